What follows belongs to an exercise in optimizing a design on an open flow for a short achievable clock period and few clock cycles; a production flow would make more cautious choices.
Where RTL was checked, it was by simulation tests only, not by an equivalence proof against the original.
Order is by start time. A run may have started before the one above it ended, and the first run may already hold edits.
Not every run is shown, and edits may drop behaviour that the tests do not exercise.
The RTL of runs 2 to 4 was laid out without a check of its function.
No activity file was given, so power comes from the tool's default toggle rates.

File: design/flow/design.v
module control(
input rst_cpu,
input [6:0] opcode,
input [2:0] funct3,
input [6:0] funct7,
output reg [2:0] branch,
output reg [2:0] imm_sel,
output reg [1:0] wd_sel,
output reg rd_we,
output reg [2:0] alu_sel,
output reg rs2_sel,
output reg dram_we,
output reg id_re
    );
always@(*) begin
    if(rst_cpu)
        imm_sel = 0;
    else if(opcode == 7'b001_0011 || opcode == 7'b000_0011 || opcode == 7'b110_0111)
        imm_sel = 'b001;
    else if(opcode == 7'b010_0011)
        imm_sel = 'b010;
    else if(opcode == 7'b110_0011)
        imm_sel = 'b011;
    else if(opcode == 7'b011_0111)
        imm_sel = 'b100;
    else if(opcode == 7'b110_1111)
        imm_sel = 'b101;
    else 
        imm_sel = 0;
end   
always@(*) begin
    if(opcode == 7'b001_0011 || opcode == 7'b011_0011)
        wd_sel = 'b00;                                               
    if(opcode == 7'b000_0011)  
        wd_sel = 'b01;                                              
    else if(opcode == 7'b011_0111) 
        wd_sel = 'b11;                                               
    else if(opcode == 7'b110_1111 || opcode == 7'b110_0111) 
        wd_sel = 'b10;                                               
    else 
        wd_sel = 0;
end
always@(*)
begin 
    if(rst_cpu) 
        branch = 0;
    else if(opcode == 7'b110_1111)
        branch = 3'b101;                 
    else if(opcode == 7'b110_0111) 
        branch = 3'b110;                
    else if(opcode == 7'b110_0011)
        begin
            if(funct3 == 3'b000) 
                branch = 3'b001;                    
            else if(funct3 == 3'b101) 
                branch = 3'b011;              
            else if(funct3 == 3'b001) 
                branch = 3'b010;              
            else if(funct3 == 3'b100) 
                branch = 3'b100;              
            else 
                branch = 3'b000;
        end
    else branch = 3'b000;
end
always@(*)
begin
    if(rst_cpu)id_re = 0;
    else if(opcode == 7'b110_1111 || opcode == 7'b011_0111)id_re = 0; 
    else id_re = 1;
end
always@(*) begin
    if(rst_cpu)
        rd_we = 1'b0;
    else if(opcode == 7'b011_0011 || opcode == 7'b001_0011) 
        rd_we = 1'b1;                                    
    else if(opcode == 7'b000_0011 || opcode ==  7'b110_0111 || opcode == 7'b110_1111)
        rd_we = 1'b1;                                    
    else if(opcode == 7'b011_0111) 
        rd_we = 1'b1;                                   
    else 
        rd_we = 1'b0;
end
always@(*) begin
    alu_sel = 'b000;
    if(opcode ==  7'b011_0011) begin
        if(funct3 == 3'b000 && funct7 == 7'b000_0000)            alu_sel = 'b000;
        else if(funct3 == 3'b000 && funct7 == 7'b010_0000)       alu_sel = 'b001;
        else if(funct3 == 3'b001 && funct7 == 7'b000_0000)       alu_sel = 'b101;
        else if(funct3 == 3'b100 && funct7 == 7'b000_0000)       alu_sel = 'b100;
        else if(funct3 == 3'b101 && funct7 == 7'b000_0000)       alu_sel = 'b110;
        else if(funct3 == 3'b101 && funct7 == 7'b010_0000)       alu_sel = 'b111;
        else if(funct3 == 3'b110 && funct7 == 7'b000_0000)       alu_sel = 'b011;
        else if(funct3 == 3'b111 && funct7 == 7'b000_0000)       alu_sel = 'b010;
        else alu_sel = 0;
        end
     else if(opcode == 7'b001_0011) begin
        if(funct3 == 3'b000)                                     alu_sel = 'b000;
        else if(funct3 == 3'b001)                                alu_sel = 'b101;
        else if(funct3 == 3'b100)                                alu_sel = 'b100;
        else if(funct3 == 3'b101 && funct7 == 7'b000_0000)       alu_sel = 'b110;
        else if(funct3 == 3'b101 && funct7 == 7'b010_0000)       alu_sel = 'b111;
        else if(funct3 == 3'b110)                                alu_sel = 'b011;
        else if(funct3 == 3'b111)                                alu_sel = 'b010;
        else alu_sel = 0;
     end
     else if(opcode == 7'b000_0011)                              alu_sel = 'b000; 
     else if(opcode == 7'b110_0111)                              alu_sel = 'b000; 
     else if(opcode == 7'b010_0011)                              alu_sel = 'b000;  
     else if(opcode == 7'b110_0011)                              alu_sel = 'b001; 
end
always@(*) begin
    if(opcode == 7'b011_0011)                                    
        rs2_sel = 1'b0;
    else if(opcode == 7'b110_0011) 
        rs2_sel = 1'b0;
    else 
        rs2_sel = 1'b1;      
end
always@(*) begin
    if(opcode == 7'b010_0011)
        dram_we = 1'b1;
    else 
        dram_we = 1'b0;
end
endmodule
module hazard(
input clk_cpu,
input rst_cpu,
input [4:0]rs1_id,
input [4:0]rs2_id,
input [1:0]wd_sel_ex,
input [4:0]rd_ex,
input [4:0]rd_mem, 
input rd_we_ex,          
input id_re,
input rd_we_mem,
input [4:0]rd_wb,
input rd_we_wb,
output reg [2:0]rD1_sel,
output reg [2:0]rD2_sel,
output reg stop
    );
 reg flag_stop;
    always@(posedge clk_cpu or posedge rst_cpu)
    begin
        if(rst_cpu)
            flag_stop <= 1;
        else if(stop) 
            flag_stop <= 0;     
        else 
            flag_stop <= 1;
    end
always@(*)
begin
	if(rst_cpu == 1)
		rD1_sel = 0;
	else if(rs1_id == rd_ex && rd_we_ex && id_re && rd_ex != 0 && flag_stop) 
		begin if(wd_sel_ex == 'b00 )
			rD1_sel = 'b001 ;
			else
			rD1_sel = 'b010 ;
		end
	else if(rs1_id == rd_mem && rd_we_mem && id_re && rd_mem != 0)
		rD1_sel = 'b011 ;
	else if(rs1_id == rd_wb && rd_we_wb && id_re && rd_wb != 0)
		rD1_sel = 'b100 ;
	else 	rD1_sel = 'b000 ;
end
always@(*)
begin
	if(rst_cpu == 1)
		rD2_sel = 0;
	else if(rs2_id == rd_ex && rd_we_ex && id_re && rd_ex != 0 && flag_stop) 
		begin if(wd_sel_ex == 'b00 )
			rD2_sel = 'b001 ;
			else
			rD2_sel = 'b010 ;
		end
	else if(rs2_id == rd_mem && rd_we_mem && id_re && rd_mem != 0)
		rD2_sel = 'b011 ;
	else if(rs2_id == rd_wb && rd_we_wb && id_re && rd_wb != 0)
		rD2_sel = 'b100 ;
	else 	rD2_sel = 'b000 ;
end
always@(*)
begin		
	if(rst_cpu == 1)
		stop = 0;
	else if(flag_stop && (rs1_id == rd_ex || rs2_id == rd_ex) && rd_we_ex && id_re && wd_sel_ex == 'b01)
		stop = 1;
	else	stop = 0;
end
endmodule
module IF(
input clk_cpu,
input rst_cpu,
input stop,
input pc_sel,
input npc_sel,
input [31:0]pc_imm, 
input [31:0]res_alu,               
input [31:0]inst,               
output reg [31:0]pc
);
always@(posedge clk_cpu or posedge rst_cpu)
begin
    if(rst_cpu) 
        pc <= 32'hffff_fffc;        
    else if(stop)
        pc <= pc;                   
    else if(pc_sel == 'b1) 
        pc <= (res_alu & (~1));       
    else if(npc_sel == 'b1) 
        pc <= pc_imm;
    else 
        pc <= pc + 4;
end
endmodule
module IF_ID(
input clk_cpu,
input rst_cpu,
input [31:0] pc_if,
input [31:0] inst_if,
input flush,
input stop,
output reg[31:0] pc_id,
output reg[31:0] inst_id
);
always@(posedge clk_cpu or posedge rst_cpu)
begin
    if(rst_cpu)
    begin
        inst_id <= 0;
        pc_id <= 32'hffff_fffc;
    end
    else if(stop)begin                             
        inst_id <= inst_id;
        pc_id <= pc_id;
    end                               
    else if(flush) begin                           
        inst_id <= 0;
        pc_id <= 32'hffff_fffc;
    end
    else begin                                    
        pc_id <= pc_if;
        inst_id <= inst_if;
    end
end
endmodule
module ID(                               
input clk_cpu,
input rst_cpu,
input [31:0]inst,                            
input [2:0] imm_sel,
input rd_we_wb,                                
input [31:0] data_wb,                       
input [4:0] rd_wb,
output [31:0] rD1_id,                        
output [31:0] rD2_id,                        
output [31:0] imm_id,                       
output [4:0] rs1_id,
output [4:0] rs2_id,
output [6:0] funct7,
output [2:0] funct3,
output [6:0] opcode,                          
output [4:0] rd_id
);
assign rs1_id = inst[19:15];
assign rs2_id = inst[24:20];
assign funct7 = inst[31:25];
assign funct3 = inst[14:12];
assign opcode = inst[6:0];
assign rd_id = inst[11:7];
assign imm_id = imm_sel == 'b001 ? {{20{inst[31]}},inst[31:20]} : 
            (imm_sel == 'b010 ? {{20{inst[31]}},inst[31:25],inst[11:7]}: 
            (imm_sel == 'b011 ? {{20{inst[31]}},inst[31],inst[7],inst[30:25],inst[11:8]}: 
            (imm_sel == 'b100 ? {inst[31:12],12'b0}:
            {{20{inst[31]}},inst[31],inst[19:12],inst[20],inst[30:21]})));
reg[31:0] Register [31:0];
integer i;
always@(posedge clk_cpu or posedge rst_cpu)           
begin
    if(rst_cpu)
    begin
        for(i = 0;i < 32;i = i + 1)
            Register[i] <= 0;                                   
    end
    else begin
    if(rd_we_wb == 1 && rd_wb != 0)
        begin
            Register[rd_wb] <= data_wb;                       
        end
    end
end
assign rD1_id = (rs1_id == 0) ? 0 : Register[rs1_id];
assign rD2_id = (rs2_id == 0) ? 0 : Register[rs2_id];        
endmodule
module ID_EX(
input clk_cpu,
input rst_cpu,
input rs2_sel_id,
input rd_we_id,
input dram_we_id,
input [2:0] rD1_sel,
input [2:0] rD2_sel,
input [31:0] hazard_ex_res,
input [31:0] hazard_ex_imm,
input [31:0] hazard_mem_data,
input [31:0] hazard_wb_wdata,
input [2:0] alu_sel_id,
input [1:0] wd_sel_id,
input [31:0] pc_id,
input [31:0]rD1_id,
input [31:0]rD2_id,
input [4:0]rd_id,
input [31:0]imm_id,
input [2:0] branch_id,
input flush,
input stop,
output reg rs2_sel_ex,
output reg rd_we_ex,
output reg dram_we_ex,
output reg [1:0] wd_sel_ex,
output reg [2:0] alu_sel_ex,
output reg[31:0] rD1_ex,
output reg[31:0] rD2_ex,
output reg [4:0] rd_ex,
output reg [31:0] pc_ex,
output reg [31:0] imm_ex,
output reg [2:0] branch_ex,
output reg flag_ex
);
always@(posedge clk_cpu or posedge rst_cpu)
begin
    if(rst_cpu)
        flag_ex <= 0;
    else if(flush) 
        flag_ex <= 1;
    else 
        flag_ex <= 0;
end
always@(posedge clk_cpu or posedge rst_cpu)
begin
    if(rst_cpu) 
        branch_ex <= 0;
    else if(stop)
        branch_ex <= branch_ex;
    else if(flush) 
        branch_ex <= 0;
    else 
        branch_ex <= branch_id;
end
always@(posedge clk_cpu or posedge rst_cpu)
begin
    if(rst_cpu) 
        rs2_sel_ex <= 0;
    else if(stop) 
        rs2_sel_ex <= rs2_sel_ex;
    else if(flush) 
        rs2_sel_ex <= 0;
    else 
        rs2_sel_ex <= rs2_sel_id;
end
always@(posedge clk_cpu or posedge rst_cpu)
begin
    if(rst_cpu) 
        alu_sel_ex <= 0;
    else if(stop) 
        alu_sel_ex <= alu_sel_ex;
    else if(flush) 
        alu_sel_ex <= 0;
    else 
        alu_sel_ex <= alu_sel_id;
end
always@(posedge clk_cpu or posedge rst_cpu)
begin
    if(rst_cpu) 
        rd_we_ex <= 0;
    else if(stop)
        rd_we_ex <= rd_we_ex;
    else if(flush) 
        rd_we_ex <= 0;
    else 
        rd_we_ex <= rd_we_id;
end
always@(posedge clk_cpu or posedge rst_cpu)
begin
    if(rst_cpu) 
        dram_we_ex <= 0;
    else if(stop)
        dram_we_ex <= dram_we_ex;
    else if(flush) 
        dram_we_ex <= 0;
    else 
        dram_we_ex <= dram_we_id;
end
always@(posedge clk_cpu or posedge rst_cpu)
begin
    if(rst_cpu) 
        wd_sel_ex <= 0;
    else if(stop) 
        wd_sel_ex <= wd_sel_ex;
    else if(flush) 
        wd_sel_ex <= 0;
    else 
        wd_sel_ex <= wd_sel_id;
end
always@(posedge clk_cpu or posedge rst_cpu)
begin
    if(rst_cpu) 
        rd_ex <= 0;
    else if(stop)
        rd_ex <= rd_ex;
    else if(flush) 
        rd_ex <= 0;
    else 
        rd_ex <= rd_id;
end
always@(posedge clk_cpu or posedge rst_cpu)
begin
    if(rst_cpu)
        pc_ex <= 32'hffff_fffc;
    else if(stop)
        pc_ex <= pc_ex;
    else if(flush) 
        pc_ex <= 32'hffff_fffc;
    else 
        pc_ex <= pc_id;
end
always@(posedge clk_cpu or posedge rst_cpu)
begin
    if(rst_cpu)
        imm_ex <= 0;
    else if(stop)
        imm_ex <= imm_ex;
    else if(flush) 
        imm_ex <= 0;
    else 
        imm_ex <= imm_id;
end
always@(posedge clk_cpu or posedge rst_cpu)
begin
    if(rst_cpu) rD1_ex <= 0;
    else if(stop) rD1_ex <= rD1_ex;
    else if(flush) rD1_ex <= 0;
    else if(rD1_sel == 'b000) rD1_ex <= rD1_id;             
    else if(rD1_sel == 'b001) rD1_ex <= hazard_ex_res;       
    else if(rD1_sel == 'b010) rD1_ex <= hazard_ex_imm;       
    else if(rD1_sel == 'b011) rD1_ex <= hazard_mem_data;     
    else if(rD1_sel == 'b100) rD1_ex <= hazard_wb_wdata;     
end
always@(posedge clk_cpu or posedge rst_cpu)
begin
    if(rst_cpu)rD2_ex <= 0;
    else if(stop) rD2_ex <= rD2_ex;
    else if(flush) rD2_ex <= 0;
    else if(rD2_sel == 'b000) rD2_ex <= rD2_id;
    else if(rD2_sel == 'b001) rD2_ex <= hazard_ex_res;
    else if(rD2_sel == 'b010) rD2_ex <= hazard_ex_imm;
    else if(rD2_sel == 'b011) rD2_ex <= hazard_mem_data;
    else if(rD2_sel == 'b100) rD2_ex <= hazard_wb_wdata;
end
endmodule
module EX(
input rst_cpu,
input [31:0]pc_ex,
input [31:0]rD1_ex, 
input [31:0]rD2_ex,
input [31:0]imm_ex,
input [2:0]alu_sel_ex,
input [2:0]branch_ex,
input rs2_sel_ex,   
output reg [31:0]res_ex,
output [31:0]pc_imm_ex,
output reg flush,
output reg pc_sel,
output reg npc_sel
);
reg [1:0]flag_branch;
wire signed [31:0]data2;
wire signed [31:0]data1;
wire signed [31:0]res_sub;
assign data2 = (rs2_sel_ex == 1'b1 ? imm_ex : rD2_ex);
assign data1 = rD1_ex;
assign res_sub = data1 + (~data2 + 1);  
always@(*) begin                                                           
    if(alu_sel_ex == 'b000)      res_ex = data1 + data2;
    else if(alu_sel_ex == 'b001) res_ex = data1 + ~data2 + 1;
    else if(alu_sel_ex == 'b010) res_ex = data1 & data2;
    else if(alu_sel_ex == 'b011)  res_ex = data1 | data2;
    else if(alu_sel_ex == 'b100) res_ex = data1 ^ data2;
    else if(alu_sel_ex == 'b101) res_ex = (data1 << data2[4:0]);
    else if(alu_sel_ex == 'b110) res_ex = (data1 >> data2[4:0]);
    else if(alu_sel_ex == 'b111) res_ex = (data1 >>> data2[4:0]);
    else res_ex = 0;
    if(res_sub == 0) flag_branch = 'b01;
    else if(data1 < data2) flag_branch = 'b11;
    else if(data1 > data2) flag_branch = 'b10;
    else flag_branch = 0;
end
assign pc_imm_ex = pc_ex + (imm_ex << 1);
always@(*) begin                                                      
    if(rst_cpu)
        flush = 'b0;
    else if(branch_ex == 3'b101)                                     
        flush = 'b1;                                                
    else if(branch_ex == 3'b110)                                     
        flush = 'b1;                                               
    else if(branch_ex == 3'b001 && flag_branch == 'b01)            
        flush = 'b1;
    else if(branch_ex == 3'b010 && flag_branch != 'b01)            
        flush = 'b1;
    else if(branch_ex == 3'b011 && (flag_branch == 'b01 || flag_branch == 'b10))         
        flush = 'b1;
    else if(branch_ex == 3'b100 && flag_branch == 'b11)             
        flush = 'b1;
    else
        flush = 'b0;
end
always@(*)
begin
    if(rst_cpu)
    begin
        pc_sel = 'b0;
        npc_sel = 'b0;
    end
    else if(branch_ex == 3'b101)
    begin
        pc_sel = 'b0;
        npc_sel = 'b1;
    end
    else if(branch_ex == 3'b110)
    begin
        pc_sel = 'b1;
        npc_sel = 'b0;
    end
    else if(branch_ex == 3'b001 && flag_branch == 'b01)
    begin
        pc_sel = 'b0;
        npc_sel = 'b1;
    end
    else if(branch_ex == 3'b010 && flag_branch != 'b01)
    begin
        pc_sel = 'b0;
        npc_sel = 'b1;
    end
    else if(branch_ex == 3'b011 && (flag_branch == 'b01 || flag_branch== 'b10))
        begin
        pc_sel = 'b0;
        npc_sel = 'b1;
    end
    else if(branch_ex == 3'b100 && flag_branch == 'b11)
        begin
        pc_sel = 'b0;
        npc_sel = 'b1;
    end
    else
        begin
        pc_sel = 'b0;
        npc_sel = 'b0;
    end    
end
endmodule
module EX_MEM(
input clk_cpu,
input rst_cpu,
input dram_we_ex,
input rd_we_ex,
input [1:0] wd_sel_ex,
input [4:0] rd_ex,
input [31:0]res_ex,
input [31:0]rD2_ex,
input [31:0]imm_ex,
input [31:0]pc_ex,
input flag_ex,
output reg[31:0]addr_mem,
output reg rd_we_mem,
output reg dram_we_mem,
output reg [1:0]wd_sel_mem,
output reg [4:0]rd_mem,
output reg [31:0]rD2_mem,
output reg [31:0]imm_mem,
output reg [31:0]pc_mem,
output reg flag_mem
);
always@(posedge clk_cpu or posedge rst_cpu) begin
    if(rst_cpu) begin
        addr_mem <= 0;
        rd_we_mem <= 0;
        dram_we_mem <= 0;
        wd_sel_mem <= 0;
        rd_mem <= 0;
        rD2_mem <= 0;
        imm_mem <= 0;
        flag_mem <= 0;
        pc_mem <= 32'hffff_fffc;
    end
    else begin
        addr_mem <= res_ex;
        rd_we_mem <= rd_we_ex;
        dram_we_mem <= dram_we_ex;
        wd_sel_mem <= wd_sel_ex;
        rd_mem <= rd_ex;
        rD2_mem <= rD2_ex;
        imm_mem <= imm_ex;
        flag_mem <= flag_ex;
        pc_mem <= pc_ex;
    end
end
endmodule
module MEM(
input clk_cpu,
input [31:0]addr_mem,
input [31:0]rD2_mem,
input [31:0]imm_mem,
input dram_we_mem,
input [1:0]wd_sel_mem,
input [31:0]dmem_rdata,
output [31:0]wd_data_mem,
output [31:0]hazard_mem_data
);
assign hazard_mem_data = (wd_sel_mem == 'b00 ? addr_mem : (wd_sel_mem == 'b01 ? wd_data_mem : imm_mem));
assign wd_data_mem = dmem_rdata;
endmodule
module MEM_WB(
input clk_cpu,
input rst_cpu,
input rd_we_mem,
input [1:0]wd_sel_mem,
input [31:0]wd_data_mem,
input [31:0]addr_mem,
input [31:0]imm_mem,
input [31:0]pc_mem,
input [4:0] rd_mem,
input flag_mem,
output reg rd_we_wb,
output reg[31:0]data_wb,
output reg[4:0]rd_wb,
output reg [31:0]pc_wb,
output reg have_inst
);
always@(posedge clk_cpu or posedge rst_cpu)
begin
    if(rst_cpu)
        have_inst <= 0;
    else if(pc_wb != pc_mem && ~flag_mem)
        have_inst <= 1;
    else 
        have_inst <= 0;
end
always@(posedge clk_cpu or posedge rst_cpu)
begin
    if(rst_cpu)
        rd_we_wb <= 0;
    else 
        rd_we_wb <= rd_we_mem;
end
always@(posedge clk_cpu or posedge rst_cpu)
begin
    if(rst_cpu)
        rd_wb <= 0;
    else 
        rd_wb <= rd_mem;
end
always@(posedge clk_cpu or posedge rst_cpu)
begin
    if(rst_cpu)
        pc_wb <= 32'hffff_fffc;
    else 
        pc_wb <= pc_mem;
end
always@(posedge clk_cpu or posedge rst_cpu)
begin
    if(rst_cpu) 
        data_wb <= 0;
    else 
    case(wd_sel_mem)
    'b00:data_wb <= addr_mem;
    'b11:data_wb <= imm_mem;
    'b10:data_wb <= pc_mem + 4;
    'b01:data_wb <= wd_data_mem;
    endcase
end
endmodule
module minirv_pipe(
    input clk,
    input rst_n,
    output [13:0] imem_addr,             
    input  [31:0] imem_rdata,            
    output [13:0] dmem_addr,             
    output [31:0] dmem_wdata,            
    output        dmem_we,               
    input  [31:0] dmem_rdata,            
    output        debug_wb_have_inst,    
    output [31:0] debug_wb_pc,           
    output        debug_wb_ena,          
    output [4:0]  debug_wb_reg,          
    output [31:0] debug_wb_value         
);
wire [31:0]inst;
wire [31:0]res;
wire [31:0]wdata;
wire dram_we;
wire [31:0]rdata;
wire [31:0]pc;
assign debug_wb_pc = pc_wb;
assign debug_wb_ena =rd_we_wb ;
assign debug_wb_value =data_wb ;
assign debug_wb_reg = rd_wb;
assign debug_wb_have_inst = have_inst;
wire [31:0] pc_if;
wire [31:0] addr_mem;
wire [31:0] rD2_mem;
wire dram_we_mem;
wire [31:0] pc_wb;
wire rd_we_wb ;
wire [4:0]  rd_wb;
wire [31:0] data_wb ;
wire have_inst;
assign pc = pc_if;
assign res = addr_mem;
assign wdata = rD2_mem;
assign dram_we = dram_we_mem;
wire rst_cpu;
assign rst_cpu = ~rst_n;
wire [31:0]inst_if;
assign inst_if = inst;
wire [31:0]pc_id;
wire [31:0]inst_id;
wire rs2_sel_id;
wire rd_we_id;
wire dram_we_id;
wire [2:0] alu_sel_id;
wire [1:0] wd_sel_id;
wire [31:0] rD1_id;
wire [31:0] rD2_id;
wire [4:0] rs1_id;
wire [4:0] rs2_id;
wire [4:0] rd_id;
wire [31:0] imm_id;
wire rs2_sel_ex;
wire rd_we_ex;
wire dram_we_ex;
wire[1:0] wd_sel_ex;
wire[2:0] alu_sel_ex;
wire[31:0] rD1_ex;
wire[31:0] rD2_ex;
wire[4:0] rs1_ex;
wire[4:0] rs2_ex;
wire[4:0] rd_ex;
wire[31:0] pc_ex;
wire[31:0] imm_ex;
wire [31:0] pc_imm_ex;
wire[31:0] res_ex;
wire npc_sel_ex;
wire pc_sel_ex;
wire rd_we_mem;
wire[1:0] wd_sel_mem;
wire[4:0] rd_mem;
wire [31:0] wd_data_mem;
wire [31:0] imm_mem;
wire [31:0] pc_mem;
wire [4:0] rs1_mem;
wire [4:0] rs2_mem;
wire flush;
wire [2:0] branch_id;
wire [2:0] branch_ex;
wire [31:0] res_ex_risk;
wire [31:0] imm_ex_risk;
wire [31:0] mem_data_risk;
wire [31:0] wb_data_risk;
wire [2:0] rD1_sel;
wire [2:0] rD2_sel;
wire stop;
wire flag_ex;
wire flag_mem;
wire [6:0]funct7;
wire [2:0]funct3;
wire [6:0]opcode;
wire [2:0]imm_sel;
wire id_re;
assign res_ex_risk = res_ex;
assign imm_ex_risk = imm_ex;
assign wb_data_risk = data_wb;
assign imem_addr = pc[15:2];
assign inst = imem_rdata;
assign dmem_addr = res[15:2];
assign dmem_wdata = wdata;
assign dmem_we = dram_we;
assign rdata = dmem_rdata;
IF u_IF(.clk_cpu(clk),
              .rst_cpu(rst_cpu),
              .stop(stop),
              .pc_sel(pc_sel_ex),
              .npc_sel(npc_sel_ex),
              .pc_imm(pc_imm_ex),
              .res_alu(res_ex),
              .pc(pc_if),
              .inst(inst) );
IF_ID u_IF_ID(.clk_cpu(clk),
              .rst_cpu(rst_cpu),
              .pc_if(pc_if),
              .inst_if(inst_if),
              .flush(flush),
              .stop(stop),
              .pc_id(pc_id),
              .inst_id(inst_id) );
ID u_ID(.clk_cpu(clk),
                .rst_cpu(rst_cpu),
                .inst(inst_id),
                .imm_sel(imm_sel),
                .rd_we_wb(rd_we_wb),
                .data_wb(data_wb),
                .rD1_id(rD1_id),
                .rD2_id(rD2_id),
                .imm_id(imm_id),
                .funct3(funct3),
                .funct7(funct7),
                .opcode(opcode),
                .rd_wb(rd_wb),
                .rd_id(rd_id),
                .rs1_id(rs1_id),
                .rs2_id(rs2_id) );
ID_EX u_ID_EX(.clk_cpu(clk),
              .rst_cpu(rst_cpu),
              .rs2_sel_id(rs2_sel_id),
              .rd_we_id(rd_we_id),
              .dram_we_id(dram_we_id),
              .rD1_sel(rD1_sel),
              .rD2_sel(rD2_sel),
              .hazard_ex_res(res_ex_risk),
              .hazard_ex_imm(imm_ex_risk),
              .hazard_mem_data(mem_data_risk),
              .hazard_wb_wdata(wb_data_risk),
              .alu_sel_id(alu_sel_id),
              .wd_sel_id(wd_sel_id),
              .pc_id(pc_id),
              .rD1_id(rD1_id),
              .rD2_id(rD2_id),
              .rd_id(rd_id),
              .imm_id(imm_id),
              .branch_id(branch_id),
              .flush(flush),
              .stop(stop),
              .rs2_sel_ex(rs2_sel_ex),
              .rd_we_ex(rd_we_ex),
              .dram_we_ex(dram_we_ex),
              .wd_sel_ex(wd_sel_ex),
              .alu_sel_ex(alu_sel_ex),
              .rD1_ex(rD1_ex),
              .rD2_ex(rD2_ex),
              .rd_ex(rd_ex),
              .pc_ex(pc_ex),
              .imm_ex(imm_ex),
              .branch_ex(branch_ex),
              .flag_ex(flag_ex) );
EX u_EX(.rst_cpu(rst_cpu),
                  .pc_ex(pc_ex),
                  .rD1_ex(rD1_ex),
                  .rD2_ex(rD2_ex),
                  .imm_ex(imm_ex),
                  .alu_sel_ex(alu_sel_ex),
                  .branch_ex(branch_ex),
                  .rs2_sel_ex(rs2_sel_ex),
                  .res_ex(res_ex),
                  .pc_imm_ex(pc_imm_ex),
                  .flush(flush),
                  .pc_sel(pc_sel_ex),
                  .npc_sel(npc_sel_ex) );
EX_MEM u_EX_MEM(.clk_cpu(clk),
                .rst_cpu(rst_cpu),
                .dram_we_ex(dram_we_ex),
                .rd_we_ex(rd_we_ex),
                .wd_sel_ex(wd_sel_ex),
                .rd_ex(rd_ex),
                .res_ex(res_ex),
                .rD2_ex(rD2_ex),
                .imm_ex(imm_ex),
                .pc_ex(pc_ex),
                .flag_ex(flag_ex),
                .addr_mem(addr_mem),
                .rd_we_mem(rd_we_mem),
                .dram_we_mem(dram_we_mem),
                .wd_sel_mem(wd_sel_mem),
                .rd_mem(rd_mem),
                .rD2_mem(rD2_mem),
                .imm_mem(imm_mem),
                .pc_mem(pc_mem),
                .flag_mem(flag_mem) );
MEM u_MEM(.clk_cpu(clk),
                .addr_mem(addr_mem),
                .rD2_mem(rD2_mem),
                .imm_mem(imm_mem),
                .dram_we_mem(dram_we_mem),
                .wd_sel_mem(wd_sel_mem),
                .dmem_rdata(rdata),
                .wd_data_mem(wd_data_mem),
                .hazard_mem_data(mem_data_risk) );
MEM_WB u_MEM_WB(.clk_cpu(clk),
                .rst_cpu(rst_cpu),
                .rd_we_mem(rd_we_mem),
                .wd_sel_mem(wd_sel_mem),
                .wd_data_mem(wd_data_mem),
                .addr_mem(addr_mem),
                .imm_mem(imm_mem),
                .pc_mem(pc_mem),
                .rd_mem(rd_mem),
                .flag_mem(flag_mem),
                .rd_we_wb(rd_we_wb),
                .data_wb(data_wb),
                .rd_wb(rd_wb),
                .pc_wb(pc_wb),
                .have_inst(have_inst) );
hazard u_hazard(.clk_cpu(clk),
            .rst_cpu(rst_cpu),
            .rs1_id(rs1_id),
            .rs2_id(rs2_id),
            .wd_sel_ex(wd_sel_ex),
            .rd_ex(rd_ex),
            .rd_mem(rd_mem),
            .rd_we_ex(rd_we_ex),
            .id_re(id_re),
            .rd_we_mem(rd_we_mem),
            .rd_wb(rd_wb),
            .rd_we_wb(rd_we_wb),
            .rD1_sel(rD1_sel),
            .rD2_sel(rD2_sel),
            .stop(stop) );
control u_control(.rst_cpu(rst_cpu),
                  .funct3(funct3),
                  .funct7(funct7),
                  .opcode(opcode),
                  .branch(branch_id),
                  .imm_sel(imm_sel),
                  .wd_sel(wd_sel_id),
                  .rd_we(rd_we_id),
                  .alu_sel(alu_sel_id),
                  .rs2_sel(rs2_sel_id),
                  .dram_we(dram_we_id),
                  .id_re(id_re) );
endmodule
File: design/flow/run.sh
#!/bin/bash
# synth_recipe.tcl (not shown) runs the flow's synth.tcl, then flattens the netlist and writes it again
# the make line also repeats each setting of config.mk as NAME=value (left out here)
make -C /OpenROAD-flow-scripts/flow DESIGN_CONFIG=/design/flow/config.mk WORK_HOME=/design/flow/orfs CLKGATE_MAP_FILE= SYNTH_SCRIPT=/design/flow/synth_recipe.tcl finish
File: design/flow/config.mk
export PLATFORM = sky130hd
export DESIGN_NAME = minirv_pipe
export DESIGN_NICKNAME = minirv_pipe
export VERILOG_FILES = /design/flow/design.v
export SDC_FILE = /design/flow/constraint.sdc
export NUM_CORES = 4
export LEC_CHECK = 0
export CAP_MARGIN = 20
export CORE_MARGIN = 2
export CORE_UTILIZATION = 40
export PLACE_DENSITY = 0.6
export SLEW_MARGIN = 20
File: design/flow/constraint.sdc
create_clock -name core_clock -period 10.0 [get_ports {clk}]
set_input_delay 2.0000 -clock core_clock [delete_from_list [all_inputs] [get_ports {clk}]]
set_output_delay 2.0000 -clock core_clock [all_outputs]
set_load 0.01 [all_outputs]
==> impl_metrics.toml, run 1 <==
[outcome]
status = "complete, no violations"

[route]
drc_errors = 0
vias = 74079
routedWlPerCell_um = 40.5
wirelength_um = 416000
drtIter0Drc = 13822
viasPerCell = 7.20
drtAntennaViolNets = 0
drt_first_pass_iters = 9

[power]
pwr-share-seq_pct = 43.8
total_power_mw = 15.3
p_int_mw = 10.6
combinationalPowerShare_pct = 16.6
vdd_drop_max_mv = 0.155
clkPwrFrac_pct = 39.6
power_density_mw_per_mm2 = 168
p_sw_share_pct = 31.1
p_leak_nw = 40.0
switchingPower_mw = 4.77

[finish]
layoutNonFillerInstCount = 10284
area_delta_synth_final_pct = 13.3
multi_input_area_mm2 = 0.0420
drive_above_1_share_pct = 25.1
nets = 7709
final_util_pct = 45.7
regArea_mm2 = 0.0363
fillers = 18752

[timing]
fmax_mhz = 126
final-hold-violation-count = 0
setup_viol = 0
fin_crit_sh_pct = 79.7
slew_viol_final = 0
tightest_slew_ns = 1.26
fin_skew_ns = 0.0566
min_period_ns = 7.97
setup_tns_ns = 0
grt_setup_unrepaired = "no"
max_slew_margin_pct = 15.1

[clock_tree]
cts_resized = 0
clk_pin_slew_ns = 0.07
cts_max_level = 4
worst_skew_pair.late_latency_ns = 0.85
cts_hold_buf = 0
cts_buffers = 154
cts_tree = "built"
cts_root_buf = "clkbuf_16"
clockBufferDepth = 3
cts_sinks = 1443
postCtsSetupBuffers = 0

[placement]
hpwl_um = 263000
port_buffers = 197
placed_cells = 9991
gp_congestion = 1.02

[grt]
grt_use_total_pct = 39.3
grt_pass1_wl_um = 569000
grt_max_degree = 189
grt_pass1_vias = 70388
antenna_found_initial = 47
gr-total-overflow = 0

[die]
die_y_um = 453
die_w_um = 453
ios = 198
rows = 164
die-area_mm2 = 0.205
start_util_pct = 40.3
core_mm2 = 0.200

[logic_synthesis]
synth_cells = 7573
ys.flop_type = "dfrtp_1"
ys_seq_elements = 1443
synth_edf_count = 0
syn_area_mm2 = 0.0807
yosys-top-cells-area = "dfrtp_1 40%, mux2_2 15%, dfstp_2 4.9%"
yosysWarnings = 10
synth_top_area_share_pct = 40.0
ys_types = 89
yosysTopAreaCell = "dfrtp_1"
yosysMostFrequentCell = "dfrtp_1"
avgSynthCellArea_um2 = 10.7
ys_seq_area_share_pct = 45.0
syn_nets = 7789
synthTopCellsByCount = "1,292 x dfrtp_1, 1,057 x mux2_2, 533 x clkbuf_1, 411 x nor2_1, 390 x a21oi_1"
synthArstFlopShare_pct = 100

[worst_setup_path]
cp-startpoint = "u_ID_EX.rs2_sel_ex"
end_kind = "register"
cp_slowest_cell = "dfrtp_2"
required_ns = 10.71
reg2regPathDepth = 25
setup.worst_path.end = "u_IF.pc[0]"
regToRegStartpoint = "u_ID_EX.rs2_sel_ex"
slowest_delay_ns = 0.71
critPathKind = "reg2reg"
cp.arrival_ns = 8.67
cp_max_fo = 26
r2r_slack_ns = 2.03
r2r-end = "u_IF.pc[0]"
critPathLaunchType = "register"

[min_path]
timing.hold.worst.class = "reg2reg"

[job]
drv_cap = 0
[metrics by stage]
step	setup slack, ns	instance area, um2	hold WS [ns]
global placement	2.24	86000	0.365
global route	1.80	91400	0.374
finish	2.03	91400	0.375
floorplan	3.72	80700	0.331
detailed placement	2.21	86000	0.369
CTS	2.19	91300	0.368
[cell families after synthesis]
family	after synthesis	synth area share (%)
compound gates	2181	19.6
xor+xnor	184	2.00
fa+ha+maj	150	2.35
buf+inv	818	4.05
flops	1443	45.0
mux	1316	18.3
simple gates	1481	8.75
[worst max-delay path, delay by kind of cell (launching register included)]
kind	cells	cell delay (ns)
AND/OR/NAND/NOR	9	2.29
buffers and inverters	6	1.72
AO/OA/AOI/OAI	7	1.58
adder cells (fa/ha/maj)	2	1.03
flip-flops	1	0.71
multiplexers	1	0.49
[power groups by stage]
| stage | clock [mW] | combinational [mW] | sequential, mW |
|---|---|---|---|
| after detailed placement | 0 | 2.44 | 6.81 |
| after global routing | 6.32 | 2.65 | 6.75 |
| final | 6.06 | 2.54 | 6.72 |
| after CTS | 6.08 | 2.46 | 6.70 |
| after global placement | 0 | 2.43 | 6.79 |
| after floorplan | 0 | 1.32 | 6.65 |
[metal layers]
| metal | vias to the layer above | wire length (um) | global-route usage, % |
|---|---|---|---|
| met1 | 37432 | 154000 | 48.8 |
| met5 | - | 654 | 0.420 |
| li1 | 28645 | - | - |
| met3 | 1819 | 54400 | 14.7 |
| met2 | 6145 | 175000 | 57.1 |
| met4 | 38 | 32300 | 25.0 |
[registers in the layout (all words and copies together), names as in the netlist, 32 cells and up]
register,count
u_EX_MEM.addr_mem,32
u_EX_MEM.imm_mem,32
u_EX_MEM.pc_mem,32
u_EX_MEM.rD2_mem,32
u_ID.Register,992
u_ID_EX.imm_ex,32
u_ID_EX.pc_ex,32
u_ID_EX.rD1_ex,32
u_ID_EX.rD2_ex,32
u_IF.pc,32
u_IF_ID.inst_id,32
u_IF_ID.pc_id,32
u_MEM_WB.data_wb,32
u_MEM_WB.pc_wb,32
[layout make-up]
| type | instances | area share [%] |
|---|---|---|
| Multi-Input combinational cell | 5312 | 46.0 |
| Sequential cell | 1443 | 39.7 |
| Clock buffer | 211 | 4.70 |
| Timing Repair Buffer | 452 | 4.37 |
| Tap cell | 2656 | 3.63 |
| Clock inverter | 68 | 1.05 |
| Inverter | 130 | 0.536 |
| Antenna cell | 12 | 0.0328 |
[how the worst min path moves through the flow]
stage / startpoint / slack (ns) / end / cells past startpoint
after detailed placement: u_ID_EX.dram_we_ex / 0.37 / u_EX_MEM.dram_we_mem / 0
after global routing: u_ID_EX.pc_ex[6] / 0.37 / u_EX_MEM.pc_mem[6] / 0
final: u_ID_EX.pc_ex[6] / 0.37 / u_EX_MEM.pc_mem[6] / 0
after floorplan: u_ID_EX.flag_ex / 0.33 / u_EX_MEM.flag_mem / 0
after global placement: u_EX_MEM.rd_we_mem / 0.37 / u_MEM_WB.rd_we_wb / 0
after CTS: u_ID_EX.pc_ex[6] / 0.37 / u_EX_MEM.pc_mem[6] / 0
[placed cells by master (no fill, tap or decap), drive strengths merged, types with 34 or more instances in the layout]
cell,count
a211oi,74
a21oi,390
a221oi,257
a222oi,64
a22o,288
a22oi,366
a31oi,47
a32o,43
and3,40
buf,255
clkbuf,212
clkdlybuf4s50,196
clkinv,47
dfrtp,1292
dfstp,151
ha,147
inv,129
mux2,1057
mux2i,238
nand2,357
nand3,156
nand4,172
nor2,412
nor2b,36
nor3,149
nor4,34
o211ai,49
o21ai,292
o22a,64
o22ai,41
xnor2,123
xor2,61
Testbench counts, summed over its fixed seeds: cycles 144,769.
==> run 2: changes to the inputs <==
==> design/flow/design.v (replaced) <==
module minirv_pipe(
    input clk,
    input rst_n,
    output [13:0] imem_addr,
    input  [31:0] imem_rdata,
    output [13:0] dmem_addr,
    output [31:0] dmem_wdata,
    output        dmem_we,
    input  [31:0] dmem_rdata,
    output        debug_wb_have_inst,
    output [31:0] debug_wb_pc,
    output        debug_wb_ena,
    output [4:0]  debug_wb_reg,
    output [31:0] debug_wb_value
);
localparam OP_LUI = 7'b0110111, OP_JAL = 7'b1101111, OP_JALR = 7'b1100111,
           OP_BR = 7'b1100011, OP_LD = 7'b0000011, OP_ST = 7'b0100011,
           OP_IMM = 7'b0010011, OP_REG = 7'b0110011;
reg [31:0] pc_f;
reg        v_d;
reg [31:0] ir_d, pc_d, ptgt_d;
reg        bp_d;
reg        v_e;
reg [31:0] a_e, b_e, r1_e, sd_e, imm_e, alt_e, ptgt_e, pc_e;
reg        sdfl_e, br_e, jalr_e, bp_e, ld_e, st_e, rdwe_e;
reg [2:0]  f3_e;
reg [4:0]  rd_e;
reg [7:0]  alu_e;    
reg        v_m;
reg [31:0] res_m, sd_m, pc_m;
reg        ld_m, st_m, rdwe_m;
reg [4:0]  rd_m;
reg        v_w;
reg [31:0] val_w, pc_w;
reg        rdwe_w;
reg [4:0]  rd_w;
reg [31:0] rf [1:31];
reg [31:1] rfv;
reg [31:0] ras0, ras1;
reg [1:0]  rasv;
wire [31:0] add_e = a_e + b_e;
wire [31:0] sub_e = a_e - b_e;
wire [31:0] sll_e = a_e << b_e[4:0];
wire [31:0] srl_e = a_e >> b_e[4:0];
wire [31:0] sra_e = $signed(a_e) >>> b_e[4:0];
wire [31:0] res_e = ({32{alu_e[0]}} & add_e) | ({32{alu_e[1]}} & sub_e) |
                    ({32{alu_e[2]}} & (a_e & b_e)) | ({32{alu_e[3]}} & (a_e | b_e)) |
                    ({32{alu_e[4]}} & (a_e ^ b_e)) | ({32{alu_e[5]}} & sll_e) |
                    ({32{alu_e[6]}} & srl_e) | ({32{alu_e[7]}} & sra_e);
wire eq_e = a_e == b_e;
wire lt_e = $signed(a_e) < $signed(b_e);
wire tk_e = f3_e[2] ? (lt_e ^ f3_e[0]) : (eq_e ^ f3_e[0]);
wire [31:0] jt_e = (r1_e + imm_e) & ~32'd1;
wire mis_e = v_e & ((br_e & (tk_e ^ bp_e)) | (jalr_e & (jt_e != ptgt_e)));
wire [31:0] rtgt_e = jalr_e ? jt_e : alt_e;
wire [6:0] op_d = ir_d[6:0];
wire [4:0] rs1_d = ir_d[19:15], rs2_d = ir_d[24:20], rd_d = ir_d[11:7];
wire [2:0] f3_d = ir_d[14:12];
wire d_lui = op_d == OP_LUI, d_jal = op_d == OP_JAL, d_jalr = op_d == OP_JALR,
     d_br = op_d == OP_BR, d_ld = op_d == OP_LD, d_st = op_d == OP_ST,
     d_imm = op_d == OP_IMM, d_reg = op_d == OP_REG;
wire use1_d = !(d_lui | d_jal);
wire use2_d = d_br | d_reg;
wire rdwe_d = d_lui | d_jal | d_jalr | d_ld | d_imm | d_reg;
wire [31:0] immi_d = {{20{ir_d[31]}}, ir_d[31:20]};
wire [31:0] imms_d = {{20{ir_d[31]}}, ir_d[31:25], ir_d[11:7]};
wire [31:0] immu_d = {ir_d[31:12], 12'b0};
wire [31:0] immb_d = {{20{ir_d[31]}}, ir_d[7], ir_d[30:25], ir_d[11:8], 1'b0};
wire [31:0] imm_d = d_lui ? immu_d : d_st ? imms_d : immi_d;
wire alu_reg_imm = d_reg | d_imm;
wire [7:0] alu_d;
assign alu_d[1] = d_reg & f3_d == 3'b000 & ir_d[30];
assign alu_d[0] = !alu_reg_imm | (f3_d == 3'b000 & !alu_d[1]);
assign alu_d[2] = alu_reg_imm & f3_d == 3'b111;
assign alu_d[3] = alu_reg_imm & f3_d == 3'b110;
assign alu_d[4] = alu_reg_imm & f3_d == 3'b100;
assign alu_d[5] = alu_reg_imm & f3_d == 3'b001;
assign alu_d[6] = alu_reg_imm & f3_d == 3'b101 & !ir_d[30];
assign alu_d[7] = alu_reg_imm & f3_d == 3'b101 & ir_d[30];
wire fe1 = v_e & rdwe_e & (rd_e != 5'd0) & (rd_e == rs1_d);
wire fe2 = v_e & rdwe_e & (rd_e != 5'd0) & (rd_e == rs2_d);
wire fm1 = v_m & rdwe_m & (rd_m != 5'd0) & (rd_m == rs1_d);
wire fm2 = v_m & rdwe_m & (rd_m != 5'd0) & (rd_m == rs2_d);
wire fw1 = v_w & rdwe_w & (rd_w != 5'd0) & (rd_w == rs1_d);
wire fw2 = v_w & rdwe_w & (rd_w != 5'd0) & (rd_w == rs2_d);
wire [31:0] mval = ld_m ? dmem_rdata : res_m;
wire [31:0] rf1 = (rs1_d != 5'd0 && rfv[rs1_d]) ? rf[rs1_d] : 32'd0;
wire [31:0] rf2 = (rs2_d != 5'd0 && rfv[rs2_d]) ? rf[rs2_d] : 32'd0;
wire [31:0] r1_d = fe1 ? res_e : fm1 ? mval : fw1 ? val_w : rf1;
wire [31:0] r2_d = fe2 ? res_e : fm2 ? mval : fw2 ? val_w : rf2;
wire stall = v_d & v_e & ld_e & ((use1_d & fe1) | (use2_d & fe2));
wire sdfl_d = d_st & fe2 & ld_e;
wire [31:0] alt_d = pc_d + (bp_d ? 32'd4 : immb_d);
assign imem_addr = pc_f[15:2];
wire [31:0] ir_f = imem_rdata;
wire f_jal  = ir_f[6:0] == OP_JAL;
wire f_br   = ir_f[6:0] == OP_BR;
wire f_jalr = ir_f[6:0] == OP_JALR;
wire [31:0] jimm_f = {{12{ir_f[31]}}, ir_f[19:12], ir_f[20], ir_f[30:21], 1'b0};
wire [31:0] bimm_f = {{20{ir_f[31]}}, ir_f[7], ir_f[30:25], ir_f[11:8], 1'b0};
wire [31:0] pc4_f = pc_f + 32'd4;
wire [31:0] tj_f = pc_f + jimm_f;
wire [31:0] tb_f = pc_f + bimm_f;
wire bp_f = f_br & ir_f[31];
wire lnk_rd_f = ir_f[11:7] == 5'd1 || ir_f[11:7] == 5'd5;
wire lnk_rs_f = ir_f[19:15] == 5'd1 || ir_f[19:15] == 5'd5;
wire push_f = (f_jal | f_jalr) & lnk_rd_f;
wire pop_f = f_jalr & lnk_rs_f & !lnk_rd_f;
wire rp_f = pop_f & rasv[0];
wire [31:0] pnpc_f = f_jal ? tj_f : bp_f ? tb_f : rp_f ? ras0 : pc4_f;
wire adv_f = !stall & !mis_e;
assign dmem_addr = res_m[15:2];
assign dmem_wdata = sd_m;
assign dmem_we = v_m & st_m;
assign debug_wb_have_inst = v_w;
assign debug_wb_pc = pc_w;
assign debug_wb_ena = rdwe_w;
assign debug_wb_reg = rd_w;
assign debug_wb_value = val_w;
always @(posedge clk or negedge rst_n) begin
    if (!rst_n) begin
        pc_f <= 32'd0;
        v_d <= 1'b0;
        v_e <= 1'b0;
        v_m <= 1'b0;
        v_w <= 1'b0;
        rasv <= 2'b00;
        rfv <= 31'd0;
    end else begin
        if (mis_e) pc_f <= rtgt_e;
        else if (!stall) pc_f <= pnpc_f;
        if (mis_e) v_d <= 1'b0;
        else if (!stall) v_d <= 1'b1;
        v_e <= v_d & !mis_e & !stall;
        v_m <= v_e;
        v_w <= v_m;
        if (adv_f) begin
            if (push_f) rasv <= {rasv[0], 1'b1};
            else if (rp_f) rasv <= {1'b0, rasv[1]};
        end
        if (v_w && rdwe_w && rd_w != 5'd0) rfv[rd_w] <= 1'b1;
    end
end
always @(posedge clk) begin
    if (adv_f) begin
        ir_d <= ir_f;
        pc_d <= pc_f;
        bp_d <= bp_f;
        ptgt_d <= pnpc_f;
        if (push_f) begin
            ras0 <= pc4_f;
            ras1 <= ras0;
        end else if (rp_f) begin
            ras0 <= ras1;
        end
    end
    if (!stall) begin
        a_e <= (d_lui) ? 32'd0 : (d_jal | d_jalr) ? pc_d : r1_d;
        b_e <= d_reg | d_br ? r2_d : (d_jal | d_jalr) ? 32'd4 : imm_d;
        r1_e <= r1_d;
        sd_e <= r2_d;
        sdfl_e <= sdfl_d;
        imm_e <= immi_d;
        alt_e <= alt_d;
        ptgt_e <= ptgt_d;
        pc_e <= pc_d;
        br_e <= d_br;
        jalr_e <= d_jalr;
        bp_e <= bp_d;
        ld_e <= d_ld;
        st_e <= d_st;
        rdwe_e <= rdwe_d;
        f3_e <= f3_d;
        rd_e <= rd_d;
        alu_e <= alu_d;
    end
    res_m <= res_e;
    sd_m <= sdfl_e ? dmem_rdata : sd_e;
    pc_m <= pc_e;
    ld_m <= ld_e;
    st_m <= st_e;
    rdwe_m <= rdwe_e;
    rd_m <= rd_e;
    val_w <= mval;
    pc_w <= pc_m;
    rdwe_w <= rdwe_m;
    rd_w <= rd_m;
    if (v_w && rdwe_w && rd_w != 5'd0) rf[rd_w] <= val_w;
end
endmodule
--- a/design/flow/config.mk
+++ b/design/flow/config.mk
@@ -6,7 +6,9 @@
 export NUM_CORES = 4
 export LEC_CHECK = 0
+export ABC_CLOCK_PERIOD_IN_PS = 3000
 export CAP_MARGIN = 20
 export CORE_MARGIN = 2
 export CORE_UTILIZATION = 40
 export PLACE_DENSITY = 0.6
+export SETUP_SLACK_MARGIN = 5
 export SLEW_MARGIN = 20
==> run 2 against run 1 <==
  * Still clean
  * Non-clock buffer count decreased by 50
  * Die area is 8.4% higher
  * Critical path depth down 12
  * Worst setup slack improved by 3.0 ns
  * Cell count down 7.2%
  * Final area up 9.3%
  * First-iteration DRC count decreased by 49%
  * Worst hold slack got worse by 0.055 ns
  * Largest power group unchanged
==> impl_metrics.toml, run 2 <==
[logic_synthesis]
yosys-top-cells-area = "edfxtp_1 48%, mux4_2 16%, dfxtp_1 4.2%"
synth_edf_count = 1410
synthArstFlopShare_pct = 4.15
yosysWarnings = 1
synth_cells = 6391
ys_seq_area_share_pct = 54.5
synthTopCellsByCount = "1,410 x edfxtp_1, 620 x mux4_2, 459 x nor2_1, 387 x nand2_1, 345 x a21oi_1"
synth_xor_area_share_pct = 1.83
synth_top_area_share_pct = 48.3
synth-compound-area-share_pct = 10.6
avgSynthCellArea_um2 = 13.7
syn_nets = 6678
yosysTopAreaCell = "edfxtp_1"
ys_seq_elements = 1663
ys.flop_type = "edfxtp_1"
syn_area_mm2 = 0.0876
synth_fa_ha_area_share_pct = 3.21
synth-simple-area-share_pct = 6.88
synth.area.mux_share_pct = 20.1
yosysMostFrequentCell = "edfxtp_1"
synth_top_family_by_area = "multiplexers"
ys_types = 96

[clock_tree]
cts_root_buf = "clkbuf_16"
clockBufferDepth = 3
cts_hold_buf = 0
worst_skew_pair.late_latency_ns = 0.89
cts_tree = "built"
cts_max_level = 4
clk_pin_slew_ns = 0.06
cts_buffers = 178
cts_sinks = 1663

[route]
drtIter0Drc = 6997
viasPerCell = 6.32
drt_first_pass_iters = 6
vias = 60284
wirelength_um = 311000
drtAntennaViolNets = 0
drc_errors = 0
routedWlPerCell_um = 32.6

[timing]
setup_tns_ns = 0
slew_viol_final = 0
setup_viol = 0
min_period_ns = 4.97
final-hold-violation-count = 0
tightest_slew_ns = 1.24
fin_skew_ns = 0.0759
fin_crit_sh_pct = 49.7
fmax_mhz = 201
max_slew_margin_pct = 16.7
grt_setup_unrepaired = "yes"
holdWs_ns = 0.320

[placement]
port_buffers = 197
gp_congestion = 0.974
hpwl_um = 207000
placed_cells = 9176

[finish]
layoutNonFillerInstCount = 9541
largest_reg_flops = 992
regArea_mm2 = 0.0478
layout_common_cells = "1,410 x edfxtp_1, 620 x mux4_2, 425 x nor2_1"
area_delta_synth_final_pct = 14.0
fillers = 19101
top_register = "rf"
drive_above_1_share_pct = 20.2
nets = 6818
multi_input_area_mm2 = 0.0381
layout_commonest_cell = "edfxtp_1"

[worst_setup_path]
critPathKind = "reg2reg"
regToRegStartpoint = "b_e[4]"
cp.arrival_ns = 5.57
cp_slowest_cell = "a211oi_1"
crit_cells = 13
r2r-end = "b_e[9]"
slowest_delay_ns = 1.02
cp_max_fo = 38
cp_common_cell = "a211oi_1"
r2r_slack_ns = 5.03
cp.buffers_inverters = 3
path_cells = "clkbuf_8 -> inv_1 -> buf_4 -> ha_2 -> or3_1 -> o211a_1 -> a211oi_1 -> or2_2 -> nor2_1 -> a211o_1 -> a211oi_1 -> o21ai_1 -> a22o_1"
cpLargestDelayFamily = "compound AO/OA/AOI/OAI gates"
reg2regPathDepth = 13
cp-startpoint = "b_e[4]"
required_ns = 10.60
critPathLaunchType = "register"
end_kind = "register"
setup.worst_path.end = "b_e[9]"

[min_path]
timing.hold.worst.class = "reg2reg"

[grt]
antenna_found_initial = 17
grt_pass1_wl_um = 440000
grt_max_degree = 90
grt_use_total_pct = 27.4
gr-total-overflow = 0
grt_pass1_vias = 58951

[power]
total_power_mw = 20.6
power_density_mw_per_mm2 = 206
p_leak_nw = 34.9
vdd_drop_max_mv = 0.179

[job]
drv_cap = 0

[die]
core_mm2 = 0.217
ios = 198
die-area_mm2 = 0.223
die_y_um = 472
start_util_pct = 40.3
rows = 171
die_w_um = 472

[outcome]
status = "complete, no violations"
[run 2: logic make-up after synthesis]
kind of cell / after synthesis
fa+ha+maj: 221
mux: 977
compound gates: 1408
simple gates: 1312
flops: 1663
xor+xnor: 177
buf+inv: 633
[run 2: worst min path at each step]
stage,start,to,slack [ns],cells past startpoint
floorplan,pc_m[0],pc_w[0],0.31,0
global placement,pc_m[13],pc_w[13],0.31,0
detailed placement,pc_m[18],pc_w[18],0.31,0
CTS,pc_m[30],pc_w[30],0.33,0
global route,pc_m[26],pc_w[26],0.33,0
finish,pc_m[21],pc_w[21],0.32,0
[run 2: layout make-up]
type | count | share of cell area (%)
Sequential cell | 1663 | 47.8
Multi-Input combinational cell | 4098 | 38.1
Clock buffer | 215 | 4.78
Timing Repair Buffer | 402 | 3.71
Tap cell | 2854 | 3.57
Clock inverter | 114 | 1.26
Inverter | 188 | 0.706
Antenna cell | 7 | 0.0175
[run 2: metrics by stage]
| stage | util (%) | area (um2) | setup slack, ns |
|---|---|---|---|
| 2_1_floorplan | - | 87600 | 5.02 |
| 3_3_place_gp | 42.8 | 93100 | 3.85 |
| 3_5_place_dp | 42.8 | 93100 | 3.65 |
| 4_1_cts | 45.8 | 99500 | 4.98 |
| 5_1_grt | 46.0 | 99900 | 4.92 |
| 6_report | 46.0 | 99900 | 5.03 |
[run 2: power by group]
part / switching (mW) / internal (mW)
logic: 2.73 / 1.84
clock network: 2.97 / 3.82
registers: 0.757 / 8.51
[run 2: routing by layer]
layer	vias up	routed length (um)	global-route usage (%)	share of wire, %
li1	25533	-	-	-
met1	31125	121000	35.5	39
met2	2933	150000	45.0	48
met3	685	23800	4.65	7.6
met4	8	17100	12.9	5.5
met5	-	63	0	0.020
[run 2: repair_timing]
item	4_1_cts	5_1_grt
gates cloned	3	0
pin swaps	7	6
setup endpoints to repair	348	397
buffers inserted	17	9
gates resized for setup	45	81
==> run 3: changes to the inputs <==
--- a/design/flow/design.v
+++ b/design/flow/design.v
@@ -22,5 +22,5 @@
 reg        bp_d;
 reg        v_e;
-reg [31:0] a_e, b_e, r1_e, sd_e, imm_e, alt_e, ptgt_e, pc_e;
+reg [31:0] a_e, b_e, r1_e, sd_e, imm_e, alt_e, jx0_e, jx1_e, pc_e;
 reg        sdfl_e, br_e, jalr_e, bp_e, ld_e, st_e, rdwe_e;
 reg [2:0]  f3_e;
@@ -52,5 +52,6 @@
 wire tk_e = f3_e[2] ? (lt_e ^ f3_e[0]) : (eq_e ^ f3_e[0]);
 wire [31:0] jt_e = (r1_e + imm_e) & ~32'd1;
-wire mis_e = v_e & ((br_e & (tk_e ^ bp_e)) | (jalr_e & (jt_e != ptgt_e)));
+wire jok_e = (r1_e == jx0_e) | (r1_e == jx1_e);
+wire mis_e = v_e & ((br_e & (tk_e ^ bp_e)) | (jalr_e & !jok_e));
 wire [31:0] rtgt_e = jalr_e ? jt_e : alt_e;
 wire [6:0] op_d = ir_d[6:0];
@@ -92,5 +93,8 @@
 wire sdfl_d = d_st & fe2 & ld_e;
 wire [31:0] alt_d = pc_d + (bp_d ? 32'd4 : immb_d);
-assign imem_addr = pc_f[15:2];
+wire [31:0] jx0_d = ptgt_d - immi_d;
+wire [31:0] jx1_d = jx0_d + 32'd1;
+reg [13:0] fa_o;
+assign imem_addr = fa_o;
 wire [31:0] ir_f = imem_rdata;
 wire f_jal  = ir_f[6:0] == OP_JAL;
@@ -109,16 +113,23 @@
 wire rp_f = pop_f & rasv[0];
 wire [31:0] pnpc_f = f_jal ? tj_f : bp_f ? tb_f : rp_f ? ras0 : pc4_f;
-wire adv_f = !stall & !mis_e;
-assign dmem_addr = res_m[15:2];
-assign dmem_wdata = sd_m;
-assign dmem_we = v_m & st_m;
-assign debug_wb_have_inst = v_w;
-assign debug_wb_pc = pc_w;
-assign debug_wb_ena = rdwe_w;
-assign debug_wb_reg = rd_w;
-assign debug_wb_value = val_w;
+wire [31:0] jp_f = rp_f ? ras0 : pc4_f;
+reg [13:0] da_o;
+reg [31:0] dw_o, pc_o, val_o;
+reg        we_o, hv_o, ena_o;
+reg [4:0]  rd_o;
+assign dmem_addr = da_o;
+assign dmem_wdata = dw_o;
+assign dmem_we = we_o;
+assign debug_wb_have_inst = hv_o;
+assign debug_wb_pc = pc_o;
+assign debug_wb_ena = ena_o;
+assign debug_wb_reg = rd_o;
+assign debug_wb_value = val_o;
 always @(posedge clk or negedge rst_n) begin
     if (!rst_n) begin
         pc_f <= 32'd0;
+        fa_o <= 14'd0;
+        we_o <= 1'b0;
+        hv_o <= 1'b0;
         v_d <= 1'b0;
         v_e <= 1'b0;
@@ -128,6 +139,13 @@
         rfv <= 31'd0;
     end else begin
-        if (mis_e) pc_f <= rtgt_e;
-        else if (!stall) pc_f <= pnpc_f;
+        if (mis_e) begin
+            pc_f <= rtgt_e;
+            fa_o <= rtgt_e[15:2];
+        end else if (!stall) begin
+            pc_f <= pnpc_f;
+            fa_o <= pnpc_f[15:2];
+        end
+        we_o <= v_e & st_e;
+        hv_o <= v_m;
         if (mis_e) v_d <= 1'b0;
         else if (!stall) v_d <= 1'b1;
@@ -135,5 +153,5 @@
         v_m <= v_e;
         v_w <= v_m;
-        if (adv_f) begin
+        if (!stall) begin
             if (push_f) rasv <= {rasv[0], 1'b1};
             else if (rp_f) rasv <= {1'b0, rasv[1]};
@@ -143,9 +161,9 @@
 end
 always @(posedge clk) begin
-    if (adv_f) begin
+    if (!stall) begin
         ir_d <= ir_f;
         pc_d <= pc_f;
         bp_d <= bp_f;
-        ptgt_d <= pnpc_f;
+        ptgt_d <= jp_f;
         if (push_f) begin
             ras0 <= pc4_f;
@@ -155,5 +173,5 @@
         end
     end
-    if (!stall) begin
+    begin
         a_e <= (d_lui) ? 32'd0 : (d_jal | d_jalr) ? pc_d : r1_d;
         b_e <= d_reg | d_br ? r2_d : (d_jal | d_jalr) ? 32'd4 : imm_d;
@@ -163,5 +181,6 @@
         imm_e <= immi_d;
         alt_e <= alt_d;
-        ptgt_e <= ptgt_d;
+        jx0_e <= jx0_d;
+        jx1_e <= jx1_d;
         pc_e <= pc_d;
         br_e <= d_br;
@@ -176,5 +195,11 @@
     end
     res_m <= res_e;
+    da_o <= res_e[15:2];
     sd_m <= sdfl_e ? dmem_rdata : sd_e;
+    dw_o <= sdfl_e ? dmem_rdata : sd_e;
+    val_o <= mval;
+    pc_o <= pc_m;
+    ena_o <= rdwe_m;
+    rd_o <= rd_m;
     pc_m <= pc_e;
     ld_m <= ld_e;
==> design/flow/flow/run.sh (new file) <==
#!/bin/bash
cp standard.sh standard_sh.txt
export SETUP_SLACK_MARGIN=${MY_SETUP_MARGIN:-6.3}
bash standard.sh > standard.log 2>&1
==> design/flow/standard.sh (new file) <==
#!/bin/bash
# synth_recipe.tcl (not shown) runs the flow's synth.tcl, then flattens the netlist and writes it again
# the make line also repeats each setting of config.mk as NAME=value (left out here)
make -C /OpenROAD-flow-scripts/flow DESIGN_CONFIG=/design/flow/config.mk WORK_HOME=/design/flow/orfs CLKGATE_MAP_FILE= SYNTH_SCRIPT=/design/flow/synth_recipe.tcl "${@:-finish}"
--- a/design/flow/config.mk
+++ b/design/flow/config.mk
@@ -6,9 +6,8 @@
 export NUM_CORES = 4
 export LEC_CHECK = 0
-export ABC_CLOCK_PERIOD_IN_PS = 3000
+export ABC_CLOCK_PERIOD_IN_PS = 3300
 export CAP_MARGIN = 20
 export CORE_MARGIN = 2
 export CORE_UTILIZATION = 40
 export PLACE_DENSITY = 0.6
-export SETUP_SLACK_MARGIN = 5
 export SLEW_MARGIN = 20
removed: design/flow/run.sh
==> run 3 against run 2 <==
  * Clock skew decreased by 0.017 ns
  * Core utilization up 3.0 points
  * Critical path depth rose by 3
  * Critical endpoint is now pc_f[29]
  * Largest power group unchanged
==> impl_metrics.toml, run 3 <==
[outcome]
status = "complete, no violations"

[grt]
grt_pass1_vias = 62076
antenna_found_initial = 20
grt_max_degree = 93
grt_use_total_pct = 29.4
use_met3_pct = 5.78
grt-busiest-layer = "met2"
grt_pass1_wl_um = 468000
met1_usage_pct = 37.3
use_met2_pct = 46.5
gr-total-overflow = 0

[clock_tree]
clockBufferDepth = 3
cts_buffers = 180
cts_tree = "built"
cts_hold_buf = 0
cts_sinks = 1695
cts_max_level = 4
clk_pin_slew_ns = 0.06
worst_skew_pair.late_latency_ns = 0.88
cts_root_buf = "clkbuf_16"

[worst_setup_path]
critPathLaunchType = "input port"
reg2regPathDepth = 17
required_ns = 10.73
path_cells = "buf_8 -> ha_4 -> inv_2 -> fa_2 -> nor2b_1 -> o21a_1 -> o21ai_2 -> a21oi_2 -> o211ai_1 -> o21bai_2 -> a21oi_4 -> buf_6 -> a31o_4 -> or3b_4 -> a21oi_4 -> a221oi_2"
cp_common_cell = "a21oi_4"
slowest_delay_ns = 0.38
end_kind = "register"
cpLargestDelayFamily = "compound AO/OA/AOI/OAI gates"
cp-startpoint = "imem_rdata[8]"
cp_max_fo = 6
r2r_slack_ns = 6.05
cp.buffers_inverters = 3
regToRegStartpoint = "ir_d[20]"
r2r-end = "b_e[2]"
critPathKind = "in2reg"
cp_slowest_cell = "or3b_4"
cp.arrival_ns = 4.72

[power]
vdd_drop_max_mv = 0.173
total_power_mw = 22.0
p_leak_nw = 38.2
power_density_mw_per_mm2 = 207

[finish]
nets = 7444
top_register = "rf"
area_delta_synth_final_pct = 21.6
layoutNonFillerInstCount = 10138
largest_reg_flops = 992
fillers = 18728
design_area_mm2 = 0.106
final_util_pct = 48.9
layout_commonest_cell = "edfxtp_1"
layout_common_cells = "1,153 x edfxtp_1, 634 x mux4_2, 481 x nor2_1"
drive_above_1_share_pct = 30.0

[timing]
final-hold-violation-count = 0
fin_crit_sh_pct = 39.9
slew_viol_final = 0
max_slew_margin_pct = 23.9
setup_tns_ns = 0
grt_setup_unrepaired = "yes"
fin_skew_ns = 0.0586
holdWs_ns = 0.304
min_period_ns = 3.99
setup_viol = 0
fmax_mhz = 251
tightest_slew_ns = 1.14
fin_ws_ns = 6.01

[logic_synthesis]
ys.flop_type = "edfxtp_1"
synth_edf_count = 1153
avgSynthCellArea_um2 = 13.1
yosysMostFrequentCell = "edfxtp_1"
yosysWarnings = 1
ys_seq_area_share_pct = 52.4
synth_cells = 6677
yosys-top-cells-area = "edfxtp_1 40%, mux4_2 16%, dfxtp_1 11%"
syn_nets = 6997
ys_types = 97
syn_area_mm2 = 0.0874
synthArstFlopShare_pct = 4.13
synth_top_area_share_pct = 39.6
synthTopCellsByCount = "1,153 x edfxtp_1, 634 x mux4_2, 556 x nor2_1, 472 x dfxtp_1, 416 x a21oi_1"
ys_seq_elements = 1695
yosysTopAreaCell = "edfxtp_1"

[die]
die-area_mm2 = 0.222
core_mm2 = 0.217
die_w_um = 471
rows = 171
start_util_pct = 40.2
ios = 198
die_y_um = 471

[min_path]
holdPathStages = 0
hold_path.startpoint = "pc_m[3]"
min_to = "pc_o[3]"
timing.hold.worst.class = "reg2reg"

[placement]
gp_congestion = 0.995
port_buffers = 197
place_ws_ns = 4.11
hpwl_um = 207000
place_area_mm2 = 0.0930
placed_cells = 9461

[route]
drc_errors = 0
drt_first_pass_iters = 6
vias = 64325
drtAntennaViolNets = 0
wirelength_um = 337000
drtIter0Drc = 7734
viasPerCell = 6.34
routedWlPerCell_um = 33.2

[job]
drv_cap = 0
==> run 3: report_power, final <==
group	switching (mW)	internal (mW)	total (mW)
logic	3.56	2.61	6.17
registers	0.684	8.42	9.10
clock network	2.97	3.79	6.76
==> run 3: cell families after synthesis <==
group           synth area share (%)
mux                             20.0
simple gates                    7.48
fa+ha+maj                       3.70
flops                           52.4
compound gates                  10.5
buf+inv                         3.07
xor+xnor                        2.77
==> run 3: worst max path at each step <==
stage | end | slack (ns) | cells past startpoint
finish | pc_f[29] | 6.01 | 16
global route | jx1_e[30] | 5.90 | 14
CTS | jx1_e[31] | 6.08 | 15
detailed placement | pc_f[31] | 4.11 | 15
global placement | pc_f[31] | 4.08 | 15
floorplan | pc_f[31] | 5.33 | 14
==> run 3: layer usage <==
metal	share of wire [%]	up-vias
li1	-	26848
met1	37	32890
met2	46	3678
met3	9.5	903
met4	7.5	6
met5	0.0098	-
==> run 3: timing repair <==
action,CTS,global route
pin swaps,124,168
cloned,41,7
gates resized for setup,941,318
endpoints found under the setup margin,583,251
buffers inserted,177,110
==> run 3: layout make-up <==
type / count / area (um2) / share of cell area (%)
diodes: 8 / 20.0 / 0.0188
clock buffers: 228 / 4790 / 4.50
clock inverters: 106 / 1150 / 1.08
inverters: 235 / 942 / 0.886
multi-input cells: 4328 / 42200 / 39.7
flip-flops and latches: 1695 / 46100 / 43.4
well taps: 2854 / 3570 / 3.36
repair buffers: 682 / 7550 / 7.10
repair inverters: 2 / 25.0 / 0.0235
==> run 4: changes to the inputs <==
==> design/flow/design.v (replaced) <==
module minirv_pipe(
    input clk,
    input rst_n,
    output [13:0] imem_addr,
    input  [31:0] imem_rdata,
    output [13:0] dmem_addr,
    output [31:0] dmem_wdata,
    output        dmem_we,
    input  [31:0] dmem_rdata,
    output        debug_wb_have_inst,
    output [31:0] debug_wb_pc,
    output        debug_wb_ena,
    output [4:0]  debug_wb_reg,
    output [31:0] debug_wb_value
);
localparam OP_LUI = 7'b0110111, OP_JAL = 7'b1101111, OP_JALR = 7'b1100111,
           OP_BR = 7'b1100011, OP_LD = 7'b0000011, OP_ST = 7'b0100011,
           OP_IMM = 7'b0010011, OP_REG = 7'b0110011;
function [10:0] inc11(input [10:0] x);
    integer k;
    begin
        for (k = 0; k < 11; k = k + 1) inc11[k] = x[k] ^ ((x & ((11'd1 << k) - 11'd1)) == ((11'd1 << k) - 11'd1));
    end
endfunction
function [10:0] dec11(input [10:0] x);
    integer k;
    begin
        for (k = 0; k < 11; k = k + 1) dec11[k] = x[k] ^ ((x & ((11'd1 << k) - 11'd1)) == 11'd0);
    end
endfunction
function [18:0] inc19(input [18:0] x);
    integer k;
    begin
        for (k = 0; k < 19; k = k + 1) inc19[k] = x[k] ^ ((x & ((19'd1 << k) - 19'd1)) == ((19'd1 << k) - 19'd1));
    end
endfunction
function [18:0] dec19(input [18:0] x);
    integer k;
    begin
        for (k = 0; k < 19; k = k + 1) dec19[k] = x[k] ^ ((x & ((19'd1 << k) - 19'd1)) == 19'd0);
    end
endfunction
reg [31:0] pc_f;
reg        v_d;
reg [31:0] ir_d, pc_d, ptgt_d;
reg        bp_d, sp_d;
reg [31:1] s1_d, s2_d;    
reg        v_e;
reg [31:0] a_e, b_e, r1_e, imm_e, alt_e, jx0_e, jx1_e, pc_e;
reg        br_e, jalr_e, bp_e, sp_e, ld_e, rdwe_e;
reg [2:0]  f3_e;
reg [4:0]  rd_e;
reg [7:0]  alu_e;    
reg [13:0] da_o;
reg [31:0] dw_o;
reg        we_o;
reg        v_w;
reg [31:0] val_w;
reg        rdwe_w;
reg [4:0]  rd_w;
reg [13:0] fa_o;    
reg        hv_o;
reg [31:0] pc_n, val_n;
reg        ena_n;
reg [4:0]  rd_n;
reg [31:0] rf [1:31];
reg [31:1] rfv;
reg [31:0] ras0, ras1;
reg [1:0]  rasv;
reg [1:0]  bht [0:63];
reg        bu_v, bu_ag;    
reg [5:0]  bu_ix;
integer i, j, k2;
wire [31:0] add_e = a_e + b_e;
wire [31:0] sub_e = a_e - b_e;
wire [31:0] sll_e = a_e << b_e[4:0];
wire [31:0] srl_e = a_e >> b_e[4:0];
wire [31:0] sra_e = $signed(a_e) >>> b_e[4:0];
wire [31:0] alu_r = ({32{alu_e[0]}} & add_e) | ({32{alu_e[1]}} & sub_e) |
                    ({32{alu_e[2]}} & (a_e & b_e)) | ({32{alu_e[3]}} & (a_e | b_e)) |
                    ({32{alu_e[4]}} & (a_e ^ b_e)) | ({32{alu_e[5]}} & sll_e) |
                    ({32{alu_e[6]}} & srl_e) | ({32{alu_e[7]}} & sra_e);
wire [31:0] res_e = ld_e ? dmem_rdata : alu_r;
wire eq_e = a_e == b_e;
wire lt_e = $signed(a_e) < $signed(b_e);
wire tk_e = f3_e[2] ? (lt_e ^ f3_e[0]) : (eq_e ^ f3_e[0]);
wire [31:0] jt_e = (r1_e + imm_e) & ~32'd1;
wire jok_e = (r1_e == jx0_e) | (r1_e == jx1_e);
wire mis_e = v_e & ((br_e & (tk_e ^ bp_e)) | (jalr_e & !jok_e));
wire [31:0] rtgt_e = jalr_e ? jt_e : alt_e;
wire [6:0] op_d = ir_d[6:0];
wire [4:0] rs1_d = ir_d[19:15], rs2_d = ir_d[24:20], rd_d = ir_d[11:7];
wire [2:0] f3_d = ir_d[14:12];
wire d_lui = op_d == OP_LUI, d_jal = op_d == OP_JAL, d_jalr = op_d == OP_JALR,
     d_br = op_d == OP_BR, d_ld = op_d == OP_LD, d_st = op_d == OP_ST,
     d_imm = op_d == OP_IMM, d_reg = op_d == OP_REG;
wire rdwe_d = d_lui | d_jal | d_jalr | d_ld | d_imm | d_reg;
wire [31:0] immi_d = {{20{ir_d[31]}}, ir_d[31:20]};
wire [31:0] imms_d = {{20{ir_d[31]}}, ir_d[31:25], ir_d[11:7]};
wire [31:0] immu_d = {ir_d[31:12], 12'b0};
wire [31:0] immb_d = {{20{ir_d[31]}}, ir_d[7], ir_d[30:25], ir_d[11:8], 1'b0};
wire [31:0] imm_d = d_lui ? immu_d : immi_d;
wire [15:0] immm_d = d_st ? imms_d[15:0] : immi_d[15:0];
wire alu_ri = d_reg | d_imm;
wire [7:0] alu_d;
assign alu_d[1] = d_reg & f3_d == 3'b000 & ir_d[30];
assign alu_d[0] = !alu_ri | (f3_d == 3'b000 & !alu_d[1]);
assign alu_d[2] = alu_ri & f3_d == 3'b111;
assign alu_d[3] = alu_ri & f3_d == 3'b110;
assign alu_d[4] = alu_ri & f3_d == 3'b100;
assign alu_d[5] = alu_ri & f3_d == 3'b001;
assign alu_d[6] = alu_ri & f3_d == 3'b101 & !ir_d[30];
assign alu_d[7] = alu_ri & f3_d == 3'b101 & ir_d[30];
wire fe1 = v_e & rdwe_e & (rd_e != 5'd0) & (rd_e == rs1_d);
wire fe2 = v_e & rdwe_e & (rd_e != 5'd0) & (rd_e == rs2_d);
wire fw1 = v_w & rdwe_w & (rd_w != 5'd0) & (rd_w == rs1_d);
wire fw2 = v_w & rdwe_w & (rd_w != 5'd0) & (rd_w == rs2_d);
reg [31:0] rf1, rf2;
always @* begin
    rf1 = 32'd0;
    rf2 = 32'd0;
    for (j = 1; j < 32; j = j + 1) begin
        rf1 = rf1 | ({32{s1_d[j] & rfv[j]}} & rf[j]);
        rf2 = rf2 | ({32{s2_d[j] & rfv[j]}} & rf[j]);
    end
end
wire [31:0] q1_d = fw1 ? val_w : rf1;
wire [31:0] q2_d = fw2 ? val_w : rf2;
wire [31:0] r1_d = fe1 ? res_e : q1_d;
wire [31:0] r2_d = fe2 ? res_e : q2_d;
wire [15:0] ea_d = q1_d[15:0] + immm_d;
wire off0_d = d_st ? (ir_d[31:25] == 7'd0 && ir_d[11:7] == 5'd0) : (ir_d[31:20] == 12'd0);
wire stall = v_d & (d_ld | d_st) & fe1 & !off0_d;
wire [31:0] alt_d = pc_d + (bp_d ? 32'd4 : immb_d);
wire [31:0] jx0_d = ptgt_d - immi_d;
wire [31:0] jx1_d = (ptgt_d | 32'd1) - immi_d;    
wire [31:0] ir_f = imem_rdata;
wire f_jal  = ir_f[6:0] == OP_JAL;
wire f_br   = ir_f[6:0] == OP_BR;
wire f_jalr = ir_f[6:0] == OP_JALR;
wire [31:0] jimm_f = {{12{ir_f[31]}}, ir_f[19:12], ir_f[20], ir_f[30:21], 1'b0};
wire [31:0] bimm_f = {{20{ir_f[31]}}, ir_f[7], ir_f[30:25], ir_f[11:8], 1'b0};
wire [31:0] pc4_f = pc_f + 32'd4;
wire [21:0] tjl_f = {1'b0, pc_f[20:0]} + {1'b0, jimm_f[20:0]};
wire [10:0] pjh_f = inc11(pc_f[31:21]), mjh_f = dec11(pc_f[31:21]);
wire [31:0] tj_f = {(tjl_f[21] == jimm_f[20]) ? pc_f[31:21] : tjl_f[21] ? pjh_f : mjh_f, tjl_f[20:0]};
wire [13:0] tbl_f = {1'b0, pc_f[12:0]} + {1'b0, bimm_f[12:0]};
wire [18:0] pbh_f = inc19(pc_f[31:13]), mbh_f = dec19(pc_f[31:13]);
wire [31:0] tb_f = {(tbl_f[13] == bimm_f[12]) ? pc_f[31:13] : tbl_f[13] ? pbh_f : mbh_f, tbl_f[12:0]};
wire sp_f = ir_f[31] | ir_f[14:12] == 3'b001 | ir_f[14:12] == 3'b101;
wire [1:0] bc_f = bht[pc_f[7:2]];
wire bp_f = f_br & (sp_f ^ bc_f[1]);
wire lnk_rd_f = ir_f[11:7] == 5'd1 || ir_f[11:7] == 5'd5;
wire lnk_rs_f = ir_f[19:15] == 5'd1 || ir_f[19:15] == 5'd5;
wire push_f = (f_jal | f_jalr) & lnk_rd_f;
wire pop_f = f_jalr & lnk_rs_f & !lnk_rd_f;
wire rp_f = pop_f & rasv[0];
wire [31:0] jp_f = rp_f ? ras0 : pc4_f;
wire [31:0] pnpc_f = f_jal ? tj_f : bp_f ? tb_f : jp_f;
wire [31:0] npc_f = mis_e ? rtgt_e : stall ? pc_f : pnpc_f;
assign imem_addr = fa_o;
assign dmem_addr = da_o;
assign dmem_wdata = dw_o;
assign dmem_we = we_o;
assign debug_wb_have_inst = hv_o;
assign debug_wb_pc = ~pc_n;
assign debug_wb_ena = ~ena_n;
assign debug_wb_reg = ~rd_n;
assign debug_wb_value = ~val_n;
always @(posedge clk or negedge rst_n) begin
    if (!rst_n) begin
        pc_f <= 32'd0;
        v_d <= 1'b0;
        v_e <= 1'b0;
        v_w <= 1'b0;
        we_o <= 1'b0;
        rasv <= 2'b00;
        bu_v <= 1'b0;
        rfv <= 31'd0;
        for (i = 0; i < 64; i = i + 1) bht[i] <= 2'd0;
    end else begin
        pc_f <= npc_f;
        if (mis_e) v_d <= 1'b0;
        else if (!stall) v_d <= 1'b1;
        v_e <= v_d & !mis_e & !stall;
        we_o <= v_d & d_st & !mis_e & !stall;
        v_w <= v_e;
        if (!stall) begin
            if (push_f) rasv <= {rasv[0], 1'b1};
            else if (rp_f) rasv <= {1'b0, rasv[1]};
        end
        if (v_w && rdwe_w && rd_w != 5'd0) rfv[rd_w] <= 1'b1;
        bu_v <= v_e & br_e;
        if (bu_v) begin
            if (bu_ag) begin
                if (bht[bu_ix] != 2'd0) bht[bu_ix] <= bht[bu_ix] - 2'd1;
            end else begin
                if (bht[bu_ix] != 2'd3) bht[bu_ix] <= bht[bu_ix] + 2'd1;
            end
        end
    end
end
always @(posedge clk) begin
    if (!stall) begin
        ir_d <= ir_f;
        for (k2 = 1; k2 < 32; k2 = k2 + 1) begin
            s1_d[k2] <= ir_f[19:15] == k2;
            s2_d[k2] <= ir_f[24:20] == k2;
        end
        pc_d <= pc_f;
        bp_d <= bp_f;
        sp_d <= sp_f;
        ptgt_d <= jp_f;
        if (push_f) begin
            ras0 <= pc4_f;
            ras1 <= ras0;
        end else if (rp_f) begin
            ras0 <= ras1;
        end
    end
    a_e <= d_lui ? 32'd0 : (d_jal | d_jalr) ? pc_d : r1_d;
    b_e <= (d_reg | d_br) ? r2_d : (d_jal | d_jalr) ? 32'd4 : imm_d;
    r1_e <= r1_d;
    imm_e <= immi_d;
    alt_e <= alt_d;
    jx0_e <= jx0_d;
    jx1_e <= jx1_d;
    pc_e <= pc_d;
    br_e <= d_br;
    jalr_e <= d_jalr;
    bp_e <= bp_d;
    sp_e <= sp_d;
    ld_e <= d_ld;
    rdwe_e <= rdwe_d;
    f3_e <= f3_d;
    rd_e <= rd_d;
    alu_e <= alu_d;
    bu_ix <= pc_e[7:2];
    bu_ag <= tk_e == sp_e;
    da_o <= fe1 ? res_e[15:2] : ea_d[15:2];
    dw_o <= r2_d;
    val_w <= res_e;
    rdwe_w <= rdwe_e;
    rd_w <= rd_e;
    fa_o <= rst_n ? npc_f[15:2] : 14'd0;
    hv_o <= rst_n & v_e;
    val_n <= ~res_e;
    pc_n <= ~pc_e;
    ena_n <= ~rdwe_e;
    rd_n <= ~rd_e;
    if (v_w && rdwe_w && rd_w != 5'd0) rf[rd_w] <= val_w;
end
endmodule
==> design/flow/flow/run.sh (replaced) <==
#!/bin/bash
cp standard.sh standard_sh.txt
export SETUP_SLACK_MARGIN=${MY_SETUP_MARGIN:-6.5}
bash standard.sh > standard.log 2>&1
==> run 4 against run 3 <==
  * Die area rose by 3.4%
  * Register-to-register slack got worse by 0.47 ns
  * Via count rose by 29%
  * Clock skew rose by 0.053 ns
  * Worst hold slack improved by 0.048 ns
  * Synthesized cell count rose by 20%
  * Fmax fell by 9.9%
  * Cell count rose by 17%
  * Count of clock-buffer cells in the layout rose by 23
  * Critical endpoint is now da_o[13]
==> impl_metrics.toml, run 4 <==
[worst_setup_path]
cp_max_fo = 20
required_ns = 10.77
critPathLaunchType = "register"
r2r-end = "da_o[13]"
reg2regPathDepth = 16
end_kind = "register"
critPathKind = "reg2reg"
regToRegStartpoint = "rfv[31]"
cp.arrival_ns = 5.19
r2r_slack_ns = 5.58
cp-startpoint = "rfv[31]"

[timing]
slew_viol_final = 0
setup_viol = 0
grt_setup_unrepaired = "yes"
final-hold-violation-count = 0
tightest_slew_ns = 1.40
setup_tns_ns = 0
fmax_mhz = 226
fin_ws_ns = 5.58
fin_skew_ns = 0.112
min_period_ns = 4.42
fin_crit_sh_pct = 44.2
max_slew_margin_pct = 5.85

[clock_tree]
cts_hold_buf = 0
cts_max_level = 4
cts_root_buf = "clkbuf_16"
clockBufferDepth = 3
worst_skew_pair.late_latency_ns = 0.94
clk_pin_slew_ns = 0.07
cts_sinks = 1846
cts_buffers = 192
cts_tree = "built"

[logic_synthesis]
syn_area_mm2 = 0.0904
synth_edf_count = 1216
synthArstFlopShare_pct = 10.7
synthTopCellsByCount = "1,216 x edfxtp_1, 552 x a22oi_1, 457 x nor2_1, 448 x clkbuf_1, 432 x dfxtp_1"
synth_top_area_share_pct = 40.4
yosys-top-cells-area = "edfxtp_1 40%, dfxtp_1 9.6%, dfrtp_1 5.5%"
synth_cells = 8014
ys_seq_area_share_pct = 55.5
avgSynthCellArea_um2 = 11.3
yosysWarnings = 2
yosysTopAreaCell = "edfxtp_1"
ys_types = 105
ys_seq_elements = 1846
syn_nets = 8334
ys.flop_type = "edfxtp_1"
yosysMostFrequentCell = "edfxtp_1"

[min_path]
timing.hold.worst.class = "reg2reg"
hold_path.startpoint = "sp_d"
holdPathStages = 0
min_to = "sp_e"

[grt]
grt_pass1_vias = 76746
grt_max_degree = 132
gr-total-overflow = 0
antenna_found_initial = 27
grt_pass1_wl_um = 604000
grt_use_total_pct = 37.1

[die]
start_util_pct = 40.2
die_w_um = 479
rows = 174
die-area_mm2 = 0.230
core_mm2 = 0.225
die_y_um = 479
ios = 198

[finish]
area_delta_synth_final_pct = 26.6
top_register = "rf"
top_regs = "rf x992, bht x128"
largest_reg_flops = 992
layout_commonest_cell = "edfxtp_1"
nets = 8950
layout_common_cells = "1,216 x edfxtp_1, 545 x a22oi_1, 508 x buf_4"
fillers = 19351
layoutNonFillerInstCount = 11812
drive_above_1_share_pct = 26.1

[job]
drv_cap = 0

[power]
p_leak_nw = 42.2
p_int_mw = 15.9
pwr-share-seq_pct = 41.2
vdd_drop_max_mv = 0.322
total_power_mw = 23.9
clkPwrFrac_pct = 32.2
p_sw_share_pct = 33.4
power_density_mw_per_mm2 = 209
combinationalPowerShare_pct = 26.6
switchingPower_mw = 7.96

[route]
drtAntennaViolNets = 0
drc_errors = 0
viasPerCell = 7.01
routedWlPerCell_um = 38.2
wirelength_um = 451000
drtIter0Drc = 17275
vias = 82813
drt_first_pass_iters = 17

[placement]
placed_cells = 10858
gp_congestion = 1.03
hpwl_um = 267000
port_buffers = 197
place_ws_ns = 3.73

[outcome]
status = "complete, no violations"
## run 4: power by group through the flow
| stage | logic (mW) | registers, mW | clock network (mW) |
|---|---|---|---|
| global placement | 4.89 | 9.92 | 0 |
| floorplan | 3.34 | 9.40 | 0 |
| detailed placement | 4.91 | 9.93 | 0 |
| CTS | 5.62 | 9.76 | 7.68 |
| finish | 6.34 | 9.83 | 7.69 |
| global route | 6.65 | 9.85 | 7.99 |
## run 4: kinds of logic after synthesis
family                     share of synthesized area [%]
AOI/OAI and AO/OA                                   19.9
xor gates and xnor gates                            3.00
adders and majority gates                           3.58
buffers and inverters                               3.86
DFF                                                 55.5
muxes                                               3.63
and+or+nand+nor                                     10.6
## run 4: worst max path at each step
stage / end / slack (ns) / depth (start not counted)
after floorplan: bp_d / 2.17 / 5
after global placement: pc_f[21] / 3.79 / 12
after detailed placement: pc_f[21] / 3.73 / 12
after CTS: da_o[12] / 5.84 / 18
after global routing: da_o[12] / 5.60 / 18
final: da_o[13] / 5.58 / 16
## run 4: final cells by class
type	instances	area (um2)	share of cell area [%]
Clock inverter	113	1410	1.23
Tap cell	2992	3740	3.27
Clock buffer	251	5360	4.69
Timing Repair Buffer	969	9630	8.41
Antenna cell	20	50.0	0.0437
Multi-Input combinational cell	5270	42300	37.0
Sequential cell	1846	50400	44.0
Timing Repair inverter	12	175	0.153
Inverter	339	1390	1.22
## run 4: per-stage QoR
step	util (%)	hold slack [ns]	instance area [um2]
4_1_cts	48.8	0.356	110000
3_3_place_gp	43.0	0.325	96500
3_5_place_dp	43.0	0.327	96600
6_report	50.9	0.352	114000
2_1_floorplan	-	0.323	91200
5_1_grt	50.9	0.371	114000
## run 4: metal layers
metal	track usage [%]	routed length (um)	vias up
met5	0.207	330	-
met4	26.2	43000	34
met3	14.4	71300	2230
met2	51.4	179000	7920
met1	47.2	157000	40258
li1	-	-	32371
## run 4: timing repair
| item | 4_1_cts | 5_1_grt |
|---|---|---|
| pin swaps | 209 | 274 |
| gates cloned | 33 | 20 |
| setup endpoints to repair | 1217 | 437 |
| setup buffers | 294 | 223 |
| gates resized for setup | 1319 | 610 |
## run 4: worst max-delay path: stages (launching register included)
cell	delay [ns]
dfrtp_1	0.41
and2_2	0.63
buf_4	0.71
a22oi_1	0.23
nand3_1	0.17
nor3_2	0.07
a31oi_2	0.34
ha_1	0.27
o21ai_1	0.09
a221oi_2	0.38
a311oi_2	0.15
buf_4	0.18
o31ai_4	0.20
nand3_1	0.11
nand2_1	0.10
xnor2_1	0.12
mux2i_1	0.09
==> run 5: changes to the inputs <==
==> design/flow/design.v (replaced) <==
module minirv_pipe(
    input clk,
    input rst_n,
    output [13:0] imem_addr,
    input  [31:0] imem_rdata,
    output [13:0] dmem_addr,
    output [31:0] dmem_wdata,
    output        dmem_we,
    input  [31:0] dmem_rdata,
    output        debug_wb_have_inst,
    output [31:0] debug_wb_pc,
    output        debug_wb_ena,
    output [4:0]  debug_wb_reg,
    output [31:0] debug_wb_value
);
localparam OP_LUI = 7'b0110111, OP_JAL = 7'b1101111, OP_JALR = 7'b1100111,
           OP_BR = 7'b1100011, OP_LD = 7'b0000011, OP_ST = 7'b0100011,
           OP_IMM = 7'b0010011, OP_REG = 7'b0110011;
function [5:0] add5(input [4:0] x, input [4:0] y, input c);
    integer k;
    reg cc;
    begin
        cc = c;
        for (k = 0; k < 5; k = k + 1) begin
            add5[k] = x[k] ^ y[k] ^ cc;
            cc = (x[k] & y[k]) | (x[k] & cc) | (y[k] & cc);
        end
        add5[5] = cc;
    end
endfunction
function [10:0] inc11(input [10:0] x);
    integer k;
    begin
        for (k = 0; k < 11; k = k + 1) inc11[k] = x[k] ^ ((x & ((11'd1 << k) - 11'd1)) == ((11'd1 << k) - 11'd1));
    end
endfunction
function [10:0] dec11(input [10:0] x);
    integer k;
    begin
        for (k = 0; k < 11; k = k + 1) dec11[k] = x[k] ^ ((x & ((11'd1 << k) - 11'd1)) == 11'd0);
    end
endfunction
function [15:0] inc16(input [15:0] x);
    integer k;
    begin
        for (k = 0; k < 16; k = k + 1) inc16[k] = x[k] ^ ((x & ((16'd1 << k) - 16'd1)) == ((16'd1 << k) - 16'd1));
    end
endfunction
function [15:0] dec16(input [15:0] x);
    integer k;
    begin
        for (k = 0; k < 16; k = k + 1) dec16[k] = x[k] ^ ((x & ((16'd1 << k) - 16'd1)) == 16'd0);
    end
endfunction
reg [15:0] pcl_f, hib_f, hdl_f;
reg        hc_f;
reg        mis_r;
reg [31:0] rt_r;
reg        v_d;
reg [31:0] ir_d, pc_d, ptgt_d;
reg        bp_d, sp_d, sm_d;
reg [31:0] rf1_d, rf2_d;    
reg        v_e;
reg [31:0] a_e, b_e, r1_e, imm_e, alt_e, jx0_e, jx1_e, pc_e;
reg        mq1_e, mq0_e, ml1_e, ml0_e, mj_e;
reg        sm_e, call_e, ret_e;
reg        br_e, jalr_e, bp_e, sp_e, ld_e, rdwe_e;
reg [2:0]  f3_e;
reg [4:0]  rd_e;
reg [8:0]  alu_e;    
reg [13:0] da_o;
reg [31:0] dw_o;
reg        we_o;
reg        v_w;
reg [31:0] val_w;
reg        rdwe_w;
reg [4:0]  rd_w;
reg [13:0] fa_o;    
reg        hv_o;
reg [31:0] pc_n, val_n;
reg        ena_n;
reg [4:0]  rd_n;
reg [31:0] rf [1:31];
reg [31:1] rfv;
reg [31:0] ras0, ras1;
reg [1:0]  rasv;
reg [1:0]  bht [0:31];
reg        bu_v, bu_ag;    
reg [4:0]  bu_ix;
integer i, j, k2;
wire [31:0] add_e = a_e + b_e;
wire [31:0] sub_e = a_e - b_e;
wire [31:0] sll_e = a_e << b_e[4:0];
wire [31:0] srl_e = a_e >> b_e[4:0];
wire [31:0] sra_e = srl_e | ({32{a_e[31]}} & ~(32'hffffffff >> b_e[4:0]));
wire [31:0] alu_r = ({32{alu_e[0]}} & add_e) | ({32{alu_e[1]}} & sub_e) |
                    ({32{alu_e[2]}} & (a_e & b_e)) | ({32{alu_e[3]}} & (a_e | b_e)) |
                    ({32{alu_e[4]}} & (a_e ^ b_e)) | ({32{alu_e[5]}} & sll_e) |
                    ({32{alu_e[6]}} & srl_e) | ({32{alu_e[7]}} & sra_e) |
                    ({32{alu_e[8]}} & b_e);
wire [31:0] res_e = ld_e ? dmem_rdata : alu_r;
reg [31:0] cl, ce;
reg [31:0] cl2, ce2;
integer c, cw;
always @* begin
    cl = ~a_e & b_e;
    ce = ~(a_e ^ b_e);
    cl[31] = a_e[31] & ~b_e[31];
    for (cw = 1; cw < 32; cw = cw * 2) begin
        cl2 = cl;
        ce2 = ce;
        for (c = 0; c < 32; c = c + 2 * cw) begin
            cl2[c] = cl[c + cw] | (ce[c + cw] & cl[c]);
            ce2[c] = ce[c + cw] & ce[c];
        end
        cl = cl2;
        ce = ce2;
    end
end
wire eq_e = ce[0];
wire lt_e = cl[0];
wire tk_e = f3_e[2] ? (lt_e ^ f3_e[0]) : (eq_e ^ f3_e[0]);
wire [31:0] jt_e = (r1_e + imm_e) & ~32'd1;
wire jok_e = (r1_e == jx0_e) | (r1_e == jx1_e);
wire mis_e = (eq_e ? mq1_e : mq0_e) | (lt_e ? ml1_e : ml0_e) | (mj_e & !jok_e);
wire [31:0] rtgt_e = jalr_e ? jt_e : alt_e;
wire [6:0] op_d = ir_d[6:0];
wire [4:0] rs1_d = ir_d[19:15], rs2_d = ir_d[24:20], rd_d = ir_d[11:7];
wire [2:0] f3_d = ir_d[14:12];
wire d_lui = op_d == OP_LUI, d_jal = op_d == OP_JAL, d_jalr = op_d == OP_JALR,
     d_br = op_d == OP_BR, d_ld = op_d == OP_LD, d_st = op_d == OP_ST,
     d_imm = op_d == OP_IMM, d_reg = op_d == OP_REG;
wire rdwe_d = d_lui | d_jal | d_jalr | d_ld | d_imm | d_reg;
wire [31:0] immi_d = {{20{ir_d[31]}}, ir_d[31:20]};
wire [31:0] imms_d = {{20{ir_d[31]}}, ir_d[31:25], ir_d[11:7]};
wire [31:0] immu_d = {ir_d[31:12], 12'b0};
wire [31:0] immb_d = {{20{ir_d[31]}}, ir_d[7], ir_d[30:25], ir_d[11:8], 1'b0};
wire [31:0] imm_d = d_lui ? immu_d : (d_jal | d_jalr) ? pc_d + 32'd4 : immi_d;
reg [15:0] immm_d;    
wire alu_ri = d_reg | d_imm;
wire [8:0] alu_d;
assign alu_d[1] = d_reg & f3_d == 3'b000 & ir_d[30];
assign alu_d[0] = (!alu_ri & !alu_d[8]) | (alu_ri & f3_d == 3'b000 & !alu_d[1]);
assign alu_d[8] = d_lui | d_jal | d_jalr;
assign alu_d[2] = alu_ri & f3_d == 3'b111;
assign alu_d[3] = alu_ri & f3_d == 3'b110;
assign alu_d[4] = alu_ri & f3_d == 3'b100;
assign alu_d[5] = alu_ri & f3_d == 3'b001;
assign alu_d[6] = alu_ri & f3_d == 3'b101 & !ir_d[30];
assign alu_d[7] = alu_ri & f3_d == 3'b101 & ir_d[30];
reg fe1, fe2, fw1, fw2, fx1, fx2;
reg [31:0] val_x;
wire [31:0] q1_d = fw1 ? val_w : fx1 ? val_x : rf1_d;
wire [31:0] q2_d = fw2 ? val_w : fx2 ? val_x : rf2_d;
wire [31:0] r1_d = fe1 ? res_e : q1_d;
wire [31:0] r2_d = fe2 ? res_e : q2_d;
wire [15:0] ea_d = q1_d[15:0] + immm_d;
wire off0_d = d_st ? (ir_d[31:25] == 7'd0 && ir_d[11:7] == 5'd0) : (ir_d[31:20] == 12'd0);
wire stall = v_d & (d_ld | d_st) & fe1 & !off0_d;
wire [31:0] alt_d = pc_d + (bp_d ? 32'd4 : immb_d);
wire [31:0] jx0_d = ptgt_d - immi_d;
wire [31:0] jx1_d = (ptgt_d | 32'd1) - immi_d;    
wire [31:0] ir_f = imem_rdata;
reg [31:0] rf1_f, rf2_f;
always @* begin
    rf1_f = 32'd0;
    rf2_f = 32'd0;
    for (j = 1; j < 32; j = j + 1) begin
        rf1_f = rf1_f | ({32{ir_f[19:15] == j && rfv[j]}} & rf[j]);
        rf2_f = rf2_f | ({32{ir_f[24:20] == j && rfv[j]}} & rf[j]);
    end
end
wire f_jal  = ir_f[6:0] == OP_JAL;
wire f_br   = ir_f[6:0] == OP_BR;
wire f_jalr = ir_f[6:0] == OP_JALR;
wire [31:0] jimm_f = {{12{ir_f[31]}}, ir_f[19:12], ir_f[20], ir_f[30:21], 1'b0};
wire [31:0] bimm_f = {{20{ir_f[31]}}, ir_f[7], ir_f[30:25], ir_f[11:8], 1'b0};
wire [15:0] hi_f = hib_f + hdl_f + {15'd0, hc_f};
wire [31:0] pc_f = {hi_f, pcl_f};
wire [16:0] p4l_f = {1'b0, pcl_f} + 17'd4;
wire [31:0] pc4_f = {p4l_f[16] ? inc16(hi_f) : hi_f, p4l_f[15:0]};
wire [16:0] tjl_f = {1'b0, pcl_f} + {1'b0, jimm_f[15:0]};
wire [16:0] tbl_f = {1'b0, pcl_f} + {1'b0, bimm_f[15:0]};
wire sp_f = ir_f[31] | ir_f[14:12] == 3'b001 | ir_f[14:12] == 3'b101;
wire same_f = ir_f[19:15] == ir_f[24:20];
wire sd_f = ir_f[14:12] == 3'b000 | ir_f[14:12] == 3'b101;
wire [1:0] bc_f = bht[pcl_f[6:2]];
wire bp_f = f_br & (same_f ? sd_f : (sp_f ^ bc_f[1]));
wire lnk_rd_f = ir_f[11:7] == 5'd1 || ir_f[11:7] == 5'd5;
wire lnk_rs_f = ir_f[19:15] == 5'd1 || ir_f[19:15] == 5'd5;
wire pop_f = f_jalr & lnk_rs_f & !lnk_rd_f;
wire rp_f = pop_f & rasv[0];
wire [31:0] jp_f = rp_f ? ras0 : pc4_f;
wire sj_f = !mis_r & !stall & f_jal;
wire sb_f = !mis_r & !stall & !f_jal & bp_f;
wire so_f = !mis_r & !stall & !f_jal & !bp_f;
wire sh_f = !mis_r & stall;
wire [15:0] npl_f = ({16{sj_f}} & tjl_f[15:0]) | ({16{sb_f}} & tbl_f[15:0]) | ({16{so_f}} & jp_f[15:0]) |
                   ({16{sh_f}} & pcl_f) | ({16{mis_r}} & rt_r[15:0]);
assign imem_addr = fa_o;
assign dmem_addr = da_o;
assign dmem_wdata = dw_o;
assign dmem_we = we_o;
assign debug_wb_have_inst = hv_o;
assign debug_wb_pc = ~pc_n;
assign debug_wb_ena = ~ena_n;
assign debug_wb_reg = ~rd_n;
assign debug_wb_value = ~val_n;
always @(posedge clk or negedge rst_n) begin
    if (!rst_n) begin
        pcl_f <= 16'd0;
        hib_f <= 16'd0;
        hdl_f <= 16'd0;
        hc_f <= 1'b0;
        mis_r <= 1'b0;
        v_d <= 1'b0;
        v_e <= 1'b0;
        mq1_e <= 1'b0;
        mq0_e <= 1'b0;
        ml1_e <= 1'b0;
        ml0_e <= 1'b0;
        mj_e <= 1'b0;
        v_w <= 1'b0;
        we_o <= 1'b0;
        rasv <= 2'b00;
        bu_v <= 1'b0;
        rfv <= 31'd0;
        for (i = 0; i < 32; i = i + 1) bht[i] <= 2'd0;
    end else begin
        pcl_f <= npl_f;
        if (mis_r) begin
            hib_f <= rt_r[31:16];
            hdl_f <= 16'd0;
            hc_f <= 1'b0;
        end else if (!stall) begin
            if (f_jal) begin
                hib_f <= hi_f;
                hdl_f <= jimm_f[31:16];
                hc_f <= tjl_f[16];
            end else if (bp_f) begin
                hib_f <= hi_f;
                hdl_f <= bimm_f[31:16];
                hc_f <= tbl_f[16];
            end else if (rp_f) begin
                hib_f <= ras0[31:16];
                hdl_f <= 16'd0;
                hc_f <= 1'b0;
            end else begin
                hib_f <= hi_f;
                hdl_f <= 16'd0;
                hc_f <= p4l_f[16];
            end
        end
        mis_r <= mis_e;
        if (mis_r) v_d <= 1'b0;
        else if (!stall) v_d <= 1'b1;
        v_e <= v_d & !mis_e & !mis_r & !stall;
        mq1_e <= v_d & !mis_e & !mis_r & !stall & d_br & !f3_d[2] & ((!f3_d[0]) ^ bp_d);
        mq0_e <= v_d & !mis_e & !mis_r & !stall & d_br & !f3_d[2] & (f3_d[0] ^ bp_d);
        ml1_e <= v_d & !mis_e & !mis_r & !stall & d_br & f3_d[2] & ((!f3_d[0]) ^ bp_d);
        ml0_e <= v_d & !mis_e & !mis_r & !stall & d_br & f3_d[2] & (f3_d[0] ^ bp_d);
        mj_e <= v_d & !mis_e & !mis_r & !stall & d_jalr;
        we_o <= v_d & d_st & !mis_e & !mis_r & !stall;
        v_w <= v_e;
        if (v_e & call_e) rasv <= {rasv[0], 1'b1};
        else if (v_e & ret_e) rasv <= {1'b0, rasv[1]};
        if (v_w && rdwe_w && rd_w != 5'd0) rfv[rd_w] <= 1'b1;
        bu_v <= v_e & br_e & !sm_e;
        if (bu_v) begin
            if (bu_ag) begin
                if (bht[bu_ix] != 2'd0) bht[bu_ix] <= bht[bu_ix] - 2'd1;
            end else begin
                if (bht[bu_ix] != 2'd3) bht[bu_ix] <= bht[bu_ix] + 2'd1;
            end
        end
    end
end
always @(posedge clk) begin
    if (!stall) begin
        ir_d <= ir_f;
        immm_d <= (ir_f[6:0] == OP_ST) ? {{4{ir_f[31]}}, ir_f[31:25], ir_f[11:7]} : {{4{ir_f[31]}}, ir_f[31:20]};
        pc_d <= pc_f;
        bp_d <= bp_f;
        sp_d <= sp_f;
        sm_d <= same_f;
        ptgt_d <= jp_f;
    end
    if (v_e & call_e) begin
        ras0 <= b_e;    
        ras1 <= ras0;
    end else if (v_e & ret_e) begin
        ras0 <= ras1;
    end
    if (stall) begin
        rf1_d <= q1_d;
        rf2_d <= q2_d;
    end else begin
        rf1_d <= rf1_f;
        rf2_d <= rf2_f;
    end
    fx1 <= !stall & v_w & rdwe_w & (rd_w != 5'd0) & (rd_w == ir_f[19:15]);
    fx2 <= !stall & v_w & rdwe_w & (rd_w != 5'd0) & (rd_w == ir_f[24:20]);
    val_x <= val_w;
    fe1 <= v_d & !stall & rdwe_d & (rd_d != 5'd0) & (rd_d == ir_f[19:15]);
    fe2 <= v_d & !stall & rdwe_d & (rd_d != 5'd0) & (rd_d == ir_f[24:20]);
    fw1 <= v_e & rdwe_e & (rd_e != 5'd0) & (rd_e == (stall ? rs1_d : ir_f[19:15]));
    fw2 <= v_e & rdwe_e & (rd_e != 5'd0) & (rd_e == (stall ? rs2_d : ir_f[24:20]));
    a_e <= r1_d;
    b_e <= (d_reg | d_br) ? r2_d : imm_d;
    r1_e <= r1_d;
    imm_e <= immi_d;
    alt_e <= alt_d;
    jx0_e <= jx0_d;
    jx1_e <= jx1_d;
    pc_e <= pc_d;
    br_e <= d_br;
    jalr_e <= d_jalr;
    bp_e <= bp_d;
    sp_e <= sp_d;
    sm_e <= sm_d;
    call_e <= (d_jal | d_jalr) & (rd_d == 5'd1 || rd_d == 5'd5);
    ret_e <= d_jalr & (rs1_d == 5'd1 || rs1_d == 5'd5) & !(rd_d == 5'd1 || rd_d == 5'd5);
    ld_e <= d_ld;
    rdwe_e <= rdwe_d;
    f3_e <= f3_d;
    rd_e <= rd_d;
    alu_e <= alu_d;
    rt_r <= rtgt_e;
    bu_ix <= pc_e[6:2];
    bu_ag <= tk_e == sp_e;
    da_o <= fe1 ? res_e[15:2] : ea_d[15:2];
    dw_o <= r2_d;
    val_w <= res_e;
    rdwe_w <= rdwe_e;
    rd_w <= rd_e;
    fa_o <= rst_n ? npl_f[15:2] : 14'd0;
    hv_o <= rst_n & v_e;
    val_n <= ~res_e;
    pc_n <= ~pc_e;
    ena_n <= ~rdwe_e;
    rd_n <= ~rd_e;
    if (v_w && rdwe_w && rd_w != 5'd0) rf[rd_w] <= val_w;
end
endmodule
--- a/design/flow/config.mk
+++ b/design/flow/config.mk
@@ -6,5 +6,4 @@
 export NUM_CORES = 4
 export LEC_CHECK = 0
-export ABC_CLOCK_PERIOD_IN_PS = 3300
 export CAP_MARGIN = 20
 export CORE_MARGIN = 2
==> run 5 against run 4 <==
  * Area after synthesis about the same
  * Sequential power about the same
  * Worst hold slack worse by 0.0079 ns
  * Non-clock buffer count down 109
  * Combinational power down 21%
  * Fmax up 17%
  * Critical path depth down 1
  * Count of clock-buffer cells in the layout unchanged
  * Sequential cell count down 4
==> impl_metrics.toml, run 5 <==
[outcome]
status = "complete, no violations"

[finish]
layout_commonest_cell = "edfxtp_1"
largest_reg_flops = 992
top_regs = "rf x992, bht x64"
final_util_pct = 50.3
top_register = "rf"
layout_common_cells = "1,160 x edfxtp_1, 456 x buf_4, 453 x dfxtp_1"
drive_above_1_share_pct = 26.1
nets = 8733
layoutNonFillerInstCount = 11548
area_delta_synth_final_pct = 25.2

[placement]
placed_cells = 10688
hpwl_um = 269000
port_buffers = 197
gp_congestion = 1.02

[grt]
grt_pass1_vias = 75606
antenna_found_initial = 26
grt_pass1_wl_um = 609000
grt_use_total_pct = 37.7
gr-total-overflow = 0
grt_max_degree = 71

[logic_synthesis]
avgSynthCellArea_um2 = 11.5
ys_seq_elements = 1842
syn_nets = 8240
yosysTopAreaCell = "edfxtp_1"
synth_top_area_share_pct = 38.6
ys_types = 117
synthTopCellsByCount = "1,160 x edfxtp_1, 536 x dfxtp_1, 451 x clkbuf_1, 435 x nor2_1, 424 x a21oi_1"
synth_cells = 7869
synthArstFlopShare_pct = 7.93
yosysMostFrequentCell = "edfxtp_1"
syn_area_mm2 = 0.0903
ys.flop_type = "edfxtp_1"
synth_edf_count = 1160
ys_seq_area_share_pct = 54.5
yosysWarnings = 2
yosys-top-cells-area = "edfxtp_1 39%, dfxtp_1 12%, ha_1 4.1%"

[worst_setup_path]
end_kind = "register"
critPathLaunchType = "register"
setup.worst_path.end = "b_e[19]"
cp.arrival_ns = 4.53
regToRegStartpoint = "b_e[2]"
critPathKind = "reg2reg"
r2r_slack_ns = 6.20
cp-startpoint = "b_e[2]"
required_ns = 10.73
reg2regPathDepth = 15
cp_max_fo = 50
r2r-end = "b_e[19]"

[min_path]
timing.hold.worst.class = "reg2reg"

[die]
start_util_pct = 40.2
die_w_um = 479
rows = 174
ios = 198
die-area_mm2 = 0.230
core_mm2 = 0.225
die_y_um = 479

[clock_tree]
cts_root_buf = "clkbuf_16"
cts_buffers = 193
cts_max_level = 4
cts_hold_buf = 0
cts_sinks = 1842
clk_pin_slew_ns = 0.07
worst_skew_pair.late_latency_ns = 0.91
clockBufferDepth = 3
cts_tree = "built"

[timing]
max_slew_margin_pct = 13.2
fin_crit_sh_pct = 38.0
fin_skew_ns = 0.0783
setup_viol = 0
min_period_ns = 3.80
grt_setup_unrepaired = "yes"
final-hold-violation-count = 0
fmax_mhz = 263
slew_viol_final = 0
tightest_slew_ns = 1.29
setup_tns_ns = 0

[route]
wirelength_um = 464000
routedWlPerCell_um = 40.2
vias = 81373
drc_errors = 0
drtIter0Drc = 16667
drt_first_pass_iters = 15
drtAntennaViolNets = 0
viasPerCell = 7.05

[power]
p_leak_nw = 41.7
power_density_mw_per_mm2 = 198
vdd_drop_max_mv = 0.166

[job]
drv_cap = 0
[run 5: per-layer routing]
layer,vias to the layer above,global-route usage (%),part of all wire (%)
met3,2578,13.6,14
li1,31487,-,-
met4,22,29.6,11
met5,-,0.787,0.083
met1,39570,44.8,33
met2,7716,55.2,41
[run 5: critical path, cell delays in order, from the launching register on]
cell,delay (ns)
dfxtp_4,0.42
inv_8,0.09
buf_4,0.12
buf_6,0.44
nor2_2,0.19
a21oi_1,0.24
nor2_1,0.13
nor4b_2,0.50
o311ai_0,0.32
buf_4,0.24
a21oi_1,0.14
o2bb2ai_1,0.15
buf_4,0.18
mux2i_1,0.08
buf_4,0.22
a2bb2oi_2,0.13
[run 5: area by class of cell]
| class | count | area [um2] |
|---|---|---|
| Inverter | 355 | 1470 |
| Clock inverter | 115 | 1230 |
| Multi-Input combinational cell | 5109 | 43200 |
| Sequential cell | 1842 | 49400 |
| Fill cell | 19591 | 112000 |
| Timing Repair inverter | 1 | 7.51 |
| Antenna cell | 23 | 57.6 |
| Timing Repair Buffer | 860 | 8610 |
| Clock buffer | 251 | 5370 |
| Tap cell | 2992 | 3740 |
[run 5: cells by family after synthesis]
group / Yosys count / share of synthesized area (%)
simple gates: 1740 / 9.73
xor+xnor: 336 / 3.26
flops: 1842 / 54.5
fa+ha+maj: 305 / 4.31
compound gates: 2371 / 19.3
mux: 344 / 4.84
buf+inv: 931 / 4.07
[run 5: timing repair]
| action | in CTS | in global routing |
|---|---|---|
| cloned | 17 | 13 |
| buffers inserted | 259 | 182 |
| pin swaps | 166 | 237 |
| setup endpoints to repair | 941 | 414 |
| resized for setup | 1166 | 483 |
[run 5: worst min path at each step]
stage / start / endpoint / slack, ns / cells after the start
floorplan: sm_d / sm_e / 0.32 / 0
global placement: sm_d / sm_e / 0.33 / 0
detailed placement: sp_d / sp_e / 0.33 / 0
CTS: sp_d / sp_e / 0.35 / 0
global route: sp_d / sp_e / 0.35 / 0
finish: pc_e[31] / pc_n[31] / 0.34 / 1
[run 5: stage by stage]
step                      hold WS (ns)  cell area [um2]  setup WS (ns)  power, mW
after detailed placement         0.331            97300           4.31       14.2
after CTS                        0.346           110000           6.25       21.9
after floorplan                  0.323            93400           5.88       12.3
after global placement           0.326            97300           4.30       14.1
after global routing             0.350           113000           6.21       23.0
final                            0.344           113000           6.20       22.4
[run 5: power by group]
part           switching (mW)  internal, mW
combinational            2.99          2.02
sequential              0.869          8.97
clock                    3.31          4.22
total                    7.17          15.2
Testbench counts for the RTL of run 5, summed over its fixed seeds: cycles 108,808.
==> run 6: changes to the inputs <==
--- a/design/flow/design.v
+++ b/design/flow/design.v
@@ -62,4 +62,5 @@
 reg [31:0] rf1_d, rf2_d;    
 reg        v_e;
+reg [4:0]  shn_e;
 reg [31:0] a_e, b_e, r1_e, imm_e, alt_e, jx0_e, jx1_e, pc_e;
 reg        mq1_e, mq0_e, ml1_e, ml0_e, mj_e;
@@ -73,12 +74,15 @@
 reg        we_o;
 reg        v_w;
-reg [31:0] val_w;
-reg        rdwe_w;
-reg [4:0]  rd_w;
+reg [31:0] val_wn;    
+reg        rdwe_wn;   
+reg [4:0]  rd_wn;
+wire [31:0] val_w = ~val_wn;
+wire       rdwe_w = ~rdwe_wn;
+wire [4:0] rd_w = ~rd_wn;
 reg [13:0] fa_o;    
 reg        hv_o;
-reg [31:0] pc_n, val_n;
-reg        ena_n;
-reg [4:0]  rd_n;
+reg [31:0] pc_o, val_o;
+reg        ena_o;
+reg [4:0]  rd_o;
 reg [31:0] rf [1:31];
 reg [31:1] rfv;
@@ -87,11 +91,13 @@
 reg [1:0]  bht [0:31];
 reg        bu_v, bu_ag;    
-reg [4:0]  bu_ix;
+reg [4:0]  bu_ixn;
+wire [4:0] bu_ix = ~bu_ixn;
 integer i, j, k2;
 wire [31:0] add_e = a_e + b_e;
 wire [31:0] sub_e = a_e - b_e;
-wire [31:0] sll_e = a_e << b_e[4:0];
-wire [31:0] srl_e = a_e >> b_e[4:0];
-wire [31:0] sra_e = srl_e | ({32{a_e[31]}} & ~(32'hffffffff >> b_e[4:0]));
+wire [4:0] sh_e = ~shn_e;
+wire [31:0] sll_e = a_e << sh_e;
+wire [31:0] srl_e = a_e >> sh_e;
+wire [31:0] sra_e = srl_e | ({32{a_e[31]}} & ~(32'hffffffff >> sh_e));
 wire [31:0] alu_r = ({32{alu_e[0]}} & add_e) | ({32{alu_e[1]}} & sub_e) |
                     ({32{alu_e[2]}} & (a_e & b_e)) | ({32{alu_e[3]}} & (a_e | b_e)) |
@@ -123,5 +129,6 @@
 wire [31:0] jt_e = (r1_e + imm_e) & ~32'd1;
 wire jok_e = (r1_e == jx0_e) | (r1_e == jx1_e);
-wire mis_e = (eq_e ? mq1_e : mq0_e) | (lt_e ? ml1_e : ml0_e) | (mj_e & !jok_e);
+wire mis_e = !mis_r & ((eq_e ? mq1_e : mq0_e) | (lt_e ? ml1_e : ml0_e) | (mj_e & !jok_e));
+wire vx_e = v_e & !mis_r;
 wire [31:0] rtgt_e = jalr_e ? jt_e : alt_e;
 wire [6:0] op_d = ir_d[6:0];
@@ -203,8 +210,8 @@
 assign dmem_we = we_o;
 assign debug_wb_have_inst = hv_o;
-assign debug_wb_pc = ~pc_n;
-assign debug_wb_ena = ~ena_n;
-assign debug_wb_reg = ~rd_n;
-assign debug_wb_value = ~val_n;
+assign debug_wb_pc = pc_o;
+assign debug_wb_ena = ena_o;
+assign debug_wb_reg = rd_o;
+assign debug_wb_value = val_o;
 always @(posedge clk or negedge rst_n) begin
     if (!rst_n) begin
@@ -222,5 +229,4 @@
         mj_e <= 1'b0;
         v_w <= 1'b0;
-        we_o <= 1'b0;
         rasv <= 2'b00;
         bu_v <= 1'b0;
@@ -255,16 +261,15 @@
         if (mis_r) v_d <= 1'b0;
         else if (!stall) v_d <= 1'b1;
-        v_e <= v_d & !mis_e & !mis_r & !stall;
-        mq1_e <= v_d & !mis_e & !mis_r & !stall & d_br & !f3_d[2] & ((!f3_d[0]) ^ bp_d);
-        mq0_e <= v_d & !mis_e & !mis_r & !stall & d_br & !f3_d[2] & (f3_d[0] ^ bp_d);
-        ml1_e <= v_d & !mis_e & !mis_r & !stall & d_br & f3_d[2] & ((!f3_d[0]) ^ bp_d);
-        ml0_e <= v_d & !mis_e & !mis_r & !stall & d_br & f3_d[2] & (f3_d[0] ^ bp_d);
-        mj_e <= v_d & !mis_e & !mis_r & !stall & d_jalr;
-        we_o <= v_d & d_st & !mis_e & !mis_r & !stall;
-        v_w <= v_e;
-        if (v_e & call_e) rasv <= {rasv[0], 1'b1};
-        else if (v_e & ret_e) rasv <= {1'b0, rasv[1]};
+        v_e <= v_d & !mis_r & !stall;
+        mq1_e <= v_d & !mis_r & !stall & d_br & !f3_d[2] & ((!f3_d[0]) ^ bp_d);
+        mq0_e <= v_d & !mis_r & !stall & d_br & !f3_d[2] & (f3_d[0] ^ bp_d);
+        ml1_e <= v_d & !mis_r & !stall & d_br & f3_d[2] & ((!f3_d[0]) ^ bp_d);
+        ml0_e <= v_d & !mis_r & !stall & d_br & f3_d[2] & (f3_d[0] ^ bp_d);
+        mj_e <= v_d & !mis_r & !stall & d_jalr;
+        v_w <= vx_e;
+        if (vx_e & call_e) rasv <= {rasv[0], 1'b1};
+        else if (vx_e & ret_e) rasv <= {1'b0, rasv[1]};
         if (v_w && rdwe_w && rd_w != 5'd0) rfv[rd_w] <= 1'b1;
-        bu_v <= v_e & br_e & !sm_e;
+        bu_v <= vx_e & br_e & !sm_e;
         if (bu_v) begin
             if (bu_ag) begin
@@ -286,8 +291,8 @@
         ptgt_d <= jp_f;
     end
-    if (v_e & call_e) begin
+    if (vx_e & call_e) begin
         ras0 <= b_e;    
         ras1 <= ras0;
-    end else if (v_e & ret_e) begin
+    end else if (vx_e & ret_e) begin
         ras0 <= ras1;
     end
@@ -304,8 +309,9 @@
     fe1 <= v_d & !stall & rdwe_d & (rd_d != 5'd0) & (rd_d == ir_f[19:15]);
     fe2 <= v_d & !stall & rdwe_d & (rd_d != 5'd0) & (rd_d == ir_f[24:20]);
-    fw1 <= v_e & rdwe_e & (rd_e != 5'd0) & (rd_e == (stall ? rs1_d : ir_f[19:15]));
-    fw2 <= v_e & rdwe_e & (rd_e != 5'd0) & (rd_e == (stall ? rs2_d : ir_f[24:20]));
+    fw1 <= vx_e & rdwe_e & (rd_e != 5'd0) & (rd_e == (stall ? rs1_d : ir_f[19:15]));
+    fw2 <= vx_e & rdwe_e & (rd_e != 5'd0) & (rd_e == (stall ? rs2_d : ir_f[24:20]));
     a_e <= r1_d;
     b_e <= (d_reg | d_br) ? r2_d : imm_d;
+    shn_e <= ~((d_reg | d_br) ? r2_d[4:0] : imm_d[4:0]);
     r1_e <= r1_d;
     imm_e <= immi_d;
@@ -327,17 +333,18 @@
     alu_e <= alu_d;
     rt_r <= rtgt_e;
-    bu_ix <= pc_e[6:2];
+    bu_ixn <= ~pc_e[6:2];    
     bu_ag <= tk_e == sp_e;
     da_o <= fe1 ? res_e[15:2] : ea_d[15:2];
     dw_o <= r2_d;
-    val_w <= res_e;
-    rdwe_w <= rdwe_e;
-    rd_w <= rd_e;
+    val_wn <= ~res_e;
+    rdwe_wn <= ~rdwe_e;
+    rd_wn <= ~rd_e;
     fa_o <= rst_n ? npl_f[15:2] : 14'd0;
-    hv_o <= rst_n & v_e;
-    val_n <= ~res_e;
-    pc_n <= ~pc_e;
-    ena_n <= ~rdwe_e;
-    rd_n <= ~rd_e;
+    hv_o <= rst_n & vx_e;
+    we_o <= rst_n & v_d & d_st & !mis_e & !mis_r & !stall;
+    val_o <= res_e;
+    pc_o <= pc_e;
+    ena_o <= rdwe_e;
+    rd_o <= rd_e;
     if (v_w && rdwe_w && rd_w != 5'd0) rf[rd_w] <= val_w;
 end
==> run 6 against run 5 <==
  * Cell count is 1.6% higher
  * Final area increased by 0.64%
  * Area after synthesis decreased by 0.52%
  * Sequential cell count up 5
  * Die area down 0.52%
==> impl_metrics.toml, run 6 <==
[finish]
largest_reg_flops = 992
layout_commonest_cell = "edfxtp_1"
top_register = "rf"
fillers = 19182
area_delta_synth_final_pct = 26.7
top_regs = "rf x992, bht x64"
nets = 8897
drive_above_1_share_pct = 24.8
layout_common_cells = "1,160 x edfxtp_1, 487 x buf_4, 474 x nand2_1"

[clock_tree]
cts_tree = "built"
worst_skew_pair.late_latency_ns = 0.97
clk_pin_slew_ns = 0.06
clockBufferDepth = 3
cts_sinks = 1847
cts_hold_buf = 0
cts_buffers = 192
cts_root_buf = "clkbuf_16"
cts_max_level = 4

[placement]
hpwl_um = 266000
port_buffers = 197
gp_congestion = 0.999

[route]
drt_first_pass_iters = 22
wl_met1_um = 160000
wl_met3_um = 73500
top_layer = "met5"
vias = 84212
drtIter0Drc = 17456
wirelength_um = 482000
met2RoutedLength_um = 193000
routedWlPerCell_um = 41.1
drc_errors = 0
viasPerCell = 7.18
drtAntennaViolNets = 0

[worst_setup_path]
critPathKind = "in2reg"
path_cells = "buf_6 -> buf_12 -> ha_4 -> fa_2 -> a21o_1 -> a21oi_2 -> o21ai_2 -> a41oi_2 -> o21ai_2 -> a21o_1 -> a21oi_2 -> xnor2_1 -> a221o_1 -> and2_1"
r2r-end = "r1_e[29]"
end_kind = "register"
cp_slowest_cell = "fa_2"
slowest_delay_ns = 0.33
required_ns = 10.80
cp_max_fo = 2
cp-startpoint = "imem_rdata[21]"
reg2regPathDepth = 14
cp.arrival_ns = 4.47
critPathLaunchType = "input port"
r2r_slack_ns = 6.39
regToRegStartpoint = "r1_e[12]"

[outcome]
status = "complete, no violations"

[grt]
grt_pass1_wl_um = 635000
grt_use_total_pct = 39.9
grt_max_degree = 80
antenna_found_initial = 46
gr-total-overflow = 0
grt_pass1_vias = 76658

[timing]
fin_skew_ns = 0.0896
grt_setup_unrepaired = "yes"
setup_tns_ns = 0
setup_viol = 0
fmax_mhz = 273
final-hold-violation-count = 0
slew_viol_final = 0
tightest_slew_ns = 1.24
min_period_ns = 3.67
fin_crit_sh_pct = 36.7
max_slew_margin_pct = 17.4

[power]
p_sw_share_pct = 31.7
clkPwrFrac_pct = 34.1
power_density_mw_per_mm2 = 196
p_int_mw = 15.3
switchingPower_mw = 7.09
combinationalPowerShare_pct = 22.3
pwr-share-seq_pct = 43.5
p_leak_nw = 42.0
vdd_drop_max_mv = 0.196
total_power_mw = 22.3

[die]
ios = 198
die_y_um = 478
die-area_mm2 = 0.228
die_w_um = 478
core_mm2 = 0.223
rows = 173
start_util_pct = 40.3

[logic_synthesis]
synthArstFlopShare_pct = 7.85
synth_top_area_share_pct = 38.8
yosysMostFrequentCell = "edfxtp_1"
yosysWarnings = 2
ys_seq_elements = 1847
synth_edf_count = 1160
synthTopCellsByCount = "1,160 x edfxtp_1, 542 x dfxtp_1, 489 x nand2_1, 466 x clkbuf_1, 443 x nor2_1"
ys_seq_area_share_pct = 54.9
syn_nets = 8326
synth_cells = 7956
ys.flop_type = "edfxtp_1"
syn_area_mm2 = 0.0898
ys_types = 107
yosysTopAreaCell = "edfxtp_1"
yosys-top-cells-area = "edfxtp_1 39%, dfxtp_1 12%, ha_1 4.1%"
avgSynthCellArea_um2 = 11.3

[min_path]
hold_path.startpoint = "pc_e[17]"
min_to = "pc_o[17]"
holdPathStages = 0
timing.hold.worst.class = "reg2reg"

[job]
drv_cap = 0
## run 6: how the worst max path moves through the flow
stage | end | slack, ns | depth (start not counted)
3_3_place_gp | fa_o[4] | 4.56 | 10
5_1_grt | fa_o[13] | 6.25 | 14
4_1_cts | fa_o[13] | 6.29 | 14
3_5_place_dp | fa_o[4] | 4.61 | 10
6_report | fa_o[13] | 6.33 | 14
2_1_floorplan | fa_o[13] | 5.84 | 12
## run 6: power by group through the flow
stage,combinational [mW],sequential (mW),clock (mW)
2_1_floorplan,2.84,9.51,0
3_3_place_gp,4.25,9.82,0
6_report,4.99,9.73,7.63
3_5_place_dp,4.29,9.82,0
5_1_grt,5.30,9.76,7.94
4_1_cts,4.58,9.68,7.62
## run 6: stage by stage
stage	hold slack (ns)	cell area, um2	cells	utilization, %	setup WS (ns)
6_report	0.320	114000	11730	51.1	6.33
4_1_cts	0.317	110000	11458	49.3	6.29
3_5_place_dp	0.312	96900	10747	43.5	4.61
2_1_floorplan	0.310	92900	7956	-	5.84
5_1_grt	0.334	114000	11676	51.0	6.25
3_3_place_gp	0.312	96900	10747	43.5	4.56
## run 6: routing by layer
| layer | vias to the layer above | GRT usage (%) |
|---|---|---|
| li1 | 32094 | - |
| met1 | 40608 | 45.4 |
| met2 | 8443 | 55.9 |
| met3 | 3010 | 19.6 |
| met4 | 57 | 32.4 |
| met5 | - | 3.40 |
## run 6: layout make-up
cell class,count,area [um2],share of cell area (%)
inverters,302,1200,1.05
clock inverters,102,1240,1.09
clock buffers,260,5450,4.79
diodes,60,150,0.132
repair buffers,928,10100,8.91
multi-input cells,5256,42400,37.2
well taps,2975,3720,3.27
flip-flops and latches,1847,49500,43.5
## run 6: repair_timing
| item | CTS | global route |
|---|---|---|
| setup buffers | 304 | 196 |
| resized for setup | 1030 | 390 |
| cloned | 45 | 16 |
| pin swaps | 139 | 213 |
| setup endpoints to repair | 604 | 340 |
## run 6: logic make-up (layout without fill, tap and decap cells)
group	count (synthesis)	in the layout	share of synthesized area [%]
compound gates	2502	2502	20.3
simple gates	1868	1897	10.2
flops	1847	1847	54.9
buf+inv	882	1592	3.80
xor+xnor	332	332	3.24
fa+ha+maj	304	304	4.32
mux	221	221	3.28
other cells	0	60	0
## run 6: worst max-delay path, delay by kind of cell
kind | cells | cell delay [ns]
buffers and inverters | 2 | 0.22
adders and majority gates | 2 | 0.49
AOI/OAI and AO/OA | 8 | 1.52
and+or+nand+nor | 1 | 0.15
xor gates and xnor gates | 1 | 0.08
Testbench counts for the RTL of run 6, summed over its fixed seeds: cycles 108,808.
==> run 7: changes to the inputs <==
--- a/design/flow/design.v
+++ b/design/flow/design.v
@@ -162,5 +162,8 @@
 wire [31:0] r1_d = fe1 ? res_e : q1_d;
 wire [31:0] r2_d = fe2 ? res_e : q2_d;
-wire [15:0] ea_d = q1_d[15:0] + immm_d;
+wire [15:0] eaw_d = val_w[15:0] + immm_d;
+wire [15:0] eax_d = val_x[15:0] + immm_d;
+wire [15:0] ear_d = rf1_d[15:0] + immm_d;
+wire [15:0] ea_d = ({16{fw1}} & eaw_d) | ({16{!fw1 & fx1}} & eax_d) | ({16{!fw1 & !fx1}} & ear_d);
 wire off0_d = d_st ? (ir_d[31:25] == 7'd0 && ir_d[11:7] == 5'd0) : (ir_d[31:20] == 12'd0);
 wire stall = v_d & (d_ld | d_st) & fe1 & !off0_d;
==> design/flow/flow/run.sh (replaced) <==
#!/bin/bash
cp standard.sh standard_sh.txt
export SETUP_SLACK_MARGIN=${MY_SETUP_MARGIN:-6.6}
bash standard.sh > standard.log 2>&1
==> run 7 against run 6 <==
  * Still clean
  * Non-clock buffer count rose by 68
  * Clock skew fell by 0.041 ns
  * Cell count rose by 1.6%
  * Critical path type unchanged
  * Critical endpoint unchanged
  * Largest power group unchanged
==> impl_metrics.toml, run 7 <==
[timing]
min_period_ns = 3.86
slew_viol_final = 0
fin_crit_sh_pct = 38.6
tightest_slew_ns = 1.27
grt_setup_unrepaired = "yes"
fmax_mhz = 259
final-hold-violation-count = 0
setup_tns_ns = 0
max_slew_margin_pct = 15.6
holdWs_ns = 0.323
setup_viol = 0
fin_skew_ns = 0.0486

[placement]
port_buffers = 197
gp_congestion = 1.03
hpwl_um = 279000

[worst_setup_path]
required_ns = 10.79
critPathKind = "in2reg"
end_kind = "register"
r2r_slack_ns = 6.17
cp_max_fo = 2
cpLargestDelayFamily = "compound AO/OA/AOI/OAI gates"
cp.buffers_inverters = 1
slowest_delay_ns = 0.43
path_cells = "buf_12 -> ha_4 -> fa_2 -> a21o_1 -> a21oi_2 -> o21ai_1 -> and2_4 -> a21o_1 -> a41o_1 -> o41ai_2 -> xnor2_1 -> a2111o_1 -> and2_1"
cp_common_cell = "a21o_1"
cp_slowest_cell = "a2111o_1"
cp.arrival_ns = 4.65
critPathLaunchType = "input port"

[clock_tree]
cts_buffers = 190
cts_sinks = 1847
cts_hold_buf = 0
clk_pin_slew_ns = 0.06
worst_skew_pair.late_latency_ns = 0.92
cts_max_level = 4
clockBufferDepth = 3
cts_tree = "built"
cts_root_buf = "clkbuf_16"

[route]
vias = 84186
drt_first_pass_iters = 17
wirelength_um = 480000
drc_errors = 0
drtIter0Drc = 17061
routedWlPerCell_um = 40.3
drtAntennaViolNets = 0
viasPerCell = 7.06

[logic_synthesis]
synth_cells = 8085
syn_nets = 8483
yosysTopAreaCell = "edfxtp_1"
synth_edf_count = 1160
syn_area_mm2 = 0.0911
ys_seq_elements = 1847
ys_seq_area_share_pct = 54.1
yosysWarnings = 2
ys.flop_type = "edfxtp_1"
synth_top_area_share_pct = 38.2
yosysMostFrequentCell = "edfxtp_1"
yosys-top-cells-area = "edfxtp_1 38%, dfxtp_1 12%, ha_1 4.4%"
avgSynthCellArea_um2 = 11.3
ys_types = 97
synthTopCellsByCount = "1,160 x edfxtp_1, 542 x dfxtp_1, 494 x clkbuf_1, 453 x nand2_1, 438 x nor2_1"
synthArstFlopShare_pct = 7.85

[die]
die-area_mm2 = 0.232
die_y_um = 481
rows = 175
start_util_pct = 40.2
core_mm2 = 0.227
die_w_um = 481
ios = 198

[grt]
grt_pass1_wl_um = 636000
grt_max_degree = 64
antenna_found_initial = 42
grt_use_total_pct = 39.5
grt_pass1_vias = 78016
gr-total-overflow = 0

[finish]
top_regs = "rf x992, bht x64"
top_register = "rf"
nets = 9117
drive_above_1_share_pct = 28.6
area_delta_synth_final_pct = 27.4
largest_reg_flops = 992
layout_common_cells = "1,160 x edfxtp_1, 514 x buf_4, 440 x dfxtp_1"
layout_commonest_cell = "edfxtp_1"

[power]
power_density_mw_per_mm2 = 197
total_power_mw = 22.9
vdd_drop_max_mv = 0.221
p_leak_nw = 42.6

[job]
drv_cap = 0

[min_path]
timing.hold.worst.class = "reg2reg"

[outcome]
status = "complete, no violations"
-- run 7: cell types whose count changed in the layout (fill, tap and decap cells not counted), sizes merged, moves of 23 or more --
cell           change
clkdlybuf4s15     -53
nand2             -36
a22oi             -27
xor2              -65
clkinvlp          +28
diode             -39
o22a              -26
clkbuf            -23
dlygate4sd2       -31
buf              +172
nand3             -27
mux2              +65
ha                +28
xnor2             +93
-- run 7: what timing repair did --
item | in CTS | in global routing
resized for setup | 1593 | 491
endpoints found under the setup margin | 624 | 344
gates cloned | 36 | 14
setup buffers | 364 | 206
hold endpoints to repair | 0 | 0
pin swaps | 183 | 236
-- run 7: layer usage --
metal  up-vias  part of all wire, %  GRT usage [%]
li1      32649                    -              -
met1     40430                   33           44.9
met2      8267                   41           56.8
met3      2786                   15           17.8
met4        54                   11           31.8
met5         -                 0.21           2.11
-- run 7: power breakdown --
part	total, mW	leakage, nW	internal, mW	switching [mW]
combinational	5.51	22.5	2.22	3.28
sequential	9.77	16.8	9.02	0.754
clock	7.62	3.22	4.30	3.32
-- run 7: final timing paths --
check                      cells after the start     startpoint   endpoint
min                                            0       pc_e[14]   pc_o[14]
max reg2reg                                   16       r1_e[12]   r1_e[31]
min in group asynchronous                      1          rst_n  bht[9][1]
max in group asynchronous                      2          rst_n   pcl_f[5]
max                                           13  imem_rdata[8]   fa_o[13]
min reg2reg                                    0       pc_e[14]   pc_o[14]
-- run 7: worst reg2reg max path, stage by stage, from the launching register on --
cell and delay [ns]:
dfxtp_2 0.35, buf_12 0.12, clkinvlp_4 0.13, ha_4 0.33
buf_4 0.15, inv_1 0.08, a21o_1 0.23, or4_1 0.54
nand2_1 0.12, o22ai_1 0.11, a31oi_4 0.37, buf_6 0.17
a41oi_4 0.10, mux2i_2 0.22, nor4_4 0.38, buf_4 0.23
o22ai_2 0.07
-- run 7: kinds of logic (layout without fill, tap and decap cells) --
group / count (synthesis) / in the layout / synth area share, %
flip-flops: 1847 / 1847 / 54.1
AND/OR/NAND/NOR: 1858 / 1873 / 10.0
adder cells (fa/ha/maj): 332 / 332 / 4.64
multiplexers: 297 / 297 / 4.06
AO/OA/AOI/OAI: 2505 / 2505 / 20.0
XOR/XNOR: 360 / 360 / 3.46
other: 0 / 21 / 0
buffers and inverters: 886 / 1674 / 3.70
-- run 7: area by class of cell --
| type | count | area [um2] |
|---|---|---|
| fill | 19559 | 111000 |
| sequential | 1847 | 49600 |
| inverter | 307 | 1310 |
| timing repair buffer | 996 | 10300 |
| antenna | 21 | 52.6 |
| clock inverter | 112 | 1440 |
| timing repair inverter | 10 | 56.3 |
| clock buffer | 249 | 5220 |
| multi-input combinational | 5367 | 44400 |
| tap | 3009 | 3760 |
-- run 7: stage by stage --
step / setup slack [ns] / util, % / std cells / cell area [um2]
after floorplan: 5.59 / - / 8085 / 94200
after global placement: 4.44 / 43.3 / 10915 / 98200
after detailed placement: 4.35 / 43.3 / 10916 / 98200
after CTS: 6.22 / 49.3 / 11677 / 112000
after global routing: 6.08 / 51.2 / 11901 / 116000
final: 6.14 / 51.2 / 11918 / 116000
Testbench counts for the RTL of run 7, summed over its fixed seeds: cycles 108,808.

[port drivers added, routing unchanged]
The results above use ideal ports. As a check the final layouts listed here were re-extracted and re-timed, cells and wires unchanged.
Step 1 (the two cells are an assumption about what drives the block):
set clk [get_ports {clk}]
set_driving_cell -lib_cell sky130_fd_sc_hd__clkbuf_16 $clk
set_driving_cell -lib_cell sky130_fd_sc_hd__buf_2 [delete_from_list [all_inputs] $clk]
Step 2 also shifts input and output timing later by t, the mid clock arrival at the registers, as if the neighbouring blocks saw the same clock.
a / b / c = ideal / step 1 / step 2; a / b = the first two.
run	shift t [ns]	setup WS [ns]	pins driven straight from the clock port
run 1	0.910	2.033 / 2.033 / 2.033	1
run 2	0.940	5.034 / 5.034 / 4.203	1
run 3	0.939	6.012 / 6.052 / 5.113	1
run 4	0.980	5.575 / 5.575 / 4.865	1
run 5	0.959	6.202 / 6.202 / 5.380	1
run 6	1.014	6.333 / 6.393 / 5.379	1
run 7	0.990	6.140 / 6.172 / 5.187	1
After both steps every run listed still meets setup and hold. The setup slack of run 6, which loses most, moves by +0.060 ns with the drivers and by -0.954 ns with both steps.
